From an optimization exercise on the open Yosys and OpenROAD flow, aimed at a short achievable clock period and few clock cycles; shortcuts taken in it are not production practice.
Function was checked by simulation only, so behaviour that the tests miss may differ from the original.
The runs stand in the order in which they began. Some may have run side by side, so a run need not build on the results above it, and the first need not be the original design.
Some runs may be left out. An edit can pass the tests and still lose a function that they never use.
No activity file was given, so power comes from the tool's default toggle rates.

$ cat flow/config.mk
export PLATFORM = sky130hd
export DESIGN_NAME = risc16
export DESIGN_NICKNAME = risc16
export VERILOG_FILES = /design/flow/design.v
export SDC_FILE = /design/flow/constraint.sdc
export NUM_CORES = 4
export LEC_CHECK = 0
export CAP_MARGIN = 20
export CORE_MARGIN = 2
export CORE_UTILIZATION = 40
export SLEW_MARGIN = 20
$ cat flow/run.sh
#!/bin/bash
# synth_recipe.tcl (not shown) runs the flow's synth.tcl, then flattens the netlist and writes it again
# the make line also repeats each setting of config.mk as NAME=value (left out here)
make -C /OpenROAD-flow-scripts/flow DESIGN_CONFIG=/design/flow/config.mk WORK_HOME=/design/flow/orfs CLKGATE_MAP_FILE= SYNTH_SCRIPT=/design/flow/synth_recipe.tcl finish
$ cat flow/design.v
module alu(
           input [15:0] a,
           input [15:0] b,
           input [9:0] imm,
           input [2:0] alu_op_code,
           output reg [15:0] result
       );
always @(*)
begin
    case(alu_op_code)
        3'b000:
            result = a + b;
        3'b001:
            result = a + {6'd0, imm};
        3'b010:
            result = {15'd0, (a == b)};
        3'b011:
            result = ~(a & b);
        3'b100:
            result = a & b;
        3'b101:
            result = a | b;
        default:
            result = 16'd0;
    endcase
end
endmodule
module gpr(
           input clk,
           input rst,
           input write_en,
           input [2:0] write_dest,
           input [15:0] write_data,
           input [2:0] read_addr_1,
           output [15:0] read_data_1,
           input [2:0] read_addr_2,
           output [15:0] read_data_2,
           output [15:0] outrega
       );
reg [15:0] r[7:0];
integer i;
always @( posedge clk )
begin
    if (rst)
    begin
        for (i = 0; i < 8; i = i + 1)
            r[i] <= 16'd0;
    end
    else if (write_en && write_dest != 0)
    begin
        r[write_dest] <= write_data;
    end
end
assign read_data_1 = r[read_addr_1];
assign read_data_2 = r[read_addr_2];
assign outrega = r[1];
endmodule
module ctrl(
           input [15:0] ir,
           input rst,
           output reg [2:0] gpr_write_addr, gpr_read_addr_0, gpr_read_addr_1, alu_op_code,
           output reg addr_bus_src,
           output reg gpr_write_en,
           output reg [9:0] imm,
           output reg [15:0] mem_addr,
           output reg rw,
           output reg [2:0] gpr_write_src,
           output reg [15:0] gpr_write_data,
           output reg [1:0] branch,
           input [15:0] pc
       );
parameter ALU = 3'b000;
parameter CTRL = 3'b001;
parameter MEM = 3'b010;
parameter GPR = 3'b000;
always @(*)
begin
    gpr_write_addr = 3'b0;
    gpr_read_addr_0 = 3'b0;
    gpr_read_addr_1 = 3'b0;
    alu_op_code = 3'b0;
    addr_bus_src = 1'b0;
    gpr_write_en = 1'b0;
    imm = 10'd0;
    mem_addr = 16'd0;
    rw = 1'b0;
    gpr_write_src = 3'b0;
    gpr_write_data = 16'd0;
    branch = 2'b0;
    begin
        case(ir[15:13])
            3'b000:
            begin
                branch = 2'b0;
                rw = 1'b0;
                gpr_write_en = 1'b1;
                gpr_write_addr = ir[12:10];
                gpr_read_addr_0 = ir[9:7];
                gpr_read_addr_1 = ir[2:0];
                gpr_write_src = ALU;
                alu_op_code = 3'b000;
                addr_bus_src = 1'b0;
            end
            3'b001:
            begin
                branch = 2'b0;
                rw = 1'b0;
                gpr_write_en = 1'b1;
                gpr_write_addr = ir[12:10];
                gpr_read_addr_0 = ir[9:7];
                imm = {4'd0, ir[6:0]};
                gpr_write_src = ALU;
                alu_op_code = 3'b001;
                addr_bus_src = 1'b0;
            end
            3'b010:
            begin
                branch = 2'b0;
                rw = 1'b0;
                gpr_write_en = 1'b1;
                gpr_write_addr = ir[12:10];
                gpr_read_addr_0 = ir[9:7];
                gpr_read_addr_1 = ir[2:0];
                gpr_write_src = ALU;
                alu_op_code = 3'b011;
                addr_bus_src = 1'b0;
            end
            3'b011:
            begin
                branch = 2'b0;
                rw = 1'b0;
                gpr_write_en = 1'b1;
                gpr_write_addr = ir[12:10];
                gpr_write_data = {ir[9:0], 6'd0};
                gpr_write_src = CTRL;
                addr_bus_src = 1'b0;
            end
            3'b100:
            begin
                gpr_write_en = 1'b0;
                branch = 2'b0;
                rw = 1'b1;
                mem_addr = 16'd0;
                gpr_read_addr_1 = ir[12:10];
                alu_op_code = 3'b001;
                gpr_read_addr_0 = ir[9:7];
                imm = {4'd0, ir[6:0]};
                addr_bus_src = 1'b1;
            end
            3'b101:
            begin
                branch = 2'b0;
                rw = 1'b0;
                gpr_write_en = 1'b1;
                gpr_write_addr = ir[12:10];
                gpr_write_src = MEM;
                mem_addr = {6'd0, ir[9:0]};
                addr_bus_src = 1'b0;
            end
            3'b110:
            begin
                branch = 2'b10;
                rw = 1'b0;
                gpr_write_en = 1'b0;
                gpr_write_addr = 3'b0;
                gpr_read_addr_0 = ir[12:10];
                gpr_read_addr_1 = ir[9:7];
                imm = ir[6:0];
                alu_op_code = 3'b010;
                addr_bus_src = 1'b0;
            end
            3'b111:
            begin
                branch = 2'b01;
                rw = 1'b0;
                gpr_write_en = 1'b1;
                gpr_write_addr = ir[12:10];
                gpr_write_data = pc + 16'd1;
                gpr_read_addr_0 = ir[9:7];
                gpr_write_src = CTRL;
                addr_bus_src = 1'b0;
            end
            default:
            begin
                branch = 2'b0;
                rw = 1'b0;
                gpr_write_en = 1'b0;
                addr_bus_src = 1'b0;
            end
        endcase
    end
end
endmodule
module risc16 (
           input clk,
           input rst,
           input extern_halt,
           input [15:0] ir,
           input [15:0] data_in,
           output[15:0] pc_out,
           output[15:0] outRegA,
           output reg [15:0] addr,
           output [15:0] data_bus,
           output mem_rw
       );
parameter PROG_START = 16'h000F;
wire halt = extern_halt;
reg [15:0] pc;
assign pc_out = pc;
wire gpr_write_en;
wire [2:0] gpr_write_addr;
reg [15:0] gpr_write_data;
wire [2:0] gpr_read_addr_1;
wire [2:0] gpr_read_addr_2;
wire [15:0] gpr_read_data_1;
wire [15:0] gpr_read_data_2;
assign data_bus = gpr_read_data_2;
gpr cpu_gpr(
        .clk(clk),
        .rst(rst),
        .write_en(gpr_write_en & ~halt),
        .write_dest(gpr_write_addr),
        .write_data(gpr_write_data),
        .read_addr_1(gpr_read_addr_1),
        .read_data_1(gpr_read_data_1),
        .read_addr_2(gpr_read_addr_2),
        .read_data_2(gpr_read_data_2),
        .outrega(outRegA)
    );
wire [9:0] imm;
wire [2:0] alu_op_code;
wire [15:0] alu_out;
alu cpu_alu(
        .a(gpr_read_data_1),
        .b(gpr_read_data_2),
        .imm(imm),
        .alu_op_code(alu_op_code),
        .result(alu_out)
    );
wire [15:0] gpr_write_data_ctrl_out;
wire [2:0] gpr_write_src;
always @(*)
begin
    case (gpr_write_src)
        3'b000: gpr_write_data = alu_out;
        3'b001: gpr_write_data = gpr_write_data_ctrl_out;
        3'b010: gpr_write_data = data_in;
        default: gpr_write_data = alu_out;
    endcase
end
wire addr_bus_src;
wire [15:0] addr_from_cpu_ctrl;
always @(*)
begin
    case (addr_bus_src)
        1'b0: addr = addr_from_cpu_ctrl;
        1'b1: addr = alu_out;
        default: addr = addr_from_cpu_ctrl;
    endcase
end
wire [1:0] branch;
wire ctrl_rw;
assign mem_rw = ctrl_rw & ~halt & ~rst;
ctrl cpu_ctrl(
         .ir(ir),
         .rst(rst),
         .gpr_write_addr(gpr_write_addr),
         .gpr_read_addr_0(gpr_read_addr_1),
         .gpr_read_addr_1(gpr_read_addr_2),
         .alu_op_code(alu_op_code),
         .addr_bus_src(addr_bus_src),
         .gpr_write_en(gpr_write_en),
         .imm(imm),
         .mem_addr(addr_from_cpu_ctrl),
         .rw(ctrl_rw),
         .gpr_write_src(gpr_write_src),
         .gpr_write_data(gpr_write_data_ctrl_out),
         .branch(branch),
         .pc(pc)
     );
always @( posedge clk )
begin
    if (rst) begin
        pc <= PROG_START;
    end else begin
        if (halt) begin
            pc <= pc;
        end else begin
            if (branch == 2'b01) begin
                pc <= gpr_read_data_1;
            end else if (branch == 2'b10) begin
                if (alu_out[0]) begin
                        pc <= (pc + 16'd1 + {9'd0, imm[6:0]});
                end else begin
                    pc <= pc + 16'd1;
                end
            end
            else begin
                pc <= pc + 16'd1;
            end
        end
    end
end
endmodule
$ cat flow/constraint.sdc
create_clock -name core_clock -period 10.0 [get_ports {clk}]
set_input_delay 2.0000 -clock core_clock [delete_from_list [all_inputs] [get_ports {clk}]]
set_output_delay 2.0000 -clock core_clock [all_outputs]
set_load 0.01 [all_outputs]
==> results of run 1 <==
-- per-layer routing --
| metal | global-route usage | share of wire | up-vias |
|---|---|---|---|
| met5 | 0 | 0 | - |
| met4 | 0.123 | 0.042 | 0 |
| met3 | 0.0448 | 0.088 | 83 |
| met2 | 0.441 | 0.45 | 530 |
| met1 | 0.384 | 0.42 | 4835 |
| li1 | - | - | 4700 |
-- worst max-delay path: cells and delay by family --
| family | cells | cell delay [ns] |
|---|---|---|
| buf+inv | 5 | 1.80 |
| fa+ha+maj | 3 | 0.99 |
| simple gates | 5 | 0.45 |
| mux | 1 | 0.37 |
| compound gates | 6 | 1.72 |
-- worst paths after layout --
| path | depth (start not counted) | from | end | slack [ns] |
|---|---|---|---|---|
| min reg2reg | 2 | pc[9] | pc[9] | 0.52 |
| min | 2 | pc[9] | pc[9] | 0.52 |
| max reg2reg | 16 | cpu_gpr.r[1][0] | cpu_gpr.r[7][8] | 5.68 |
| max | 20 | ir[14] | addr[14] | 0.66 |
-- stage by stage --
step                      hold slack, ns  cells
after floorplan                    0.526   1269
after global placement             0.506   1664
after detailed placement           0.513   1664
after CTS                          0.526   1696
after global routing               0.588   1697
final                              0.524   1697
-- layout by cell type, fill, tap and decap left out, drive strengths merged, types with 8 or more instances in the layout --
cell type / instances
nand2b: 9
mux2: 20
clkbuf: 17
xor2: 18
o22ai: 10
o21ai: 50
ha: 39
a311oi: 9
o211ai: 14
xnor2: 16
buf: 44
nand3: 67
a21oi: 45
and2: 36
nor3: 50
nand2: 247
a211oi: 35
nor2: 172
nor2b: 8
mux2i: 28
a21o: 9
edfxtp: 128
clkdlybuf4s50: 97
a31oi: 23
conb: 16
o21a: 12
inv: 25
dfxtp: 16
-- sequential cells by signal (all words and copies together) (netlist names) --
signal and count:
cpu_gpr.r 128, pc 16
-- power groups by stage --
stage | Sequential [mW] | Combinational [mW] | Clock (mW)
after global placement | 0.724 | 0.705 | 0
final | 0.712 | 0.722 | 0.678
after global routing | 0.716 | 0.775 | 0.700
after CTS | 0.712 | 0.710 | 0.679
after detailed placement | 0.724 | 0.707 | 0
after floorplan | 0.718 | 0.441 | 0
-- logic make-up (layout without fill, tap and decap cells) --
group                    count (synthesis)  count (layout)  share of synthesized area
XOR/XNOR                                34              34                     0.0290
AO/OA/AOI/OAI                          257             257                      0.169
adder cells (fa/ha/maj)                 42              42                     0.0514
multiplexers                            50              50                     0.0538
flip-flops                             144             144                      0.395
other                                    1              16                   0.000356
buffers and inverters                  100             193                     0.0392
AND/OR/NAND/NOR                        626             626                      0.262
-- final cells by class --
cell class / instances / area share
well taps: 335 / 0.0332
flip-flops and latches: 144 / 0.330
clock buffers: 17 / 0.0337
clock inverters: 15 / 0.0142
inverters: 20 / 0.00594
multi-input cells: 1025 / 0.481
repair buffers: 141 / 0.103
==> notes.md, run 1 <==
- Fillers: between 2,000 and 3,000
- Slew Limit Fails: 0
- H-tree depth: 4
- Design area: ~13,000 µm²
- Clk pin slew, worst setup/hold paths: approximately 0.070 ns
- Max-slew headroom: 0.282
- Clock Latency Late Sink: between 0.4 and 0.5 ns
- Initial antenna violation count: 0
- Slowest cell on crit path: clkdlybuf4s50_1
- Post-CTS Setup Inserts: 0
- Synth top area cells: edfxtp_1 36%, nand2_1 8.8%, nor2_1 6.1%
- Ys flop type: edfxtp_1
- Die X: about 170 µm
- Net Sw Power: approximately 0.76 mW
- Port buffer count: a little under 100
- Area of the multi-input gates: 6080 µm²
- DR pass1 iterations: 5
- Fin worst setup slack: roughly 0.66 ns
- Clock root buffer: clkbuf_16
- Register area share after synthesis: 0.395
- Site Rows: 59
- Mapped cell area: ~11,000 µm²
- # hold bufs at CTS: 0
- EDFF count, synth: 128
- Arrival @ worst endpoint: roughly 7.3 ns
- Total grt overflow: 0
- Routed len/inst: approximately 23 µm
- Area delta synth->final: 19.8%
- VDD IR max: between 0.0001 and 0.00015 V
- Synth async-reset ratio: 0
- Req. time, crit path: 8.00 ns
- RSZ-0062 raised after global routing: no
- Yosys top cell area share: 0.365
- CP Launch Type: input port
- CP max FO: 19
- Seq pwr share: 0.337
- Clock Skews: 0.0154 ns
- Period utilisation layout: 0.934
- Tot Pwr: approximately 2.1 mW
- ANT nets after route: 0
- Worst path cell trace: clkdlybuf4s50_1, buf_4, maj3_4, o22a_2, buf_4, nand2_1, nand3_1, nand3_1, o21ai_0, ha_1, inv_1, fa_1, nor2b_1, o21a_1, o21ai_1, a211oi_1, o221a_2, mux2_2, nor2_1, clkdlybuf4s50_1
- Cell Pwr Density: 167 nW/µm²
- Run status: finished clean
- Capturing element type of the critical path: output port
- Yosys top cell by area: edfxtp_1
- Post-Place Setup Slack: ~0.80 ns
- Core box area: roughly 26,000 µm²
- Max-capacitance violation count: 0
- Starting Density: 0.406
- Yosys warnings: 4
- First-pass GRT wire length: just under 60 mm
- Detailed Route Iter0 Violations: roughly 1,100
- Die Y-Extent: roughly 170 µm
- Clock buffer depth: 2
- I/O pin total: 100
- Sw frac: 0.360
- Combinational group share of total power: 0.342
- Cell with the most instances after synthesis: nand2_1
- Sequential cell area: about 4200 µm²
- CTS tree: done
- Internal power: roughly 1.4 mW
- DP HPWL: between 20 and 30 mm
- Clock sink total: 144
- CTS Buf Count: 17
- Top post-synthesis cells by count: 247 x nand2_1, 172 x nor2_1, 128 x edfxtp_1
- CP max stage delay: 0.63 ns
- DRT Wirelength: just under 40 mm
- Fmax: 107 MHz
- Clk pwr share: 0.321
- Mapped Cells: ~1,300
- Largest net degree at the start of global routing: 45
- Final #Nets: approximately 1,400
- Vias in the first global route: 9,605
- Synth unique cells: 80
- Leakage power: roughly 4.7 nW
- Worst slew pin tran: 1.08 ns
- Setup Crit Path Kind: input port to output port
- Setup tns final: 0 ns
- DRC: 0
- Layout cell share with drive strength beyond 1: 0.0947
- Mean Syn Cell Area: around 8.4 µm²
- Final hold vios: 0
- Antenna Cells: 0
- Vias: 10,100
- Final Util: 0.486
- CTS-repair resized insts: 0
- Tmin final: ~9.3 ns
- Final setup violation count: 0
- Placed Instance Area: ~12,000 µm²
- Hold WC Path Type: register to register
- Total Die Area: 27,700 µm²
- #FFs+latches synth: around 140
- Vias per inst: 5.98
- Total track usage: 0.281
- RePlAce Congestion: 0.994
Testbench counts, summed over its fixed seeds: cycles 7,154.
==> run 2, diff against run 1 <==
==> flow/design.v (replaced) <==
module alu(
           input [15:0] a,
           input [15:0] b,
           output [15:0] sum,
           output [15:0] nand_out
       );
assign sum = a + b;
assign nand_out = ~(a & b);
endmodule
module gpr(
           input clk,
           input rst,
           input [7:1] we,
           input [15:0] wdata,
           input [7:1] sel_a,
           input [7:1] sel_b,
           input [7:1] sel_c,
           output [15:0] rd_a,
           output [15:0] rd_b,
           output [15:0] rd_c,
           output [15:0] outrega
       );
reg [15:0] r[7:1];
integer i;
always @(posedge clk)
begin
    if (rst)
    begin
        for (i = 1; i < 8; i = i + 1)
            r[i] <= 16'd0;
    end
    else
    begin
        for (i = 1; i < 8; i = i + 1)
            if (we[i])
                r[i] <= wdata;
    end
end
reg [15:0] a, b, c;
always @(*)
begin
    a = 16'd0;
    b = 16'd0;
    c = 16'd0;
    for (i = 1; i < 8; i = i + 1)
    begin
        a = a | ({16{sel_a[i]}} & r[i]);
        b = b | ({16{sel_b[i]}} & r[i]);
        c = c | ({16{sel_c[i]}} & r[i]);
    end
end
assign rd_a = a;
assign rd_b = b;
assign rd_c = c;
assign outrega = r[1];
endmodule
module ctrl(
           input [15:0] ir,
           output [7:1] sel_a,      
           output [7:1] sel_b,      
           output use_imm,          
           output [7:1] sel_c,      
           output [7:1] we,         
           output w_sum, w_nand, w_lui, w_ld, w_link,
           output is_sw, is_lw, is_beq, is_jalr
       );
wire [2:0] op = ir[15:13];
wire [7:0] dec_a = 8'd1 << ir[12:10];
wire [7:0] dec_b = 8'd1 << ir[9:7];
wire [7:0] dec_c = 8'd1 << ir[2:0];
wire op_add  = (op == 3'b000);
wire op_addi = (op == 3'b001);
wire op_nand = (op == 3'b010);
wire op_lui  = (op == 3'b011);
wire op_sw   = (op == 3'b100);
wire op_lw   = (op == 3'b101);
wire op_beq  = (op == 3'b110);
wire op_jalr = (op == 3'b111);
wire writes = ~(op_sw | op_beq);
assign sel_a = dec_b[7:1];
assign sel_b = (op_add | op_nand) ? dec_c[7:1] : 7'd0;
assign use_imm = op_addi | op_sw;
assign sel_c = dec_a[7:1];
assign we = writes ? dec_a[7:1] : 7'd0;
assign w_sum = op_add | op_addi;
assign w_nand = op_nand;
assign w_lui = op_lui;
assign w_ld = op_lw;
assign w_link = op_jalr;
assign is_sw = op_sw;
assign is_lw = op_lw;
assign is_beq = op_beq;
assign is_jalr = op_jalr;
endmodule
module risc16 (
           input clk,
           input rst,
           input extern_halt,
           input [15:0] ir,
           input [15:0] data_in,
           output[15:0] pc_out,
           output[15:0] outRegA,
           output [15:0] addr,
           output [15:0] data_bus,
           output mem_rw
       );
parameter PROG_START = 16'h000F;
wire halt = extern_halt;
reg [15:0] pc;
assign pc_out = pc;
reg        btb_v   [0:15];
reg [3:0]  btb_tag [0:15];
reg [15:0] btb_tgt [0:15];
wire [3:0] f_idx = pc[3:0];
wire f_hit = btb_v[f_idx] && (btb_tag[f_idx] == pc[7:4]);
wire [15:0] f_pc1 = pc + 16'd1;
wire [15:0] f_pred = f_hit ? btb_tgt[f_idx] : f_pc1;
wire [7:1] d_sel_a, d_sel_b, d_sel_c, d_we;
wire d_use_imm, d_w_sum, d_w_nand, d_w_lui, d_w_ld, d_w_link;
wire d_is_sw, d_is_lw, d_is_beq, d_is_jalr;
ctrl cpu_ctrl(
         .ir(ir),
         .sel_a(d_sel_a),
         .sel_b(d_sel_b),
         .use_imm(d_use_imm),
         .sel_c(d_sel_c),
         .we(d_we),
         .w_sum(d_w_sum),
         .w_nand(d_w_nand),
         .w_lui(d_w_lui),
         .w_ld(d_w_ld),
         .w_link(d_w_link),
         .is_sw(d_is_sw),
         .is_lw(d_is_lw),
         .is_beq(d_is_beq),
         .is_jalr(d_is_jalr)
     );
reg        e_valid;
reg [7:1]  e_sel_a, e_sel_b, e_sel_c, e_we;
reg        e_use_imm, e_w_sum, e_w_nand, e_w_lui, e_w_ld, e_w_link;
reg        e_is_sw, e_is_beq, e_is_jalr;
reg [9:0]  e_imm;
reg [15:0] e_pc1;
reg [3:0]  e_idx;
reg [3:0]  e_tag;
reg [15:0] addr_r, data_r;
reg        rw_r;
reg        buf_v;
reg [15:0] buf_addr, buf_data;
assign addr = addr_r;
assign data_bus = data_r;
assign mem_rw = rw_r;
wire [15:0] rd_a, rd_b, rd_c;
wire [15:0] wdata;
gpr cpu_gpr(
        .clk(clk),
        .rst(rst),
        .we(e_we & {7{~halt}}),
        .wdata(wdata),
        .sel_a(e_sel_a),
        .sel_b(e_sel_b),
        .sel_c(e_sel_c),
        .rd_a(rd_a),
        .rd_b(rd_b),
        .rd_c(rd_c),
        .outrega(outRegA)
    );
wire [15:0] op_b = rd_b | ({16{e_use_imm}} & {9'd0, e_imm[6:0]});
wire [15:0] sum, nand_out;
alu cpu_alu(
        .a(rd_a),
        .b(op_b),
        .sum(sum),
        .nand_out(nand_out)
    );
wire fwd = buf_v && (buf_addr == addr_r);
wire [15:0] ld_data = fwd ? buf_data : data_in;
assign wdata = ({16{e_w_sum}} & sum)
             | ({16{e_w_nand}} & nand_out)
             | ({16{e_w_lui}} & {e_imm, 6'd0})
             | ({16{e_w_ld}} & ld_data)
             | ({16{e_w_link}} & e_pc1);
wire eq = (rd_c == rd_a);
wire [15:0] e_bt = e_pc1 + {9'd0, e_imm[6:0]};
wire taken_beq = e_is_beq & eq;
wire m_seq = (e_pc1 != pc);
wire m_bt = (e_bt != pc);
wire m_rb = (rd_a != pc);
wire mispredict = e_valid & (e_is_jalr ? m_rb : (taken_beq ? m_bt : m_seq));
wire [15:0] e_npc = e_is_jalr ? rd_a : (taken_beq ? e_bt : e_pc1);
wire redirect = e_is_jalr | taken_beq;
wire st_new = e_is_sw;
wire ld_next = d_is_lw;
integer i;
always @(posedge clk)
begin
    if (rst)
    begin
        pc <= PROG_START;
        e_valid <= 1'b0;
        e_we <= 7'd0;
        e_is_sw <= 1'b0;
        e_is_beq <= 1'b0;
        e_is_jalr <= 1'b0;
        rw_r <= 1'b0;
        buf_v <= 1'b0;
        for (i = 0; i < 16; i = i + 1)
            btb_v[i] <= 1'b0;
    end
    else if (!halt)
    begin
        pc <= mispredict ? e_npc : f_pred;
        e_valid <= ~mispredict;
        e_sel_a <= d_sel_a;
        e_sel_b <= d_sel_b;
        e_sel_c <= d_sel_c;
        e_we <= mispredict ? 7'd0 : d_we;
        e_use_imm <= d_use_imm;
        e_w_sum <= d_w_sum;
        e_w_nand <= d_w_nand;
        e_w_lui <= d_w_lui;
        e_w_ld <= d_w_ld;
        e_w_link <= d_w_link;
        e_is_sw <= d_is_sw & ~mispredict;
        e_is_beq <= d_is_beq & ~mispredict;
        e_is_jalr <= d_is_jalr & ~mispredict;
        e_imm <= ir[9:0];
        e_pc1 <= f_pc1;
        e_idx <= pc[3:0];
        e_tag <= pc[7:4];
        if (e_valid)
        begin
            if (redirect)
            begin
                btb_v[e_idx] <= 1'b1;
                btb_tag[e_idx] <= e_tag;
                btb_tgt[e_idx] <= e_npc;
            end
            else if (mispredict)
                btb_v[e_idx] <= 1'b0;
        end
        if (ld_next)
        begin
            addr_r <= {6'd0, ir[9:0]};
            rw_r <= 1'b0;
            if (st_new)
            begin
                buf_v <= 1'b1;
                buf_addr <= sum;
                buf_data <= rd_c;
            end
        end
        else if (buf_v)
        begin
            addr_r <= buf_addr;
            data_r <= buf_data;
            rw_r <= 1'b1;
            buf_v <= st_new;
            buf_addr <= sum;
            buf_data <= rd_c;
        end
        else if (st_new)
        begin
            addr_r <= sum;
            data_r <= rd_c;
            rw_r <= 1'b1;
        end
        else
            rw_r <= 1'b0;
    end
end
endmodule
==> flow/flow/run.sh (new file) <==
#!/bin/bash
set -euo pipefail
bash standard.sh SETUP_SLACK_MARGIN=7 finish > standard.log 2>&1
==> flow/standard.sh (new file) <==
#!/bin/bash
# synth_recipe.tcl (not shown) runs the flow's synth.tcl, then flattens the netlist and writes it again
# the make line also repeats each setting of config.mk as NAME=value (left out here)
make -C /OpenROAD-flow-scripts/flow DESIGN_CONFIG=/design/flow/config.mk WORK_HOME=/design/flow/orfs CLKGATE_MAP_FILE= SYNTH_SCRIPT=/design/flow/synth_recipe.tcl "${@:-finish}"
--- a/flow/config.mk
+++ b/flow/config.mk
@@ -7,2 +7,3 @@
 export LEC_CHECK = 0
+export ABC_CLOCK_PERIOD_IN_PS = 1500
 export CAP_MARGIN = 20
@@ -10,2 +11,4 @@
 export CORE_UTILIZATION = 40
+export SETUP_SLACK_MARGIN = 5
 export SLEW_MARGIN = 20
+export TNS_END_PERCENT = 100
removed: flow/run.sh
==> run 2 against run 1 <==
Net effect:
- design area increased to 3.0 times the previous value
- setup slack better by 4.9 ns
- clock skew grew 0.029 ns
- still clean
- area after synthesis rose to 2.6 times the previous value
- combinational power up 23%
- largest power group is now sequential cells
- utilization up 7.4 points
- sequential share of layout area is 11 points higher
==> notes.md, run 2 <==
- H-tree depth: 3
- Layout cell share with drive strength beyond 1: 0.425
- Cell with the most instances after synthesis: edfxtp_1
- Clk pwr share: 0.407
- Die X: between 200 and 300 µm
- Biggest register: btb_tgt
- Final #Nets: around 2,500
- Core box area: just under 70,000 µm²
- Combinational group share of total power: 0.142
- CP Launch Type: register
- DP HPWL: 56.9 mm
- Worst path cell trace: buf_6, buf_6, a222oi_1, nand3_2, xor2_2, nor4_4, buf_4, nand3b_1, buf_4, nor3_4, xnor2_2, o221ai_2, o41ai_4, a41oi_2, buf_12, or4b_1, a21oi_1
- Yosys top cell by area: edfxtp_1
- Seq pwr share: 0.451
- ANT nets after route: 0
- Net Sw Power: 1.64 mW
- I/O pin total: 100
- Slowest cell on crit path: or4b_1
- Total grt overflow: 0
- Total track usage: 0.274
- Post-Synth XOR/XNOR Area: 0.0313
- Internal power: 4.63 mW
- Fin worst setup slack: between 5 and 6 ns
- Most common cell after layout, fill and taps aside: edfxtp_1
- Leakage power: between 10 and 15 nW
- Synth top area cells: edfxtp_1 50%, dfxtp_1 11%, mux4_2 8.6%
- Yosys warnings: 3
- Max-slew headroom: 0.133
- Setup tns final: 0 ns
- CTS tree: done
- Total Die Area: approximately 71,000 µm²
- Antenna Cells: 0
- Period utilisation layout: 0.445
- Clock Skews: between 0.04 and 0.05 ns
- Largest regs: btb_tgt x256, cpu_gpr.r x112, btb_tag x64
- Top post-synthesis cells by count: 461 x edfxtp_1, 181 x nor2_1, 145 x dfxtp_1
- Max-capacitance violation count: 0
- Yosys top cell area share: 0.504
- Tmin final: 4.45 ns
- CP bufs+invs: 5
- # hold bufs at CTS: 0
- CTS Buf Count: 67
- DRC: 0
- Synth async-reset ratio: 0
- Clock buffer depth: 3
- Routed len/inst: around 30 µm
- Req. time, crit path: about 11 ns
- Mean Syn Cell Area: between 10 and 15 µm²
- Max reg flops: about 260
- Clock root buffer: clkbuf_16
- Hold WC Path Type: register to register
- Area delta synth->final: 39.3%
- #FFs+latches synth: slightly above 600
- Final hold vios: 0
- Ys flop type: edfxtp_1
- Simple-gate share of the synthesized area: 0.0744
- Clock sink total: 606
- Most frequent cells in the layout: 461 x edfxtp_1, 201 x buf_4, 158 x buf_6
- Register area share after synthesis: 0.610
- Synth unique cells: 74
- RSZ-0062 raised after global routing: yes
- Capturing element type of the critical path: register
- DRT Wirelength: between 90 and 100 mm
- Sequential cell area: 16,900 µm²
- Vias per inst: 6.26
- Setup Crit Path Kind: register to register
- RePlAce Congestion: between 0.9 and 1
- EDFF count, synth: ~460
- Compound-cell area share of the yosys netlist: 0.126
- Vias in the first global route: 20,500
- CP max FO: 5
- Vias: 21,100
- CP max stage delay: about 0.46 ns
- Arrival @ worst endpoint: approximately 5 ns
- Post-Place Setup Slack: ~4.4 ns
- Port buffer count: between 90 and 100
- Area of the multi-input gates: 12,200 µm²
- Mapped cell area: ~27,000 µm²
- Clk pin slew, worst setup/hold paths: 0.07 ns
- Initial antenna violation count: 1
- Detailed Route Iter0 Violations: between 2,000 and 3,000
- Mapped Cells: roughly 2,000
- Gate family responsible for the most delay along the worst path: simple AND/OR/NAND/NOR gates
- Run status: finished clean
- Slew Limit Fails: 0
- Cell Pwr Density: ~160 nW/µm²
- Final setup violation count: 0
- Fmax: between 200 and 250 MHz
- Largest family of logic cells by synthesized area: compound AO/OA/AOI/OAI gates
- Final Util: 0.561
- DR pass1 iterations: 11
- Site Rows: 96
- VDD IR max: about 0.00014 V
- Fillers: approximately 5,400
- Multiplexer share of the synthesized area: 0.120
- Worst slew pin tran: about 1.3 ns
- Clock Latency Late Sink: approximately 0.64 ns
- Starting Density: 0.402
- Adder-cell share of the synthesized area: 0.0124
- Die Y-Extent: between 200 and 300 µm
- Largest net degree at the start of global routing: 93
- First-pass GRT wire length: 142 mm
- Sw frac: 0.261
==> run 2: cell count changes in the layout (fill, tap and decap cells not counted), moves of 47 or more <==
cell             previous run  this run
a211oi_2                    1        67
a22oi_1                     3       120
buf_12                      0        61
buf_4                      42       201
buf_6                       0       158
clkbuf_16                  17        71
clkdlybuf4s50_1            97        29
dfxtp_1                    16       109
edfxtp_1                  128       461
mux4_2                      2       105
nand2_1                   247        68
nor2_4                      0        47
==> run 2: path summary, 6_finish.rpt <==
check	depth (start not counted)	from	slack (ns)	end
worst min register to register	2	e_is_beq	0.47	e_is_beq
worst min-delay path	2	e_is_beq	0.47	e_is_beq
worst max register to register	17	e_sel_c[4]	5.55	e_is_beq
worst max-delay path	17	e_sel_c[4]	5.55	e_is_beq
==> run 2: cell families (layout without fill, tap and decap cells) <==
group / count (synthesis) / count (layout)
xor+xnor: 98 / 98
mux: 193 / 193
buf+inv: 181 / 660
fa+ha+maj: 26 / 26
compound gates: 462 / 462
simple gates: 435 / 452
flops: 606 / 606
==> run 2: cell type report <==
cell class | instances | area share
Clock buffer | 83 | 0.0459
Multi-Input combinational cell | 1231 | 0.318
Timing Repair inverter | 1 | 0.000196
Clock inverter | 37 | 0.0138
Sequential cell | 606 | 0.441
Tap cell | 882 | 0.0288
Inverter | 23 | 0.00235
Timing Repair Buffer | 516 | 0.150
==> run 2: worst register-to-register path: stages (launching register included) <==
cell      delay (ns)
edfxtp_1        0.44
buf_6           0.15
buf_6           0.12
a222oi_1        0.38
nand3_2         0.33
xor2_2          0.28
nor4_4          0.25
buf_4           0.18
nand3b_1        0.13
buf_4           0.17
nor3_4          0.29
xnor2_2         0.19
o221ai_2        0.18
o41ai_4         0.33
a41oi_2         0.21
buf_12          0.18
or4b_1          0.46
a21oi_1         0.12
==> run 2: what timing repair did <==
action	in CTS	in global routing
endpoints found under the setup margin	973	867
setup buffers	308	55
gates resized for setup	636	163
gates cloned	32	5
pin swaps	142	84
==> run 2: metal layers <==
metal  global-route usage  routed length (µm)  vias up
met4                0.157                7220        0
met3               0.0426                7900      338
met1                0.343               36800    10700
met5                    0                   0        -
met2                0.455               47900     1234
li1                     -                   -     8857
==> run 2: through the flow <==
stage / hold slack, ns / cell area [µm²] / instances / power, mW
4_1_cts: 0.469 / 36900 / 3318 / 6.21
3_3_place_gp: 0.438 / 29800 / 2853 / 3.49
6_report: 0.472 / 38300 / 3379 / 6.27
3_5_place_dp: 0.457 / 29900 / 2858 / 3.50
2_1_floorplan: 0.437 / 28100 / 2001 / 3.27
5_1_grt: 0.488 / 38300 / 3379 / 6.43
==> run 2: power groups by stage <==
stage          registers [mW]  logic (mW)  clock network, mW
2_1_floorplan            2.84       0.431                  0
3_3_place_gp             2.91       0.581                  0
3_5_place_dp             2.91       0.588                  0
4_1_cts                  2.83       0.811               2.58
5_1_grt                  2.83       0.926               2.68
6_report                 2.83       0.891               2.55
Testbench counts for the RTL of run 2, summed over its fixed seeds: cycles 7,494.
==> run 3, diff against run 2 <==
==> flow/run.sh (new file) <==
#!/bin/bash
# synth_recipe.tcl (not shown) runs the flow's synth.tcl, then flattens the netlist and writes it again
# the make line also repeats each setting of config.mk as NAME=value (left out here)
make -C /OpenROAD-flow-scripts/flow DESIGN_CONFIG=/design/flow/config.mk WORK_HOME=/design/flow/orfs CLKGATE_MAP_FILE= SYNTH_SCRIPT=/design/flow/synth_recipe.tcl finish
--- a/flow/config.mk
+++ b/flow/config.mk
@@ -7,3 +7,3 @@
 export LEC_CHECK = 0
-export ABC_CLOCK_PERIOD_IN_PS = 1500
+export ABC_CLOCK_PERIOD_IN_PS = 3000
 export CAP_MARGIN = 20
@@ -13,2 +13 @@
 export SLEW_MARGIN = 20
-export TNS_END_PERCENT = 100
removed: flow/flow/run.sh
removed: flow/standard.sh
==> run 3 against run 2 <==
Net effect:
- non-clock buffer count shrank 283
- wire length is 14% lower
- global-route usage is 3.1 points lower
- area after synthesis is the same
- first-iteration DRC count rose by 0.81%
- final cell count is 8.6% lower
- total power fell by 3.1%
- critical path type unchanged
- highest routed layer is now met5
==> notes.md, run 3 <==
- Max-capacitance violation count: 0
- Port buffer count: 99
- DRT Wirelength: approximately 86 mm
- Design area: ~33,000 µm²
- Most frequent cells in the layout: 461 x edfxtp_1, 166 x nor2_1, 141 x dfxtp_1
- First-pass GRT wire length: 127 mm
- ANT nets after route: 0
- Setup Crit Path Kind: register to register
- Fillers: a little under 6,000
- # hold bufs at CTS: 0
- Layout cell share with drive strength beyond 1: 0.214
- Leakage power: roughly 11 nW
- Vias: between 15,000 and 20,000
- I/O pin total: 100
- Grt met3 use: 0.0430
- Period utilisation layout: 0.483
- EDFF count, synth: about 460
- Total grt overflow: 0
- Synth async-reset ratio: 0
- H-tree depth: 3
- Setup tns final: 0 ns
- DRC: 0
- Starting Density: 0.402
- Yosys top cell area share: 0.504
- VDD IR max: about 0.00021 V
- Ys flop type: edfxtp_1
- Synth top area cells: edfxtp_1 50%, dfxtp_1 11%, mux4_2 8.6%
- RSZ-0062 raised after global routing: no
- CTS tree: done
- GR peak layer: met2
- Clock Skews: around 0.03 ns
- Clock buffer depth: 3
- #FFs+latches synth: 606
- Mapped cell area: 27,500 µm²
- Internal power: 4.54 mW
- CTS Buf Count: 69
- Critical Path Sink: cpu_gpr.r[5][14]
- Top post-synthesis cells by count: 461 x edfxtp_1, 181 x nor2_1, 145 x dfxtp_1
- Clock Latency Late Sink: between 0.6 and 0.7 ns
- Seq pwr share: 0.468
- Mean Syn Cell Area: ~14 µm²
- R2R cell count: 18
- Clk pwr share: 0.423
- Detailed Route Iter0 Violations: about 2,600
- Total Die Area: 70,800 µm²
- Clk pin slew, worst setup/hold paths: about 0.060 ns
- Synth unique cells: 74
- Largest net degree at the start of global routing: between 100 and 150
- Vias per inst: about 6.2
- Final hold vios: 0
- Yosys top cell by area: edfxtp_1
- Die Y-Extent: roughly 270 µm
- Final #Nets: 2,211
- Hold Slack: 0.467 ns
- Worst slew pin tran: ~1.1 ns
- Max-slew headroom: 0.234
- Tmin final: 4.83 ns
- Run status: finished clean
- Clock sink total: roughly 600
- DP HPWL: roughly 56 mm
- Clock root buffer: clkbuf_16
- Area delta synth->final: 19.4%
- FF-to-FF End: cpu_gpr.r[5][14]
- Final setup violation count: 0
- R2r setup slk: between 5 and 6 ns
- Net Sw Power: 1.53 mW
- Mapped Cells: between 2,000 and 2,500
- CP Launch Type: register
- Register area share after synthesis: 0.610
- R2r startpoint: e_sel_b[4]
- Vias in the first global route: 18,600
- Total track usage: 0.244
- Largest regs: btb_tgt x256, cpu_gpr.r x112, btb_tag x64
- Core box area: between 60,000 and 70,000 µm²
- Max reg flops: about 260
- Cell with the most instances after synthesis: edfxtp_1
- Site Rows: 96
- Capturing element type of the critical path: register
- CP max FO: 16
- Cell Pwr Density: between 150 and 200 nW/µm²
- Initial antenna violation count: 1
- Antenna Cells: 0
- Placed Instance Area: slightly below 30,000 µm²
- Slew Limit Fails: 0
- Die X: around 270 µm
- DR pass1 iterations: 9
- Sw frac: 0.253
- RePlAce Congestion: a little under 1
- Hold WC Path Type: register to register
- M1 GR Usage: 0.317
- Met2 Use GR: 0.393
- Critical Path Start: e_sel_b[4]
- Fmax: 207 MHz
- Combinational group share of total power: 0.109
- Arrival @ worst endpoint: approximately 5.3 ns
- Biggest register: btb_tgt
- Most common cell after layout, fill and taps aside: edfxtp_1
- Req. time, crit path: around 11 ns
- Yosys warnings: 3
- Routed len/inst: around 28 µm
run 3: logic make-up after synthesis:
family                   count (synthesis)  synth area share
XOR/XNOR                                98            0.0313
AND/OR/NAND/NOR                        435            0.0744
buffers and inverters                  181            0.0257
adder cells (fa/ha/maj)                 26            0.0124
flip-flops                             606             0.610
multiplexers                           193             0.120
AO/OA/AOI/OAI                          462             0.126
run 3: worst min-delay path by stage:
stage | startpoint | endpoint | slack, ns | depth (start not counted)
3_3_place_gp | rw_r | rw_r | 0.44 | 1
2_1_floorplan | e_is_beq | e_is_beq | 0.44 | 2
6_report | rw_r | rw_r | 0.47 | 1
3_5_place_dp | rw_r | rw_r | 0.45 | 1
5_1_grt | rw_r | rw_r | 0.50 | 1
4_1_cts | rw_r | rw_r | 0.46 | 1
run 3: power by group through the flow:
stage	clock network (mW)	logic (mW)	registers, mW
after floorplan	0	0.406	2.84
after global placement	0	0.566	2.91
after detailed placement	0	0.573	2.91
after CTS	2.61	0.635	2.84
after global routing	2.70	0.700	2.84
final	2.57	0.662	2.84
run 3: per-stage QoR:
step	utilization	worst slack (ns)	power, mW	cells
after global routing	0.481	5.00	6.24	3087
after global placement	0.433	3.71	3.48	2879
final	0.481	5.17	6.07	3087
after floorplan	-	5.15	3.25	2001
after CTS	0.477	5.01	6.08	3066
after detailed placement	0.433	3.55	3.48	2882
run 3: critical path, stage by stage, from the launching register on:
cell and delay [ns]:
edfxtp_1 0.36, buf_4 0.25, a22oi_1 0.22, nand4_1 0.34, ha_1 0.40, fa_1 0.48, a21o_1 0.21, a21oi_1 0.24
o21bai_1 0.09, a21oi_1 0.24, o21bai_1 0.11, a21oi_1 0.23, o21bai_1 0.13, a2111o_1 0.48, a41oi_2 0.24, xnor2_2 0.20
a21oi_4 0.10, buf_12 0.18, a211oi_1 0.24
run 3: repair_timing:
action,4_1_cts,5_1_grt
gates resized for setup,26,20
endpoints found under the setup margin,404,195
pin swaps,6,9
setup buffers,55,20
cloned,3,0
run 3: final cells by class:
class	count	area, µm²	share of cell area
multi-input combinational	1217	10400	0.318
tap	882	1100	0.0337
sequential	606	16800	0.511
inverter	23	90.1	0.00275
clock buffer	84	1800	0.0550
timing repair buffer	233	2100	0.0639
clock inverter	42	518	0.0158
run 3: per-layer routing:
| layer | up-vias | routed length [µm] |
|---|---|---|
| met5 | - | 9 |
| met3 | 253 | 6460 |
| met1 | 9562 | 34100 |
| met4 | 2 | 5040 |
| met2 | 1003 | 40800 |
| li1 | 8247 | - |
==> run 4, diff against run 3 <==
--- a/flow/design.v
+++ b/flow/design.v
@@ -6,5 +6,59 @@
        );
-assign sum = a + b;
+add16 adder(.a(a), .b(b), .sum(sum));
 assign nand_out = ~(a & b);
 endmodule
+module add16(
+           input [15:0] a,
+           input [15:0] b,
+           output [15:0] sum
+       );
+wire [15:0] p0 = a ^ b;
+wire [15:0] g0 = a & b;
+wire [15:0] g1, p1, g2, p2, g3, p3, g4;
+genvar i;
+generate
+    for (i = 0; i < 16; i = i + 1)
+    begin : lvl
+        if (i >= 1)
+        begin : l1
+            assign g1[i] = g0[i] | (p0[i] & g0[i-1]);
+            assign p1[i] = p0[i] & p0[i-1];
+        end
+        else
+        begin : l1n
+            assign g1[i] = g0[i];
+            assign p1[i] = p0[i];
+        end
+        if (i >= 2)
+        begin : l2
+            assign g2[i] = g1[i] | (p1[i] & g1[i-2]);
+            assign p2[i] = p1[i] & p1[i-2];
+        end
+        else
+        begin : l2n
+            assign g2[i] = g1[i];
+            assign p2[i] = p1[i];
+        end
+        if (i >= 4)
+        begin : l3
+            assign g3[i] = g2[i] | (p2[i] & g2[i-4]);
+            assign p3[i] = p2[i] & p2[i-4];
+        end
+        else
+        begin : l3n
+            assign g3[i] = g2[i];
+            assign p3[i] = p2[i];
+        end
+        if (i >= 8)
+        begin : l4
+            assign g4[i] = g3[i] | (p3[i] & g3[i-8]);
+        end
+        else
+        begin : l4n
+            assign g4[i] = g3[i];
+        end
+    end
+endgenerate
+assign sum = p0 ^ {g4[14:0], 1'b0};
+endmodule
 module gpr(
@@ -111,8 +165,19 @@
 reg        btb_v   [0:15];
-reg [3:0]  btb_tag [0:15];
+reg [11:0] btb_tag [0:15];
 reg [15:0] btb_tgt [0:15];
-wire [3:0] f_idx = pc[3:0];
-wire f_hit = btb_v[f_idx] && (btb_tag[f_idx] == pc[7:4]);
+reg [15:0] f_hitv;
+reg [15:0] f_tgt;
+integer k;
+always @(*)
+begin
+    f_tgt = 16'd0;
+    for (k = 0; k < 16; k = k + 1)
+    begin
+        f_hitv[k] = btb_v[k] && (btb_tag[k] == pc[15:4]) && (pc[3:0] == k);
+        f_tgt = f_tgt | ({16{f_hitv[k]}} & btb_tgt[k]);
+    end
+end
+wire f_hit = |f_hitv;
 wire [15:0] f_pc1 = pc + 16'd1;
-wire [15:0] f_pred = f_hit ? btb_tgt[f_idx] : f_pc1;
+wire [15:0] f_pred = f_hit ? f_tgt : f_pc1;
 wire [7:1] d_sel_a, d_sel_b, d_sel_c, d_we;
@@ -138,4 +203,4 @@
 reg        e_valid;
-reg [7:1]  e_sel_a, e_sel_b, e_sel_c, e_we;
-reg        e_use_imm, e_w_sum, e_w_nand, e_w_lui, e_w_ld, e_w_link;
+reg [7:1]  e_we;
+reg        e_w_sum, e_w_nand, e_w_lui, e_w_ld, e_w_link;
 reg        e_is_sw, e_is_beq, e_is_jalr;
@@ -144,3 +209,6 @@
 reg [3:0]  e_idx;
-reg [3:0]  e_tag;
+reg [11:0] e_tag;
+reg        e_hit;       
+reg        e_imm_nz;    
+reg [15:0] op_a, op_b, op_c;    
 reg [15:0] addr_r, data_r;
@@ -159,5 +227,5 @@
         .wdata(wdata),
-        .sel_a(e_sel_a),
-        .sel_b(e_sel_b),
-        .sel_c(e_sel_c),
+        .sel_a(d_sel_a),
+        .sel_b(d_sel_b),
+        .sel_c(d_sel_c),
         .rd_a(rd_a),
@@ -167,6 +235,12 @@
     );
-wire [15:0] op_b = rd_b | ({16{e_use_imm}} & {9'd0, e_imm[6:0]});
+wire fwd_a = |(d_sel_a & e_we);
+wire fwd_b = |(d_sel_b & e_we);
+wire fwd_c = |(d_sel_c & e_we);
+wire [15:0] b_reg = rd_b | ({16{d_use_imm}} & {9'd0, ir[6:0]});
+wire [15:0] a_next = fwd_a ? wdata : rd_a;
+wire [15:0] b_next = fwd_b ? wdata : b_reg;
+wire [15:0] c_next = fwd_c ? wdata : rd_c;
 wire [15:0] sum, nand_out;
 alu cpu_alu(
-        .a(rd_a),
+        .a(op_a),
         .b(op_b),
@@ -182,10 +256,9 @@
              | ({16{e_w_link}} & e_pc1);
-wire eq = (rd_c == rd_a);
-wire [15:0] e_bt = e_pc1 + {9'd0, e_imm[6:0]};
-wire taken_beq = e_is_beq & eq;
-wire m_seq = (e_pc1 != pc);
-wire m_bt = (e_bt != pc);
-wire m_rb = (rd_a != pc);
-wire mispredict = e_valid & (e_is_jalr ? m_rb : (taken_beq ? m_bt : m_seq));
-wire [15:0] e_npc = e_is_jalr ? rd_a : (taken_beq ? e_bt : e_pc1);
+wire eq = (op_c == op_a);
+wire [15:0] e_bt;
+add16 bt_adder(.a(e_pc1), .b({9'd0, e_imm[6:0]}), .sum(e_bt));
+wire taken_beq = e_is_beq & eq & e_imm_nz;
+wire m_rb = (op_a != pc);
+wire mispredict = e_is_jalr ? m_rb : (e_is_beq ? (eq & e_imm_nz) ^ e_hit : e_valid & e_hit);
+wire [15:0] e_npc = e_is_jalr ? op_a : (taken_beq ? e_bt : e_pc1);
 wire redirect = e_is_jalr | taken_beq;
@@ -205,5 +278,5 @@
         rw_r <= 1'b0;
+        addr_r <= 16'd0;
+        data_r <= 16'd0;
         buf_v <= 1'b0;
-        for (i = 0; i < 16; i = i + 1)
-            btb_v[i] <= 1'b0;
     end
@@ -213,7 +286,3 @@
         e_valid <= ~mispredict;
-        e_sel_a <= d_sel_a;
-        e_sel_b <= d_sel_b;
-        e_sel_c <= d_sel_c;
         e_we <= mispredict ? 7'd0 : d_we;
-        e_use_imm <= d_use_imm;
         e_w_sum <= d_w_sum;
@@ -229,14 +298,8 @@
         e_idx <= pc[3:0];
-        e_tag <= pc[7:4];
-        if (e_valid)
-        begin
-            if (redirect)
-            begin
-                btb_v[e_idx] <= 1'b1;
-                btb_tag[e_idx] <= e_tag;
-                btb_tgt[e_idx] <= e_npc;
-            end
-            else if (mispredict)
-                btb_v[e_idx] <= 1'b0;
-        end
+        e_tag <= pc[15:4];
+        e_hit <= f_hit;
+        e_imm_nz <= |ir[6:0];
+        op_a <= a_next;
+        op_b <= b_next;
+        op_c <= c_next;
         if (ld_next)
@@ -249,3 +312,3 @@
                 buf_addr <= sum;
-                buf_data <= rd_c;
+                buf_data <= op_c;
             end
@@ -259,3 +322,3 @@
             buf_addr <= sum;
-            buf_data <= rd_c;
+            buf_data <= op_c;
         end
@@ -264,3 +327,3 @@
             addr_r <= sum;
-            data_r <= rd_c;
+            data_r <= op_c;
             rw_r <= 1'b1;
@@ -270,2 +333,21 @@
     end
+end
+always @(posedge clk)
+begin
+    if (rst)
+    begin
+        for (i = 0; i < 16; i = i + 1)
+            btb_v[i] <= 1'b0;
+    end
+    else if (e_valid)
+    begin
+        if (redirect)
+        begin
+            btb_v[e_idx] <= 1'b1;
+            btb_tag[e_idx] <= e_tag;
+            btb_tgt[e_idx] <= e_npc;
+        end
+        else if (mispredict)
+            btb_v[e_idx] <= 1'b0;
+    end
 end
==> flow/flow/run.sh (new file) <==
#!/bin/bash
set -euo pipefail
bash standard.sh SETUP_SLACK_MARGIN=7 finish > standard.log 2>&1
==> flow/standard.sh (new file) <==
#!/bin/bash
# synth_recipe.tcl (not shown) runs the flow's synth.tcl, then flattens the netlist and writes it again
# the make line also repeats each setting of config.mk as NAME=value (left out here)
make -C /OpenROAD-flow-scripts/flow DESIGN_CONFIG=/design/flow/config.mk WORK_HOME=/design/flow/orfs CLKGATE_MAP_FILE= SYNTH_SCRIPT=/design/flow/synth_recipe.tcl "${@:-finish}"
--- a/flow/config.mk
+++ b/flow/config.mk
@@ -7,3 +7,3 @@
 export LEC_CHECK = 0
-export ABC_CLOCK_PERIOD_IN_PS = 3000
+export ABC_CLOCK_PERIOD_IN_PS = 1500
 export CAP_MARGIN = 20
@@ -13 +13,2 @@
 export SLEW_MARGIN = 20
+export TNS_END_PERCENT = 100
removed: flow/run.sh
==> run 4 against run 3 <==
Net effect:
- critical path type is now register to output port
- hold slack better by 0.012 ns
- fmax up 45%
- clock power up 19%
- count of clock-buffer cells in the layout up 27
- largest power group unchanged
- final cell count up 41%
- setup slack better by 1.5 ns
- die area up 26%
==> notes.md, run 4 <==
- Run status: finished clean
- Yosys top cell by area: edfxtp_1
- DP HPWL: 72.9 mm
- Total Die Area: around 90,000 µm²
- DRC: 0
- Initial antenna violation count: 2
- Vias: around 28,000
- CP max FO: 2
- Mapped Cells: between 2,000 and 3,000
- RSZ-0062 raised after global routing: yes
- Site Rows: around 110
- Clock sink total: around 770
- Setup tns final: 0 ns
- Synth async-reset ratio: 0
- Hold Slack: around 0.48 ns
- Arrival @ worst endpoint: roughly 1.3 ns
- Post-Place Setup Slack: approximately 4.7 ns
- Area delta synth->final: 32.7%
- Vias in the first global route: ~26,000
- Largest net degree at the start of global routing: 71
- Biggest register: btb_tgt
- Routed len/inst: a little over 30 µm
- Clk pin slew, worst setup/hold paths: 0.06 ns
- Ys flop type: edfxtp_1
- Clock Skews: ~0.036 ns
- Top post-synthesis cells by count: 593 x edfxtp_1, 231 x xnor2_1, 173 x dfxtp_1
- Fillers: 7,059
- Slew Limit Fails: 0
- Total grt overflow: 0
- Capturing element type of the critical path: output port
- Final hold vios: 0
- H-tree depth: 3
- Detailed Route Iter0 Violations: between 3,000 and 4,000
- Clock buffer depth: 3
- Hold WC Path Type: register to register
- CTS Buf Count: between 80 and 90
- Clock Latency Late Sink: approximately 0.67 ns
- Mapped cell area: between 30,000 and 40,000 µm²
- Register area share after synthesis: 0.612
- Req. time, crit path: about 8.0 ns
- Starting Density: 0.402
- VDD IR max: 0.000143 V
- Max-capacitance violation count: 0
- Synth top area cells: edfxtp_1 51%, dfxtp_1 10%, xnor2_1 5.8%
- Yosys warnings: 3
- Die X: ~300 µm
- Clock root buffer: clkbuf_16
- Cell with the most instances after synthesis: edfxtp_1
- CTS tree: done
- Tot Pwr: between 7 and 8 mW
- Final #Nets: 3,207
- # hold bufs at CTS: 0
- Setup Crit Path Kind: register to output port
- Vias per inst: 6.32
- Largest regs: btb_tgt x256, btb_tag x192, cpu_gpr.r x112
- RePlAce Congestion: approximately 0.93
- Cell Pwr Density: 163 nW/µm²
- DRT Wirelength: 134 mm
- Port buffer count: between 90 and 100
- CP Launch Type: register
- Die Y-Extent: 299 µm
- Total track usage: 0.286
- EDFF count, synth: 593
- I/O pin total: 100
- Most common cell after layout, fill and taps aside: edfxtp_1
- Tmin final: around 3.3 ns
- Fmax: between 300 and 400 MHz
- First-pass GRT wire length: roughly 190 mm
- Max-slew headroom: 0.261
- Final setup violation count: 0
- Synth unique cells: 67
- Max reg flops: 256
- Fin worst setup slack: approximately 6.7 ns
- Layout cell share with drive strength beyond 1: 0.313
- Mean Syn Cell Area: roughly 13 µm²
- Yosys top cell area share: 0.513
- Most frequent cells in the layout: 593 x edfxtp_1, 228 x buf_4, 227 x xnor2_1
- Core box area: 86,500 µm²
- Worst slew pin tran: about 1.1 ns
- DR pass1 iterations: 6
- Period utilisation layout: 0.332
- ANT nets after route: 0
- Leakage power: between 15 and 20 nW
- #FFs+latches synth: between 700 and 800
run 4: changes by cell type after synthesis, moves of 38 or more:
cell and delta:
a21oi_1 +125, a221oi_1 +38, edfxtp_1 +132, mux4_2 -82, nand2_1 +41, nand4_1 +58, o21ai_0 +89, xnor2_1 +176
run 4: where the power goes:
group | internal (mW) | switching [mW] | total, mW
clock | 1.72 | 1.33 | 3.06
sequential | 3.48 | 0.0733 | 3.56
combinational | 0.373 | 0.517 | 0.890
run 4: metal layers:
metal,global-route usage,up-vias,routed length (µm)
met3,0.0645,398,15900
met4,0.109,2,6290
li1,-,11400,-
met1,0.394,13900,51900
met5,0,-,12
met2,0.441,1885,60200
run 4: final timing paths:
check | cells after the start | slack, ns | end | start
worst max-delay path | 2 | 6.68 | pc_out[14] | pc[14]
worst min-delay path | 2 | 0.48 | addr_r[12] | addr_r[12]
worst max register to register | 11 | 6.76 | pc[6] | pc[4]
worst min register to register | 2 | 0.48 | addr_r[12] | addr_r[12]
run 4: critical path, stage by stage (launching register included):
cell and delay (ns):
dfxtp_4 0.40, buf_12 0.14, buf_6 0.10
run 4: stage by stage:
| step | cell area [µm²] | utilization | std cells |
|---|---|---|---|
| 2_1_floorplan | 35700 | - | 2732 |
| 3_3_place_gp | 37400 | 0.433 | 3874 |
| 3_5_place_dp | 37400 | 0.433 | 3874 |
| 4_1_cts | 44200 | 0.511 | 4271 |
| 5_1_grt | 46100 | 0.533 | 4364 |
| 6_report | 46100 | 0.533 | 4365 |
run 4: kinds of logic (layout without fill, tap and decap cells):
kind of cell | Yosys count | after routing | synth area share
flops | 766 | 766 | 0.612
compound gates | 705 | 709 | 0.139
simple gates | 585 | 594 | 0.0900
xor+xnor | 277 | 277 | 0.0698
buf+inv | 234 | 698 | 0.0288
mux | 136 | 136 | 0.0494
fa+ha+maj | 29 | 29 | 0.0109
other cells | 0 | 1 | 0
run 4: what timing repair did:
| item | CTS | global route |
|---|---|---|
| buffers inserted | 214 | 78 |
| endpoints found under the setup margin | 998 | 805 |
| gates cloned | 34 | 11 |
| resized for setup | 695 | 233 |
| pin swaps | 61 | 61 |
run 4: final cells by class:
| class | instances | area (µm²) | share of cell area |
|---|---|---|---|
| timing repair buffer | 499 | 6020 | 0.131 |
| timing repair inverter | 1 | 7.51 | 0.000163 |
| inverter | 49 | 214 | 0.00464 |
| sequential | 766 | 21400 | 0.465 |
| tap | 1155 | 1450 | 0.0313 |
| clock inverter | 38 | 394 | 0.00855 |
| clock buffer | 111 | 2280 | 0.0495 |
| multi-input combinational | 1745 | 14300 | 0.310 |
| antenna | 1 | 2.50 | 0.0000543 |
Testbench counts for the RTL of run 4, summed over its fixed seeds: cycles 7,491.
==> run 5, diff against run 4 <==
==> flow/flow/run.sh (replaced) <==
#!/bin/bash
set -euo pipefail
bash standard.sh SETUP_SLACK_MARGIN=7.5 finish > standard.log 2>&1
--- a/flow/config.mk
+++ b/flow/config.mk
@@ -7,6 +7,5 @@
 export LEC_CHECK = 0
-export ABC_CLOCK_PERIOD_IN_PS = 1500
 export CAP_MARGIN = 20
 export CORE_MARGIN = 2
-export CORE_UTILIZATION = 40
+export CORE_UTILIZATION = 60
 export SETUP_SLACK_MARGIN = 5
==> run 5 against run 4 <==
Net effect:
- the flow now stops in global routing
- area after synthesis unchanged
- synthesized cell count unchanged
==> notes.md, run 5 <==
- Worst ep type: output port
- Placed insts: ~3,500
- Die X: between 200 and 250 µm
- Synth unique cells: 67
- Cell with the most instances after synthesis: edfxtp_1
- #FFs+latches synth: 766
- Mapped cell area: 34,700 µm²
- Tool error: [ERROR GRT-0232] Routing congestion too high. Check the congestion heatmap in the GUI.
- Synth top area cells: edfxtp_1 51%, dfxtp_1 10%, xnor2_1 5.8%
- Die Y-Extent: around 240 µm
- Site Rows: 88
- Clock root buffer: clkbuf_16
- Top post-synthesis cells by count: 593 x edfxtp_1, 231 x xnor2_1, 173 x dfxtp_1
- Ys flop type: edfxtp_1
- GRT repair_timing worst endpoint: pc_out[13]
- Yosys top cell area share: 0.513
- CTS Buf Count: between 70 and 80
- Largest net degree at the start of global routing: between 40 and 50
- Mapped Cells: roughly 2,700
- Starting Density: 0.604
- H-tree depth: 3
- DP HPWL: 70.0 mm
- Total grt overflow: 337
- Yosys warnings: 3
- Register area share after synthesis: 0.612
- Synth async-reset ratio: 0
- Clock sink total: 766
- I/O pin total: 100
- EDFF count, synth: 593
- Clock buffer depth: 3
- Failing step: global routing
- Run status: aborted with a tool error
- Port buffer count: 99
- Initial antenna violation count: 16
- Total track usage: 0.841
- Mean Syn Cell Area: approximately 13 µm²
- RePlAce Congestion: 0.956
- Yosys top cell by area: edfxtp_1
-- run 5: cell counts after synthesis --
No cell type changed its count.
-- run 5: timing repair --
action | 4_1_cts
hold buffers | 0
buffers inserted | 396
gates cloned | 97
setup endpoints to repair | 1164
resized for setup | 1250
pin swaps | 175
-- run 5: worst max-delay path by stage --
stage / endpoint / cells after the start / slack, ns / startpoint
after floorplan: pc[8] / 7 / 5.52 / rst
after global placement: op_b[14] / 8 / 5.11 / ir[1]
after detailed placement: op_b[1] / 9 / 5.00 / ir[1]
after CTS: pc_out[13] / 2 / 6.73 / pc[13]
-- run 5: cell families after synthesis --
group	Yosys count	synth area share
multiplexers	136	0.0494
flip-flops	766	0.612
buffers and inverters	234	0.0288
AO/OA/AOI/OAI	705	0.139
AND/OR/NAND/NOR	585	0.0900
adder cells (fa/ha/maj)	29	0.0109
XOR/XNOR	277	0.0698
-- run 5: metal layers --
metal	GRT overflow	GRT usage
met5	2	0.512
met2	143	0.952
met4	148	0.802
met1	22	0.854
met3	22	0.743
-- run 5: power groups by stage --
stage,sequential (mW),clock (mW),combinational (mW)
CTS,3.56,2.97,0.961
detailed placement,3.64,0,0.590
global placement,3.64,0,0.579
floorplan,3.59,0,0.421
-- run 5: stage by stage --
step           worst slack, ns   util  area (µm²)  hold WS (ns)  power, mW
2_1_floorplan             5.52      -       36200         0.427       4.01
3_3_place_gp              5.11  0.647       37200         0.473       4.22
3_5_place_dp              5.00  0.647       37200         0.478       4.23
4_1_cts                   6.73  0.861       49500         0.501       7.49
==> run 6, diff against run 5 <==
--- a/flow/design.v
+++ b/flow/design.v
@@ -164,20 +164,3 @@
 assign pc_out = pc;
-reg        btb_v   [0:15];
-reg [11:0] btb_tag [0:15];
-reg [15:0] btb_tgt [0:15];
-reg [15:0] f_hitv;
-reg [15:0] f_tgt;
-integer k;
-always @(*)
-begin
-    f_tgt = 16'd0;
-    for (k = 0; k < 16; k = k + 1)
-    begin
-        f_hitv[k] = btb_v[k] && (btb_tag[k] == pc[15:4]) && (pc[3:0] == k);
-        f_tgt = f_tgt | ({16{f_hitv[k]}} & btb_tgt[k]);
-    end
-end
-wire f_hit = |f_hitv;
 wire [15:0] f_pc1 = pc + 16'd1;
-wire [15:0] f_pred = f_hit ? f_tgt : f_pc1;
 wire [7:1] d_sel_a, d_sel_b, d_sel_c, d_we;
@@ -202,12 +185,9 @@
      );
-reg        e_valid;
 reg [7:1]  e_we;
 reg        e_w_sum, e_w_nand, e_w_lui, e_w_ld, e_w_link;
-reg        e_is_sw, e_is_beq, e_is_jalr;
+reg        e_is_sw;
+reg        e_beq;       
+reg        e_jalr;      
 reg [9:0]  e_imm;
 reg [15:0] e_pc1;
-reg [3:0]  e_idx;
-reg [11:0] e_tag;
-reg        e_hit;       
-reg        e_imm_nz;    
 reg [15:0] op_a, op_b, op_c;    
@@ -259,7 +239,4 @@
 add16 bt_adder(.a(e_pc1), .b({9'd0, e_imm[6:0]}), .sum(e_bt));
-wire taken_beq = e_is_beq & eq & e_imm_nz;
-wire m_rb = (op_a != pc);
-wire mispredict = e_is_jalr ? m_rb : (e_is_beq ? (eq & e_imm_nz) ^ e_hit : e_valid & e_hit);
-wire [15:0] e_npc = e_is_jalr ? op_a : (taken_beq ? e_bt : e_pc1);
-wire redirect = e_is_jalr | taken_beq;
+wire mispredict = (e_beq & eq) | e_jalr;
+wire [15:0] e_target = e_jalr ? op_a : e_bt;
 wire st_new = e_is_sw;
@@ -272,7 +249,6 @@
         pc <= PROG_START;
-        e_valid <= 1'b0;
         e_we <= 7'd0;
         e_is_sw <= 1'b0;
-        e_is_beq <= 1'b0;
-        e_is_jalr <= 1'b0;
+        e_beq <= 1'b0;
+        e_jalr <= 1'b0;
         rw_r <= 1'b0;
@@ -284,4 +260,3 @@
     begin
-        pc <= mispredict ? e_npc : f_pred;
-        e_valid <= ~mispredict;
+        pc <= mispredict ? e_target : ((d_is_jalr & fwd_a) ? wdata : f_pc1);
         e_we <= mispredict ? 7'd0 : d_we;
@@ -293,10 +268,6 @@
         e_is_sw <= d_is_sw & ~mispredict;
-        e_is_beq <= d_is_beq & ~mispredict;
-        e_is_jalr <= d_is_jalr & ~mispredict;
+        e_beq <= d_is_beq & (ir[6:0] != 7'd0) & ~mispredict;
+        e_jalr <= d_is_jalr & ~fwd_a & ~mispredict;
         e_imm <= ir[9:0];
         e_pc1 <= f_pc1;
-        e_idx <= pc[3:0];
-        e_tag <= pc[15:4];
-        e_hit <= f_hit;
-        e_imm_nz <= |ir[6:0];
         op_a <= a_next;
@@ -333,21 +304,2 @@
     end
-end
-always @(posedge clk)
-begin
-    if (rst)
-    begin
-        for (i = 0; i < 16; i = i + 1)
-            btb_v[i] <= 1'b0;
-    end
-    else if (e_valid)
-    begin
-        if (redirect)
-        begin
-            btb_v[e_idx] <= 1'b1;
-            btb_tag[e_idx] <= e_tag;
-            btb_tgt[e_idx] <= e_npc;
-        end
-        else if (mispredict)
-            btb_v[e_idx] <= 1'b0;
-    end
 end
==> flow/flow/run.sh (replaced) <==
#!/bin/bash
set -euo pipefail
bash standard.sh SETUP_SLACK_MARGIN=7 finish > standard.log 2>&1
--- a/flow/config.mk
+++ b/flow/config.mk
@@ -7,5 +7,6 @@
 export LEC_CHECK = 0
+export ABC_CLOCK_PERIOD_IN_PS = 1500
 export CAP_MARGIN = 20
 export CORE_MARGIN = 2
-export CORE_UTILIZATION = 60
+export CORE_UTILIZATION = 40
 export SETUP_SLACK_MARGIN = 5
==> run 6 against run 5 <==
Net effect:
- now clean on timing, DRC and antenna
- synthesized cell count is 39% lower
- area after synthesis is 55% lower
==> notes.md, run 6 <==
- Total grt overflow: 0
- Clock buffer depth: 3
- Yosys warnings: 3
- Synth top area cells: dfxtp_1 22%, edfxtp_1 21%, mux2i_1 6.9%
- Final setup violation count: 0
- Mean Syn Cell Area: ~9.5 µm²
- Most frequent cells in the layout: 165 x buf_4, 145 x nor2_1, 112 x o21ai_0
- Clock root buffer: clkbuf_16
- Adder-cell share of the synthesized area: 0.0216
- RePlAce Congestion: 0.951
- Biggest register: cpu_gpr.r
- Max reg flops: around 110
- Largest net degree at the start of global routing: 70
- Req. time, crit path: 10.50 ns
- Post-Synth XOR/XNOR Area: 0.0366
- Yosys top cell area share: 0.218
- First-pass GRT wire length: roughly 99 mm
- Total track usage: 0.321
- Register area share after synthesis: 0.429
- Arrival @ worst endpoint: about 3.7 ns
- Ys flop type: dfxtp_1
- Layout cell share with drive strength beyond 1: 0.358
- Max-slew headroom: 0.377
- Synth async-reset ratio: 0
- Post-Place Setup Slack: around 5.2 ns
- Fmax: between 300 and 400 MHz
- Clock sink total: ~280
- Die X: roughly 200 µm
- CTS tree: done
- Vias in the first global route: about 15,000
- Total Die Area: 41,100 µm²
- Fin worst setup slack: slightly below 7 ns
- Placed insts: 2,173
- Most common cell after layout, fill and taps aside: buf_4
- DRC: 0
- DP HPWL: roughly 42 mm
- Setup tns final: 0 ns
- Yosys top cell by area: dfxtp_1
- Largest family of logic cells by synthesized area: compound AO/OA/AOI/OAI gates
- Site Rows: between 70 and 80
- Die Y-Extent: between 200 and 250 µm
- Detailed Route Iter0 Violations: 2,396
- Clock Latency Late Sink: about 0.60 ns
- Setup Crit Path Kind: input port to register
- Clk pin slew, worst setup/hold paths: 0.07 ns
- Port buffer count: 99
- DR pass1 iterations: 8
- CP max FO: 5
- Core box area: between 30,000 and 40,000 µm²
- Multiplexer share of the synthesized area: 0.125
- Routed len/inst: slightly below 30 µm
- Slew Limit Fails: 0
- Vias: 15,900
- Vias per inst: ~6.5
- Initial antenna violation count: 2
- Starting Density: 0.407
- Cell with the most instances after synthesis: nor2_1
- Period utilisation layout: 0.321
- Sequential cell area: approximately 6900 µm²
- ANT nets after route: 0
- Synth unique cells: 75
- CP Launch Type: input port
- I/O pin total: 100
- Worst slew pin tran: just over 0.9 ns
- Area delta synth->final: 41.1%
- Simple-gate share of the synthesized area: 0.120
- Run status: finished clean
- Top post-synthesis cells by count: 187 x nor2_1, 172 x dfxtp_1, 130 x a21oi_1, 130 x o21ai_0, 111 x edfxtp_1
- Tmin final: 3.21 ns
- H-tree depth: 1
- Mapped Cells: approximately 1,700
- Final hold vios: 0
- VDD IR max: 0.000139 V
- Non-filler cells in the finished layout: about 2,400
- Clock Skews: 0.0232 ns
- Hold Slack: slightly below 0.5 ns
- RSZ-0062 raised after global routing: yes
- Compound-cell area share of the yosys netlist: 0.225
- #FFs+latches synth: ~280
- Cell Pwr Density: ~140 nW/µm²
- Leakage power: about 8.3 nW
- Max-capacitance violation count: 0
- Capturing element type of the critical path: register
- DRT Wirelength: roughly 71 mm
- EDFF count, synth: 111
- Mapped cell area: 15,800 µm²
- Hold WC Path Type: register to register
- Area of the multi-input gates: 9590 µm²
- CTS Buf Count: 31
- # hold bufs at CTS: 0
- Fillers: between 3,000 and 4,000
- Final #Nets: slightly below 2,000
- Antenna Cells: 0
## run 6: changes by cell type after synthesis, moves of 27 or more
cell and change:
clkbuf_1 -37, xnor2_1 -184, xor2_1 -27, edfxtp_1 -482
mux2i_1 +50, nand4_1 -62, a21oi_1 -33, a22oi_1 -98
## run 6: critical path: stages
cell and delay, ns:
buf_12 0.10, buf_12 0.13, mux4_2 0.34, inv_2 0.04, a21oi_4 0.23, and2_4 0.27
buf_12 0.14, nor2_2 0.04, a211o_1 0.23, a31oi_1 0.17
## run 6: final cells by class
cell class / instances / share of cell area
timing repair inverter: 1 / 0.000337
inverter: 29 / 0.00696
clock buffer: 41 / 0.0407
multi-input combinational: 1222 / 0.430
clock inverter: 17 / 0.00668
timing repair buffer: 336 / 0.175
sequential: 283 / 0.311
tap: 518 / 0.0291
## run 6: through the flow
stage	power (mW)	util	instance area, µm²
floorplan	1.55	-	16500
global placement	1.69	0.449	17400
detailed placement	1.69	0.449	17400
CTS	2.99	0.546	21200
global route	3.14	0.574	22300
finish	3.06	0.574	22300
## run 6: final timing paths
path / startpoint / end / slack, ns / depth (start not counted)
worst max-delay path: ir[8] / pc[8] / 6.79 / 10
worst min-delay path: data_r[11] / data_r[11] / 0.49 / 2
worst max register to register: op_b[0] / cpu_gpr.r[4][12] / 6.95 / 12
worst min register to register: data_r[11] / data_r[11] / 0.49 / 2
## run 6: metal layers
metal  up-vias  global-route usage  part of all wire
li1       6784                   -                 -
met1      7613               0.420              0.37
met2      1148               0.498              0.44
met3       319              0.0612              0.11
met4         0               0.182             0.073
met5         -                   0                 0
## run 6: logic make-up after synthesis
kind of cell | after synthesis
flops | 283
xor+xnor | 66
buf+inv | 168
simple gates | 419
fa+ha+maj | 26
compound gates | 535
mux | 168
## run 6: power breakdown
part	leakage [nW]	switching [mW]	total (mW)	internal, mW
clock network	0.528	0.508	1.20	0.690
logic	5.27	0.321	0.577	0.257
registers	2.47	0.0488	1.29	1.24
total	8.27	0.877	3.06	2.19
## run 6: timing repair
| item | 4_1_cts | 5_1_grt |
|---|---|---|
| hold endpoints to repair | 0 | 0 |
| pin swaps | 51 | 53 |
| endpoints found under the setup margin | 355 | 226 |
| gates cloned | 23 | 9 |
| setup buffers | 134 | 50 |
| gates resized for setup | 637 | 123 |
Testbench counts for the RTL of run 6, summed over its fixed seeds: cycles 7,513.
==> run 7, diff against run 6 <==
--- a/flow/design.v
+++ b/flow/design.v
@@ -186,2 +186,4 @@
 reg [7:1]  e_we;
+reg [2:0]  e_dest;      
+reg        e_wen;       
 reg        e_w_sum, e_w_nand, e_w_lui, e_w_ld, e_w_link;
@@ -215,5 +217,5 @@
     );
-wire fwd_a = |(d_sel_a & e_we);
-wire fwd_b = |(d_sel_b & e_we);
-wire fwd_c = |(d_sel_c & e_we);
+wire fwd_a = e_wen & (ir[9:7] == e_dest);
+wire fwd_b = e_wen & (ir[2:0] == e_dest) & ~ir[15] & ~ir[13];    
+wire fwd_c = e_wen & (ir[12:10] == e_dest);
 wire [15:0] b_reg = rd_b | ({16{d_use_imm}} & {9'd0, ir[6:0]});
@@ -250,2 +252,3 @@
         e_we <= 7'd0;
+        e_wen <= 1'b0;
         e_is_sw <= 1'b0;
@@ -260,4 +263,7 @@
     begin
-        pc <= mispredict ? e_target : ((d_is_jalr & fwd_a) ? wdata : f_pc1);
+        pc <= (d_is_jalr & fwd_a & ~mispredict) ? wdata :
+              (mispredict ? e_target : f_pc1);
         e_we <= mispredict ? 7'd0 : d_we;
+        e_dest <= ir[12:10];
+        e_wen <= |d_we & ~mispredict;
         e_w_sum <= d_w_sum;
==> run 7 against run 6 <==
Net effect:
- first-iteration DRC count is 23% lower
- synthesized cell count fell by 3.4%
- clock skew is 0.013 ns higher
- global-route usage shrank 1.1 points
- count of clock-buffer cells in the layout grew 8
- register-to-register slack better by 0.07 ns
- final cell count is 3.2% lower
- sequential power hardly changed
- flip-flop and latch count is 4 higher
- via count fell by 6.0%
==> notes.md, run 7 <==
- Run status: finished clean
- CP dominant cell by count: buf_12
- Clock root buffer: clkbuf_16
- Core box area: between 30,000 and 40,000 µm²
- Die Y-Extent: just over 200 µm
- Detailed Route Iter0 Violations: 1,853
- Hold WC Path Type: register to register
- Mapped Cells: between 1,500 and 2,000
- Clk pwr share: 0.422
- Slew Limit Fails: 0
- Seq pwr share: 0.409
- Setup tns final: 0 ns
- Leakage power: 8.17 nW
- Sw frac: 0.274
- Vias: ~15,000
- Total Die Area: between 40,000 and 50,000 µm²
- Critical Path Start: ir[7]
- Top post-synthesis cells by count: 204 x nor2_1, 173 x dfxtp_1, 142 x a211oi_1
- Req. time, crit path: about 10 ns
- Area delta synth->final: 40.6%
- R2r startpoint: op_b[4]
- Clock buffer depth: 3
- Mapped cell area: 15,600 µm²
- Largest net degree at the start of global routing: 90
- Site Rows: 72
- Synth unique cells: 73
- Tot Pwr: around 3.2 mW
- Most frequent cells in the layout: 190 x nor2_1, 138 x buf_4, 133 x a211oi_1
- Die X: a little over 200 µm
- CP Launch Type: input port
- Capturing element type of the critical path: register
- Sequential cell area: about 7000 µm²
- VDD IR max: 0.0000930 V
- DRC: 0
- Multiplexer share of the synthesized area: 0.101
- Hold Path Depth: 2
- Synth top area cells: dfxtp_1 22%, edfxtp_1 22%, a211oi_1 6.8%
- Vias in the first global route: 14,100
- R2R cell count: 10
- CTS tree: done
- Starting Density: 0.405
- EDFF count, synth: 114
- Yosys warnings: 3
- Initial antenna violation count: 1
- Combinational group share of total power: 0.170
- Max-slew headroom: 0.239
- Layout cell share with drive strength beyond 1: 0.348
- CP max FO: 4
- Worst path cell trace: buf_8, buf_12, xnor2_2, nand4_1, buf_12, or2_4, nand3_4, o22ai_2, a211o_1, o21ai_1
- Compound-cell area share of the yosys netlist: 0.231
- First-pass GRT wire length: around 94 mm
- Largest family of logic cells by synthesized area: compound AO/OA/AOI/OAI gates
- Worst slew pin tran: around 1.1 ns
- Final hold vios: 0
- RePlAce Congestion: 0.939
- Clock Skews: 0.0358 ns
- Cell Pwr Density: around 140 nW/µm²
- Non-filler cells in the finished layout: 2,369
- Arrival @ worst endpoint: roughly 3.6 ns
- CTS Buf Count: 34
- Simple-gate share of the synthesized area: 0.117
- Post-Synth XOR/XNOR Area: 0.0470
- Adder-cell share of the synthesized area: 0.0218
- Most common cell after layout, fill and taps aside: nor2_1
- Register area share after synthesis: 0.440
- I/O pin total: 100
- Port buffer count: 99
- Mean Syn Cell Area: ~10 µm²
- Hold Slack: around 0.44 ns
- DRT Wirelength: between 60 and 70 mm
- Total grt overflow: 0
- Synth async-reset ratio: 0
- RSZ-0062 raised after global routing: yes
- Area of the multi-input gates: roughly 9300 µm²
- Final #Nets: 1,885
- Ys flop type: dfxtp_1
- H-tree depth: 2
- Net Sw Power: around 0.87 mW
- DR pass1 iterations: 8
- Final setup violation count: 0
- Hold Startpoint: e_we[7]
- Cell with the most instances after synthesis: nor2_1
- Setup Crit Path Kind: input port to register
- Period utilisation layout: 0.314
- # hold bufs at CTS: 0
- Internal power: around 2.3 mW
- CP max stage delay: roughly 0.28 ns
- Yosys top cell area share: 0.221
- #FFs+latches synth: 287
- Yosys top cell by area: dfxtp_1
- Max-capacitance violation count: 0
- Vias per inst: ~6.3
- Clock sink total: roughly 290
- DP HPWL: roughly 40 mm
- Clk pin slew, worst setup/hold paths: roughly 0.06 ns
- Fillers: approximately 3,200
- Routed len/inst: ~28 µm
- Slowest cell on crit path: or2_4
- Biggest register: cpu_gpr.r
- Max reg flops: roughly 110
- Placed insts: 2,122
- Tmin final: 3.14 ns
- Clock Latency Late Sink: approximately 0.57 ns
- ANT nets after route: 0
- Total track usage: 0.310
- Fmax: 318 MHz
## run 7: cell types whose count changed in the layout (fill, tap and decap cells not counted), sizes merged, moves of 13 or more
| cell | change |
|---|---|
| a211oi | +67 |
| o21ai | -65 |
| a21oi | -52 |
| mux2i | -44 |
| buf | -28 |
| a22oi | +25 |
| a22o | -18 |
| nor2 | +17 |
| nand3 | -13 |
| xnor2 | +13 |
## run 7: area by class of cell
cell class,instances,share of cell area
multi-input combinational,1159,0.424
timing repair inverter,1,0.000512
sequential,287,0.320
tap,518,0.0295
clock buffer,49,0.0461
timing repair buffer,309,0.164
inverter,32,0.00723
clock inverter,13,0.00791
antenna,1,0.000114
## run 7: logic make-up (layout without fill, tap and decap cells)
kind of cell,after synthesis,in the layout
XOR/XNOR,84,84
adder cells (fa/ha/maj),26,26
AND/OR/NAND/NOR,415,420
AO/OA/AOI/OAI,499,501
buffers and inverters,169,404
other,0,1
flip-flops,287,287
multiplexers,128,128
## run 7: layer usage
metal | track usage | part of all wire
met1 | 0.405 | 0.39
met3 | 0.0530 | 0.093
met2 | 0.479 | 0.45
met5 | 0 | 0
met4 | 0.190 | 0.068
## run 7: final timing paths
check | slack, ns | to
setup reg to reg | 7.02 | pc[9]
hold / removal | 0.44 | e_we[7]
hold reg to reg | 0.44 | e_we[7]
setup / recovery | 6.86 | pc[11]
## run 7: per-stage QoR
| step | area, µm² | setup slack, ns | utilization |
|---|---|---|---|
| after floorplan | 16300 | 6.38 | - |
| after global placement | 17400 | 4.96 | 0.449 |
| after detailed placement | 17400 | 5.23 | 0.450 |
| after CTS | 21300 | 6.92 | 0.550 |
| after global routing | 22000 | 6.76 | 0.569 |
| final | 22000 | 6.86 | 0.569 |
## run 7: worst max-delay path, delay by kind of cell
family	cells	cell delay, ns
buffers and inverters	3	0.45
AO/OA/AOI/OAI	3	0.46
XOR/XNOR	1	0.10
AND/OR/NAND/NOR	3	0.58
## run 7: power by group through the flow
stage / registers (mW) / logic, mW / clock network, mW
global placement: 1.33 / 0.363 / 0
global route: 1.30 / 0.562 / 1.40
floorplan: 1.31 / 0.252 / 0
CTS: 1.30 / 0.491 / 1.35
detailed placement: 1.33 / 0.365 / 0
finish: 1.30 / 0.539 / 1.34
## run 7: what timing repair did
item / CTS / global route
setup buffers: 132 / 25
gates resized for setup: 593 / 101
endpoints found under the setup margin: 401 / 226
cloned: 22 / 4
pin swaps: 38 / 56
Testbench counts for the RTL of run 7, summed over its fixed seeds: cycles 7,513.
==> run 8, diff against run 7 <==
==> flow/flow/run.sh (replaced) <==
#!/bin/bash
set -euo pipefail
bash standard.sh SETUP_SLACK_MARGIN=8 finish > standard.log 2>&1
==> run 8 against run 7 <==
Net effect:
- sequential power hardly changed
- critical endpoint is now op_b[7]
- total power up 5.8%
- fmax is 8.9% lower
==> notes.md, run 8 <==
- Run status: finished clean
- Final setup violation count: 0
- Vias: between 15,000 and 20,000
- Slew Limit Fails: 0
- EDFF count, synth: ~110
- Clock Skews: 0.0250 ns
- ANT nets after route: 0
- Die X: a little over 200 µm
- Vias in the first global route: about 16,000
- Worst path cell trace: buf_12, buf_4, buf_16, mux2i_1, o21ai_0, a211oi_2, a21oi_1
- I/O pin total: 100
- Vias per inst: a little under 7
- CTS Buf Count: 35
- Largest net degree at the start of global routing: 46
- Max reg flops: between 100 and 150
- Hold WC Path Type: register to register
- Max-slew headroom: 0.238
- Fmax: between 200 and 300 MHz
- DRT Wirelength: 88.3 mm
- Tmin final: approximately 3.4 ns
- CP Launch Type: input port
- Mapped cell area: roughly 16,000 µm²
- Gate family responsible for the most delay along the worst path: compound AO/OA/AOI/OAI gates
- Clock Latency Late Sink: between 0.5 and 0.6 ns
- Synth top area cells: dfxtp_1 22%, edfxtp_1 22%, a211oi_1 6.8%
- Register area share after synthesis: 0.440
- Clock buffer depth: 3
- Starting Density: 0.405
- Capturing element type of the critical path: register
- Ys flop type: dfxtp_1
- Worst slew pin tran: between 1 and 1.5 ns
- Top post-synthesis cells by count: 204 x nor2_1, 173 x dfxtp_1, 142 x a211oi_1
- Post-Place Setup Slack: between 5 and 6 ns
- Port buffer count: 99
- Initial antenna violation count: 6
- Clock sink total: around 290
- DRC: 0
- Detailed Route Iter0 Violations: 2,644
- Slowest cell on crit path: o21ai_0
- Die Y-Extent: around 200 µm
- Total Die Area: 40,700 µm²
- CTS tree: done
- Mean Syn Cell Area: around 9.7 µm²
- Clk pin slew, worst setup/hold paths: ~0.06 ns
- Total grt overflow: 0
- Site Rows: 72
- Cell Pwr Density: between 100 and 150 nW/µm²
- CP max FO: 10
- Setup Crit Path Kind: input port to register
- Final Util: 0.699
- Fin worst setup slack: between 6 and 7 ns
- Max-capacitance violation count: 0
- Hold Slack: 0.453 ns
- Leakage power: ~10 nW
- Core box area: roughly 39,000 µm²
- Yosys top cell by area: dfxtp_1
- RePlAce Congestion: just over 0.9
- Final #Nets: about 2,100
- DP HPWL: between 40 and 50 mm
- Routed len/inst: between 30 and 40 µm
- Setup tns final: 0 ns
- Yosys warnings: 3
- Total track usage: 0.383
- Synth async-reset ratio: 0
- Most common cell after layout, fill and taps aside: buf_6
- Final hold vios: 0
- Biggest register: cpu_gpr.r
- Arrival @ worst endpoint: between 3 and 4 ns
- Area delta synth->final: 72.8%
- Fillers: about 2,500
- Most frequent cells in the layout: 181 x buf_6, 170 x buf_4, 160 x nor2_1
- H-tree depth: 2
- CP max stage delay: between 0.8 and 0.9 ns
- VDD IR max: between 0.0001 and 0.00015 V
- RSZ-0062 raised after global routing: yes
- Period utilisation layout: 0.345
- Clock root buffer: clkbuf_16
- CP bufs+invs: 3
- Req. time, crit path: around 10 ns
- First-pass GRT wire length: 114 mm
- Cell with the most instances after synthesis: nor2_1
- #FFs+latches synth: 287
- Mapped Cells: roughly 1,600
- # hold bufs at CTS: 0
- Synth unique cells: 73
- Layout cell share with drive strength beyond 1: 0.547
- Yosys top cell area share: 0.221
- DR pass1 iterations: 8
run 8: stage by stage:
stage,instances,cell area (µm²),total power [mW]
floorplan,1608,17300,1.58
global placement,2123,18000,1.71
detailed placement,2124,18000,1.71
CTS,2509,25100,3.23
global route,2594,27000,3.42
finish,2598,27000,3.36
run 8: cell type report:
cell class,count,area [µm²],area share
multi-input combinational,1157,10800,0.401
timing repair buffer,524,6900,0.255
antenna,4,10.0,0.000370
inverter,32,171,0.00634
sequential,287,7050,0.261
timing repair inverter,13,236,0.00875
clock buffer,54,1060,0.0393
clock inverter,9,97.6,0.00361
tap,518,648,0.0240
run 8: path summary, 6_finish.rpt:
kind / from / to / slack, ns / cells past startpoint
setup reg to reg: op_a[1] / pc[5] / 6.94 / 10
hold reg to reg: rw_r / rw_r / 0.45 / 2
setup / recovery: ir[0] / op_b[7] / 6.55 / 7
hold / removal: rw_r / rw_r / 0.45 / 2
run 8: kinds of logic after synthesis:
family	Yosys count	synth area share
AO/OA/AOI/OAI	499	0.231
AND/OR/NAND/NOR	415	0.117
XOR/XNOR	84	0.0470
buffers and inverters	169	0.0426
adder cells (fa/ha/maj)	26	0.0218
flip-flops	287	0.440
multiplexers	128	0.101
run 8: what timing repair did:
| action | in CTS | in global routing |
|---|---|---|
| setup endpoints to repair | 429 | 422 |
| hold endpoints to repair | 0 | 0 |
| gates resized for setup | 935 | 209 |
| pin swaps | 168 | 186 |
| gates cloned | 54 | 17 |
| setup buffers | 268 | 68 |
run 8: worst reg2reg max path: cells and delay by family (launching register included):
family,cells,cell delay (ns)
AOI/OAI and AO/OA,2,0.56
and+or+nand+nor,4,1.17
DFF,1,0.51
xor gates and xnor gates,1,0.16
buffers and inverters,3,0.56
run 8: power by group:
group | total (mW) | switching (mW) | internal, mW
logic | 0.745 | 0.400 | 0.344
registers | 1.30 | 0.0432 | 1.25
clock network | 1.32 | 0.538 | 0.782
total | 3.36 | 0.982 | 2.38
run 8: layer usage:
layer  track usage  wire length [µm]  up-vias
met1         0.448             29800     8472
li1              -                 -     7000
met3         0.113             11300      629
met5             0                14        -
met2         0.585             37100     1517
met4         0.310             10100        2
==> run 9, diff against run 8 <==
==> flow/flow/run.sh (replaced) <==
#!/bin/bash
set -euo pipefail
bash standard.sh SETUP_SLACK_MARGIN=7 finish > standard.log 2>&1
--- a/flow/config.mk
+++ b/flow/config.mk
@@ -7,6 +7,5 @@
 export LEC_CHECK = 0
-export ABC_CLOCK_PERIOD_IN_PS = 1500
 export CAP_MARGIN = 20
 export CORE_MARGIN = 2
-export CORE_UTILIZATION = 40
+export CORE_UTILIZATION = 50
 export SETUP_SLACK_MARGIN = 5
==> run 9 against run 8 <==
Net effect:
- total power fell by 9.2%
- first-iteration DRC count decreased by 28%
- clock skew is 0.0016 ns higher
- flip-flop and latch count did not move
- utilization is 1.9 points higher
- global-route usage up 0.93 points
- die area is 20% lower
- final cell count fell by 13%
- clock power fell by 9.8%
- count of clock-buffer cells in the layout shrank 3
- via count decreased by 13%
- combinational power down 25%
- largest cell class unchanged
==> notes.md, run 9 <==
- Biggest register: cpu_gpr.r
- Fin worst setup slack: 6.81 ns
- Site Rows: 64
- R2R cell count: 12
- Max-capacitance violation count: 0
- Synth async-reset ratio: 0
- Setup tns final: 0 ns
- M1 GR Usage: 0.512
- #FFs+latches synth: 287
- Port buffer count: 99
- Total grt overflow: 0
- Initial antenna violation count: 1
- Max-slew headroom: 0.247
- FF-to-FF End: cpu_gpr.r[2][15]
- Final hold vios: 0
- Final setup violation count: 0
- Die Y-Extent: 181 µm
- Ys flop type: dfxtp_1
- Capturing element type of the critical path: register
- DP HPWL: a little under 40 mm
- Mapped Cells: between 1,500 and 2,000
- Slowest cell on crit path: or2_4
- Clock sink total: between 200 and 300
- # hold bufs at CTS: 0
- R2r startpoint: op_b[1]
- Clock Skews: 0.0266 ns
- Grt met3 use: 0.0883
- Most frequent cells in the layout: 188 x nor2_1, 144 x buf_4, 123 x a211oi_1
- Most common cell after layout, fill and taps aside: nor2_1
- CTS tree: done
- Yosys top cell by area: dfxtp_1
- Critical Path Sink: pc[12]
- Critical Path Start: ir[8]
- Top post-synthesis cells by count: 204 x nor2_1, 173 x dfxtp_1, 142 x a211oi_1
- Post-Place Setup Slack: ~5.3 ns
- Largest net degree at the start of global routing: approximately 70
- VDD IR max: 0.000129 V
- H-tree depth: 2
- First-pass GRT wire length: about 96 mm
- DR pass1 iterations: 6
- Met2 Use GR: 0.589
- Detailed Route Iter0 Violations: around 1,900
- Final Util: 0.719
- Slew Limit Fails: 0
- Hold Slack: between 0.4 and 0.5 ns
- Worst slew pin tran: about 1.1 ns
- Tmin final: about 3.2 ns
- Clock root buffer: clkbuf_16
- RSZ-0062 raised after global routing: yes
- Area delta synth->final: 40.9%
- CTS Buf Count: 34
- Mapped cell area: ~16,000 µm²
- Worst path cell trace: buf_12, buf_12, xnor2_2, nand4_1, buf_12, or2_4, nand3_4, o22ai_2, a211o_1, o21ai_1
- Cell with the most instances after synthesis: nor2_1
- Clock buffer depth: 3
- Leakage power: around 8.3 nW
- DRC: 0
- Synth unique cells: 73
- Hold WC Path Type: register to register
- Synth top area cells: dfxtp_1 22%, edfxtp_1 22%, a211oi_1 6.8%
- CP max stage delay: 0.31 ns
- Cell Pwr Density: between 100 and 150 nW/µm²
- Final #Nets: ~1,900
- Vias per inst: roughly 6.7
- Req. time, crit path: about 10 ns
- Yosys warnings: 3
- Register area share after synthesis: 0.440
- Mean Syn Cell Area: about 10 µm²
- CP max FO: 4
- Setup Crit Path Kind: input port to register
- DRT Wirelength: a little under 70 mm
- Total Die Area: between 30,000 and 40,000 µm²
- Run status: finished clean
- Starting Density: 0.510
- Total track usage: 0.393
- RePlAce Congestion: approximately 0.97
- Vias: ~15,000
- Period utilisation layout: 0.319
- I/O pin total: 100
- CP Launch Type: input port
- Vias in the first global route: about 14,000
- ANT nets after route: 0
- Arrival @ worst endpoint: approximately 3.6 ns
- Die X: between 150 and 200 µm
- R2r setup slk: around 7 ns
- Design area: between 20,000 and 25,000 µm²
- Fmax: between 300 and 400 MHz
- Antenna Cells: 0
- Placed Instance Area: roughly 17,000 µm²
- GR peak layer: met2
- Core box area: just over 30,000 µm²
- Yosys top cell area share: 0.221
- Clk pin slew, worst setup/hold paths: 0.06 ns
- Max reg flops: around 110
- Layout cell share with drive strength beyond 1: 0.367
- Routed len/inst: 30.0 µm
- CP dominant cell by count: buf_12
- EDFF count, synth: 114
- Clock Latency Late Sink: roughly 0.54 ns
-- run 9: cell counts after synthesis --
Identical to the previous run, type by type.
-- run 9: how the worst min path moves through the flow --
stage          startpoint       to  slack (ns)  cells past startpoint
2_1_floorplan     e_we[1]  e_we[1]        0.42                      2
3_3_place_gp      e_we[3]  e_we[3]        0.43                      2
3_5_place_dp         rw_r     rw_r        0.44                      2
4_1_cts              rw_r     rw_r        0.44                      2
5_1_grt              rw_r     rw_r        0.48                      2
6_report             rw_r     rw_r        0.44                      2
-- run 9: worst max-delay path, delay by kind of cell --
kind / cells / cell delay (ns)
buffers and inverters: 3 / 0.40
AOI/OAI and AO/OA: 3 / 0.50
xor gates and xnor gates: 1 / 0.13
and+or+nand+nor: 3 / 0.60
-- run 9: final cells by class --
type                       instances  area [µm²]
timing repair inverter             1        16.3
clock inverter                    10        50.0
multi-input combinational       1157        9410
timing repair buffer             338        3890
clock buffer                      51         987
fill                            2225        8630
inverter                          32         159
sequential                       287        7030
tap                              396         495
-- run 9: timing repair --
action / 4_1_cts / 5_1_grt
pin swaps: 59 / 57
buffers inserted: 143 / 40
gates resized for setup: 585 / 143
setup endpoints to repair: 400 / 208
gates cloned: 28 / 2
endpoints found under the hold margin: 0 / 0
-- run 9: cells by family after synthesis --
| kind of cell | share of synthesized area |
|---|---|
| xor+xnor | 0.0470 |
| flops | 0.440 |
| fa+ha+maj | 0.0218 |
| compound gates | 0.231 |
| buf+inv | 0.0426 |
| mux | 0.101 |
| simple gates | 0.117 |
-- run 9: per-stage QoR --
stage	power [mW]	std cells
after floorplan	1.56	1608
after CTS	2.99	2229
after global placement	1.69	1994
after global routing	3.12	2272
after detailed placement	1.69	1997
final	3.05	2272
-- run 9: per-layer routing --
layer / wire length [µm] / part of all wire
met5: 15 / 0.00022
met4: 5140 / 0.075
met3: 7300 / 0.11
met2: 30100 / 0.44
met1: 25600 / 0.38
-- run 9: power breakdown --
part           leakage (nW)  switching (mW)  internal (mW)
clock network         0.512           0.509          0.683
logic                  5.28           0.311          0.251
registers              2.50          0.0442           1.25
==> run 10, diff against run 9 <==
==> flow/flow/run.sh (replaced) <==
#!/bin/bash
set -euo pipefail
bash standard.sh SETUP_SLACK_MARGIN=6.5 finish > standard.log 2>&1
--- a/flow/config.mk
+++ b/flow/config.mk
@@ -7,5 +7,6 @@
 export LEC_CHECK = 0
+export ABC_CLOCK_PERIOD_IN_PS = 1500
 export CAP_MARGIN = 20
 export CORE_MARGIN = 2
-export CORE_UTILIZATION = 50
+export CORE_UTILIZATION = 40
 export SETUP_SLACK_MARGIN = 5
==> run 10 against run 9 <==
Net effect:
- non-clock buffer count down 174
- design area down 14%
- sequential share of layout area grew 4.8 points
- die area rose by 24%
- combinational power shrank about 30%
- clock power is 4% lower
- count of clock-buffer cells in the layout shrank 5
- critical path type unchanged
- largest cell class unchanged
==> notes.md, run 10 <==
- Synth unique cells: 73
- Initial antenna violation count: 1
- Largest net degree at the start of global routing: 90
- Site Rows: ~70
- Cell Pwr Density: roughly 150 nW/µm²
- R2r setup slk: around 6.6 ns
- Gate family responsible for the most delay along the worst path: simple AND/OR/NAND/NOR gates
- Worst slew pin tran: between 1 and 1.5 ns
- Placed Instance Area: 17,100 µm²
- CTS Buf Count: 31
- Cell with the most instances after synthesis: nor2_1
- Final #Nets: roughly 1,700
- CP bufs+invs: 2
- Top post-synthesis cells by count: 204 x nor2_1, 173 x dfxtp_1, 142 x a211oi_1
- Hold Startpoint: rw_r
- Design area: 18,900 µm²
- VDD IR max: 0.000135 V
- Yosys warnings: 3
- Slew Limit Fails: 0
- Clock root buffer: clkbuf_16
- Yosys top cell area share: 0.221
- Vias in the first global route: between 10,000 and 15,000
- Total Die Area: slightly above 40,000 µm²
- Period utilisation layout: 0.346
- Starting Density: 0.405
- Detailed Route Iter0 Violations: ~1,600
- Yosys top cell by area: dfxtp_1
- Slowest cell on crit path: dlygate4sd2_1
- Fmax: 289 MHz
- Total track usage: 0.281
- Register area share after synthesis: 0.440
- H-tree depth: 1
- FF-to-FF End: op_a[12]
- Hold Path Depth: 2
- Fillers: between 3,000 and 4,000
- DP HPWL: between 30 and 40 mm
- Capturing element type of the critical path: register
- Total grt overflow: 0
- Arrival @ worst endpoint: ~3.8 ns
- RSZ-0062 raised after global routing: yes
- Max reg flops: 112
- Setup tns final: 0 ns
- Max-capacitance violation count: 0
- Tmin final: ~3.5 ns
- CTS tree: done
- EDFF count, synth: approximately 110
- Worst path cell trace: dlygate4sd2_1, nor2_1, nand2_2, nor2_4, buf_4, a22o_1, a221oi_1, nand3_1, nor2_1, a21oi_1
- Run status: finished clean
- Mapped Cells: between 1,500 and 2,000
- #FFs+latches synth: approximately 290
- Sequential cell area: 6930 µm²
- Hold WC Path Type: register to register
- Hold Slack: 0.444 ns
- Vias per inst: 6.26
- R2R cell count: 10
- Core box area: 38,600 µm²
- Most common cell after layout, fill and taps aside: nor2_1
- DRT Wirelength: ~59 mm
- Routed len/inst: 26.8 µm
- DR pass1 iterations: 6
- Die X: 202 µm
- # hold bufs at CTS: 0
- CP Launch Type: input port
- Clock Latency Late Sink: between 0.5 and 0.6 ns
- Mapped cell area: ~16,000 µm²
- Clock Skews: 0.0147 ns
- RePlAce Congestion: slightly above 0.9
- Max-slew headroom: 0.231
- Clock buffer depth: 3
- Layout cell share with drive strength beyond 1: 0.162
- Clk pin slew, worst setup/hold paths: 0.06 ns
- Area of the multi-input gates: between 8000 and 9000 µm²
- Port buffer count: slightly below 100
- Synth top area cells: dfxtp_1 22%, edfxtp_1 22%, a211oi_1 6.8%
- Setup Crit Path Kind: input port to register
- Die Y-Extent: 202 µm
- Crit path depth: 10
- First-pass GRT wire length: just under 90 mm
- Vias: 13,800
- Most frequent cells in the layout: 196 x nor2_1, 146 x dfxtp_1, 140 x a211oi_1
- I/O pin total: 100
- Leakage power: ~6.7 nW
- Worst Hold Path EP: rw_r
- Area delta synth->final: 20.6%
- CP max FO: 8
- ANT nets after route: 0
- CP max stage delay: around 0.44 ns
- DRC: 0
- Mean Syn Cell Area: a little under 10 µm²
- Req. time, crit path: roughly 10 ns
- CP dominant cell by count: nor2_1
- Synth async-reset ratio: 0
- Final hold vios: 0
- R2r startpoint: op_a[0]
- Clock sink total: around 290
- Biggest register: cpu_gpr.r
- Final setup violation count: 0
- Ys flop type: dfxtp_1
- Tot Pwr: around 2.8 mW
==> run 10: cell families after synthesis <==
group | count (synthesis) | synth area share
AOI/OAI and AO/OA | 499 | 0.231
xor gates and xnor gates | 84 | 0.0470
adders and majority gates | 26 | 0.0218
buffers and inverters | 169 | 0.0426
DFF | 287 | 0.440
muxes | 128 | 0.101
and+or+nand+nor | 415 | 0.117
==> run 10: worst register-to-register path, stage by stage (launching register included) <==
cell	delay, ns
edfxtp_1	0.51
ha_1	0.31
fa_1	0.45
a211oi_2	0.25
o21a_1	0.20
o21ai_0	0.20
a31o_2	0.30
a21oi_2	0.24
xnor2_4	0.19
a21oi_4	0.36
mux2i_1	0.13
==> run 10: power by group <==
part	internal (mW)	total, mW	switching, mW
Clock	0.657	1.14	0.485
Combinational	0.151	0.393	0.242
Sequential	1.26	1.31	0.0488
==> run 10: per-stage QoR <==
| stage | utilization | cells | setup slack (ns) |
|---|---|---|---|
| after CTS | 0.480 | 2199 | 6.50 |
| final | 0.488 | 2212 | 6.54 |
| after floorplan | - | 1608 | 6.38 |
| after global routing | 0.488 | 2211 | 6.40 |
| after detailed placement | 0.442 | 2124 | 4.93 |
| after global placement | 0.442 | 2122 | 5.09 |
==> run 10: worst max path at each step <==
stage	start	end
finish	ir[15]	op_b[3]
global route	ir[15]	op_b[3]
CTS	ir[9]	pc[10]
detailed placement	ir[2]	op_b[4]
global placement	ir[2]	op_b[5]
floorplan	ir[15]	buf_addr[0]
==> run 10: repair_timing <==
action	4_1_cts	5_1_grt
resized for setup	137	34
cloned	4	5
pin swaps	10	4
setup endpoints to repair	241	70
setup buffers	16	7
==> run 10: metal layers <==
metal | GRT usage | wire length [µm]
met4 | 0.126 | 3190
met5 | 0 | 0
met3 | 0.0484 | 4890
met1 | 0.389 | 25100
met2 | 0.430 | 26100
==> run 10: cell type report <==
class	instances	share of cell area
Multi-Input combinational cell	1155	0.446
Sequential cell	287	0.367
Timing Repair Buffer	164	0.0909
Clock buffer	46	0.0490
Tap cell	518	0.0344
Inverter	32	0.00842
Clock inverter	9	0.00371
Antenna cell	1	0.000133
==> run 11, diff against run 10 <==
==> flow/flow/run.sh (replaced) <==
#!/bin/bash
set -euo pipefail
bash standard.sh SETUP_SLACK_MARGIN=7.5 finish > standard.log 2>&1
==> run 11 against run 10 <==
Net effect:
- still clean on timing, DRC and antenna
- clock skew increased by 0.029 ns
- setup slack improved by 0.087 ns
- flip-flop and latch count did not move
- largest cell class unchanged
==> notes.md, run 11 <==
- Run status: finished clean
- Setup Crit Path Kind: input port to register
- Cell with the most instances after synthesis: nor2_1
- H-tree depth: 2
- Fin worst setup slack: between 6 and 7 ns
- I/O pin total: 100
- Clock Latency Late Sink: 0.59 ns
- Top post-synthesis cells by count: 204 x nor2_1, 173 x dfxtp_1, 142 x a211oi_1
- Most frequent cells in the layout: 148 x buf_6, 145 x buf_4, 137 x nor2_1
- Fmax: ~300 MHz
- Die Y-Extent: 202 µm
- Cell Pwr Density: 128 nW/µm²
- Tmin final: 3.37 ns
- Placed insts: 2,120
- Vias per inst: between 6 and 7
- Hold Slack: 0.464 ns
- Total track usage: 0.391
- Vias: 17,100
- Layout cell share with drive strength beyond 1: 0.519
- DP HPWL: 39.8 mm
- Clock sink total: roughly 290
- EDFF count, synth: roughly 110
- Final #Nets: around 2,000
- Final hold vios: 0
- Final Util: 0.674
- Mean Syn Cell Area: around 9.7 µm²
- R2r setup slk: roughly 7 ns
- Core box area: about 39,000 µm²
- Routed len/inst: 33.0 µm
- Ys flop type: dfxtp_1
- Clock Skews: about 0.044 ns
- Yosys warnings: 3
- Total grt overflow: 0
- DRT Wirelength: ~83 mm
- #FFs+latches synth: 287
- R2r startpoint: op_b[4]
- CTS tree: done
- RSZ-0062 raised after global routing: yes
- RePlAce Congestion: 0.900
- Worst slew pin tran: between 1 and 1.5 ns
- Mapped cell area: between 15,000 and 20,000 µm²
- Register area share after synthesis: 0.440
- Arrival @ worst endpoint: between 3 and 4 ns
- CTS Buf Count: 36
- Clock buffer depth: 3
- FF-to-FF End: op_a[9]
- Hold Path Depth: 2
- Most common cell after layout, fill and taps aside: buf_6
- Detailed Route Iter0 Violations: ~2,500
- Port buffer count: 99
- # hold bufs at CTS: 0
- Slew Limit Fails: 0
- Post-Place Setup Slack: 4.96 ns
- Total Die Area: ~41,000 µm²
- Capturing element type of the critical path: register
- VDD IR max: approximately 0.00015 V
- CP max FO: 20
- Final setup violation count: 0
- Clk pin slew, worst setup/hold paths: around 0.07 ns
- Hold WC Path Type: register to register
- Hold Startpoint: rw_r
- Mapped Cells: ~1,600
- Vias in the first global route: between 15,000 and 20,000
- R2R cell count: 12
- Req. time, crit path: about 10 ns
- Non-filler cells in the finished layout: 2,528
- Leakage power: 9.69 nW
- Worst Hold Path EP: rw_r
- Yosys top cell by area: dfxtp_1
- CP Launch Type: input port
- Clock root buffer: clkbuf_16
- DRC: 0
- Synth top area cells: dfxtp_1 22%, edfxtp_1 22%, a211oi_1 6.8%
- ANT nets after route: 0
- Site Rows: 72
- Tot Pwr: around 3.3 mW
- DR pass1 iterations: 10
- Max-slew headroom: 0.206
- Setup tns final: 0 ns
- Yosys top cell area share: 0.221
- Initial antenna violation count: 2
- Area delta synth->final: 66.5%
- Max reg flops: 112
- First-pass GRT wire length: around 120 mm
- Biggest register: cpu_gpr.r
- Synth unique cells: 73
- Design area: ~26,000 µm²
- Largest net degree at the start of global routing: 75
- Die X: about 200 µm
- Period utilisation layout: 0.337
- Placed Instance Area: between 15,000 and 20,000 µm²
- Synth async-reset ratio: 0
- Max-capacitance violation count: 0
- Starting Density: 0.405
run 11: cell count changes in the layout (fill, tap and decap cells not counted), moves of 45 or more:
cell           delta
buf_12           +67
a211oi_2        +119
dlygate4sd2_1    -45
buf_6           +145
nor2_1           -59
a211oi_1        -122
buf_4           +103
run 11: report_power, final:
part	leakage (nW)	internal (mW)	switching, mW
sequential	2.51	1.25	0.0490
combinational	6.60	0.317	0.373
clock	0.582	0.774	0.556
total	9.69	2.34	0.979
run 11: metal layers:
metal  GRT usage  share of wire  routed length [µm]
met5           0        0.00032                  27
met4       0.315           0.11                9220
met3       0.121           0.13               10600
met2       0.585           0.42               35300
met1       0.465           0.34               28200
run 11: layout make-up:
class / count / area [µm²]
Antenna cell: 2 / 5.00
Tap cell: 518 / 648
Fill cell: 2691 / 12600
Clock inverter: 14 / 87.6
Timing Repair inverter: 11 / 229
Multi-Input combinational cell: 1158 / 10700
Timing Repair Buffer: 454 / 6090
Inverter: 32 / 170
Sequential cell: 287 / 7040
Clock buffer: 52 / 1110
run 11: worst max path at each step:
stage | from | endpoint
6_report | ir[0] | op_b[7]
5_1_grt | ir[0] | op_b[7]
2_1_floorplan | ir[15] | buf_addr[0]
3_5_place_dp | ir[0] | op_b[3]
3_3_place_gp | ir[0] | op_b[10]
4_1_cts | ir[7] | pc[0]
run 11: repair_timing:
| item | in CTS | in global routing |
|---|---|---|
| resized for setup | 1002 | 153 |
| setup buffers | 231 | 45 |
| pin swaps | 142 | 120 |
| gates cloned | 58 | 6 |
| endpoints found under the setup margin | 417 | 402 |
run 11: critical path, stage by stage:
cell and delay (ns):
buf_6 0.25, xor2_2 0.60, nor3_4 0.09, buf_12 0.19, a211oi_1 0.42, a21oi_1 0.11
run 11: cell families after synthesis:
family                   after synthesis  share of synthesized area
adder cells (fa/ha/maj)               26                     0.0218
XOR/XNOR                              84                     0.0470
multiplexers                         128                      0.101
buffers and inverters                169                     0.0426
AND/OR/NAND/NOR                      415                      0.117
flip-flops                           287                      0.440
AO/OA/AOI/OAI                        499                      0.231
==> run 12, diff against run 11 <==
==> flow/flow/run.sh (replaced) <==
#!/bin/bash
set -euo pipefail
bash standard.sh SETUP_SLACK_MARGIN=7 finish > standard.log 2>&1
--- a/flow/config.mk
+++ b/flow/config.mk
@@ -7,6 +7,5 @@
 export LEC_CHECK = 0
-export ABC_CLOCK_PERIOD_IN_PS = 1500
 export CAP_MARGIN = 20
 export CORE_MARGIN = 2
-export CORE_UTILIZATION = 40
+export CORE_UTILIZATION = 30
 export SETUP_SLACK_MARGIN = 5
==> run 12 against run 11 <==
Net effect:
- still clean
- count of clock-buffer cells in the layout fell by 6
- highest routed layer unchanged
- global-route usage fell by 16 points
- wire length down 16%
- utilization fell by 22 points
- critical path type unchanged
- critical endpoint is now pc[7]
- clock power barely moved
- area after synthesis unchanged
- combinational power fell by 16%
- final cell count rose by 2.4%
- via count fell by 8.2%
==> notes.md, run 12 <==
- # hold bufs at CTS: 0
- Yosys top cell area share: 0.221
- Clock Latency Late Sink: about 0.55 ns
- Hold Slack: 0.500 ns
- Core box area: approximately 51,000 µm²
- Cell Pwr Density: 138 nW/µm²
- CP Launch Type: input port
- Max reg flops: 112
- CTS tree: done
- Port buffer count: 99
- Internal power: between 2 and 2.5 mW
- Worst Hold Path EP: addr_r[10]
- Ys flop type: dfxtp_1
- Sequential cell area: around 7000 µm²
- Most common cell after layout, fill and taps aside: nor2_1
- Mapped Cells: ~1,600
- Fillers: between 4,000 and 5,000
- Capturing element type of the critical path: register
- Clock root buffer: clkbuf_16
- Max-slew headroom: 0.427
- Register area share after synthesis: 0.440
- Clock sink total: roughly 290
- R2r setup slk: 6.91 ns
- Placed insts: 2,277
- Run status: finished clean
- Layout cell share with drive strength beyond 1: 0.383
- RSZ-0062 raised after global routing: yes
- Design area: between 20,000 and 25,000 µm²
- Final hold vios: 0
- Synth top area cells: dfxtp_1 22%, edfxtp_1 22%, a211oi_1 6.8%
- Setup tns final: 0 ns
- Slew Limit Fails: 0
- VDD IR max: between 0.00009 and 0.0001 V
- Seq pwr share: 0.407
- Clock Skews: approximately 0.023 ns
- Sw frac: 0.280
- Placed Instance Area: about 18,000 µm²
- Total track usage: 0.236
- Initial antenna violation count: 1
- Vias: around 16,000
- First-pass GRT wire length: about 95 mm
- #FFs+latches synth: 287
- Gate family responsible for the most delay along the worst path: simple AND/OR/NAND/NOR gates
- Req. time, crit path: ~10 ns
- Combinational group share of total power: 0.182
- Synth unique cells: between 70 and 80
- Die X: 232 µm
- EDFF count, synth: around 110
- CTS Buf Count: 34
- Most frequent cells in the layout: 185 x nor2_1, 171 x buf_4, 120 x a211oi_1
- Yosys warnings: 3
- Net Sw Power: about 0.9 mW
- R2R cell count: 12
- Clock buffer depth: 3
- CP bufs+invs: 4
- Fmax: approximately 300 MHz
- Clk pwr share: 0.412
- Max-capacitance violation count: 0
- Tmin final: about 3.3 ns
- Worst slew pin tran: about 0.86 ns
- I/O pin total: 100
- CP max stage delay: around 0.28 ns
- Vias in the first global route: between 10,000 and 15,000
- Arrival @ worst endpoint: around 3.7 ns
- ANT nets after route: 0
- Synth async-reset ratio: 0
- DP HPWL: around 40 mm
- Final #Nets: 1,943
- Final setup violation count: 0
- Site Rows: 83
- Yosys top cell by area: dfxtp_1
- Cell with the most instances after synthesis: nor2_1
- Hold Path Depth: 2
- DRT Wirelength: ~70 mm
- Area delta synth->final: 47.5%
- Starting Density: 0.304
- Die Y-Extent: about 230 µm
- Routed len/inst: 27.2 µm
- Top post-synthesis cells by count: 204 x nor2_1, 173 x dfxtp_1, 142 x a211oi_1
- Mapped cell area: 15,600 µm²
- Worst path cell trace: buf_8, buf_12, xnor2_4, nand4_1, buf_6, or2_4, buf_4, nor2_4, nand2_1, a32o_1
- Total grt overflow: 0
- Clk pin slew, worst setup/hold paths: 0.06 ns
- Hold WC Path Type: register to register
- Slowest cell on crit path: or2_4
- Period utilisation layout: 0.325
- CP max FO: 4
- DRC: 0
- R2r startpoint: op_b[1]
- Non-filler cells in the finished layout: around 2,600
- Hold Startpoint: addr_r[10]
- Leakage power: 8.47 nW
- Setup Crit Path Kind: input port to register
- Total Die Area: 54,000 µm²
- Largest net degree at the start of global routing: 85
- RePlAce Congestion: between 0.9 and 1
- H-tree depth: 2
- Vias per inst: slightly above 6
- FF-to-FF End: cpu_gpr.r[3][13]
- Biggest register: cpu_gpr.r
- DR pass1 iterations: 9
- Detailed Route Iter0 Violations: between 2,000 and 2,500
- Area of the multi-input gates: 9640 µm²
- Mean Syn Cell Area: approximately 9.7 µm²
[run 12: per-stage QoR]
step           worst slack (ns)  total power, mW   util
2_1_floorplan              6.38             1.56      -
3_3_place_gp               4.77             1.69  0.340
3_5_place_dp               4.69             1.70  0.342
4_1_cts                    6.85             3.10  0.420
5_1_grt                    6.68             3.26  0.449
6_report                   6.75             3.19  0.449
[run 12: worst min-delay path: cells and delay by family (launching register included)]
family	cells	cell delay [ns]
flops	1	0.36
compound gates	1	0.06
simple gates	1	0.05
[run 12: how the worst max path moves through the flow]
stage / startpoint / end / slack (ns) / depth (start not counted)
floorplan: ir[15] / buf_addr[0] / 6.38 / 7
global placement: ir[9] / pc[0] / 4.77 / 11
detailed placement: ir[9] / pc[4] / 4.69 / 11
CTS: ir[7] / pc[4] / 6.85 / 12
global route: ir[7] / pc[12] / 6.68 / 10
finish: ir[9] / pc[7] / 6.75 / 10
[run 12: cells by family (layout without fill, tap and decap cells)]
family / count (synthesis) / after routing / share of synthesized area
compound gates: 499 / 499 / 0.231
simple gates: 415 / 422 / 0.117
xor+xnor: 84 / 84 / 0.0470
flops: 287 / 287 / 0.440
other cells: 0 / 2 / 0
buf+inv: 169 / 460 / 0.0426
fa+ha+maj: 26 / 26 / 0.0218
mux: 128 / 128 / 0.101
[run 12: area by class of cell]
type                       count  area share
timing repair buffer         367       0.182
clock inverter                14     0.00803
sequential                   287       0.306
timing repair inverter         1    0.000705
inverter                      32     0.00689
multi-input combinational   1159       0.418
antenna                        2    0.000217
clock buffer                  46      0.0420
tap                          680      0.0369
[run 12: power by group through the flow]
stage | Combinational [mW] | Sequential, mW | Clock [mW]
floorplan | 0.252 | 1.31 | 0
global placement | 0.362 | 1.33 | 0
detailed placement | 0.369 | 1.33 | 0
CTS | 0.485 | 1.30 | 1.31
global route | 0.598 | 1.30 | 1.36
finish | 0.579 | 1.30 | 1.31
[run 12: per-layer routing]
layer	share of wire	vias to the layer above	routed length (µm)	GRT usage
met3	0.12	303	8360	0.0542
met5	0.00037	-	26	0
met4	0.067	2	4700	0.112
li1	-	6623	-	-
met2	0.44	1185	31000	0.370
met1	0.37	7579	26300	0.306
[run 12: repair_timing]
item	in CTS	in global routing
pin swaps	54	68
setup buffers	149	67
setup endpoints to repair	400	263
gates cloned	18	13
gates resized for setup	655	143

==> separate check: timing with driven ports <==
How much do the figures lean on ideal ports? The routed layouts below were timed once more, with nothing changed but the port constraints.
Step 1 assumes that a clkbuf_16 drives the clock port and a buf_2 every other input.
Step 2 moves the port delays by t, midway between the first and last clock arrival at a register: inputs arrive t later, outputs are due t later. That takes back most of the time a late clock gives input paths.
Three values: no drivers, after step 1, after step 2; two values: the first two.
run | shift t [ns] | slack for setup (ns) | worst register clock-pin slew, ns | worst slew at a driven data input, ns
run 1 | 0.476 | 0.659 / 0.626 / 0.626 | 0.07 / 0.07 | 0.04
run 2 | 0.684 | 5.551 / 5.551 / 5.551 | 0.07 / 0.07 | 0.06
run 3 | 0.669 | 5.173 / 5.173 / 4.555 | 0.07 / 0.07 | 0.05
run 4 | 0.713 | 6.683 / 6.618 / 6.112 | 0.07 / 0.07 | 0.29
run 6 | 0.642 | 6.791 / 6.799 / 6.157 | 0.07 / 0.07 | 0.07
run 7 | 0.603 | 6.860 / 6.857 / 6.254 | 0.07 / 0.07 | 0.08
run 8 | 0.605 | 6.552 / 6.558 / 5.953 | 0.06 / 0.06 | 0.23
run 9 | 0.579 | 6.810 / 6.821 / 6.242 | 0.07 / 0.07 | 0.07
run 10 | 0.639 | 6.543 / 6.490 / 5.939 | 0.07 / 0.07 | 0.04
run 11 | 0.625 | 6.630 / 6.634 / 6.009 | 0.07 / 0.07 | 0.27
run 12 | 0.594 | 6.746 / 6.755 / 6.161 | 0.07 / 0.07 | 0.10
After both steps every run listed still meets setup and hold. For run 6, which loses most, drivers alone change the setup slack by +0.008 ns; drivers and shift together by -0.634 ns.
